What follows belongs to an exercise in optimizing a design on an open flow for small area and a short achievable clock period; a production flow would make more cautious choices. Where RTL was checked, it was by simulation tests only, not by an equivalence proof against the original. Order is by start time. A run may have started before the one above it ended, and the first run may already hold edits. The series may have gaps, and a smaller design here may also do less where the tests do not look. The RTL of run 2 was laid out without a check of its function.

--- flow/run.sh ---
#!/bin/bash
# synth_recipe.tcl (not shown) runs the flow's synth.tcl, then flattens the netlist and writes it again
# the make line also repeats each setting of config.mk as NAME=value (left out here)
make -C /OpenROAD-flow-scripts/flow DESIGN_CONFIG=/design/flow/config.mk WORK_HOME=/design/flow/orfs CLKGATE_MAP_FILE= SYNTH_SCRIPT=/design/flow/synth_recipe.tcl finish
--- flow/design.v ---
module fir_filter #(
    parameter coeff_width = 16,
    parameter input_width = 16,
    parameter output_width = 16,
    parameter internal_width = 16
) (    
    input                                   aclk,
    input[input_width-1:0]                  s_axis_tdata,
    input                                   s_axis_tlast,
    input                                   s_axis_tvalid,
    output                                  s_axis_tready,
    output[output_width-1:0]                m_axis_tdata,
    output reg                              m_axis_tlast,
    output reg                              m_axis_tvalid,
    input                                   m_axis_tready,
    input                                   rst_i,    
    input signed[coeff_width-1:0]           b0_i,
    input signed[coeff_width-1:0]           b1_i,
    input signed[coeff_width-1:0]           b2_i,
    input signed[coeff_width-1:0]           b3_i,
    input signed[coeff_width-1:0]           b4_i,
    input signed[coeff_width-1:0]           b5_i,
    input signed[coeff_width-1:0]           b6_i,
    input signed[coeff_width-1:0]           b7_i,
    input signed[coeff_width-1:0]           b8_i,
    input signed[coeff_width-1:0]           b9_i,
    input signed[coeff_width-1:0]           b10_i,
    input signed[coeff_width-1:0]           b11_i,
    input signed[coeff_width-1:0]           b12_i,
    input signed[coeff_width-1:0]           b13_i,
    input signed[coeff_width-1:0]           b14_i,
    input signed[coeff_width-1:0]           b15_i,
    input signed[coeff_width-1:0]           b16_i,
    input signed[coeff_width-1:0]           b17_i,
    input signed[coeff_width-1:0]           b18_i,
    input signed[coeff_width-1:0]           b19_i,
    input signed[coeff_width-1:0]           b20_i,
    input signed[coeff_width-1:0]           b21_i,
    input signed[coeff_width-1:0]           b22_i,
    input signed[coeff_width-1:0]           b23_i,
    input signed[coeff_width-1:0]           b24_i,
    input signed[coeff_width-1:0]           b25_i,
    input signed[coeff_width-1:0]           b26_i,
    input signed[coeff_width-1:0]           b27_i,
    input signed[coeff_width-1:0]           b28_i,
    input signed[coeff_width-1:0]           b29_i,
    input signed[coeff_width-1:0]           b30_i
);
    reg signed[internal_width-1:0] pipe0, pipe1, pipe2, pipe3, pipe4, pipe5, pipe6, pipe7, pipe8, pipe9, pipe10, 
                                pipe11, pipe12, pipe13, pipe14, pipe15, pipe16, pipe17, pipe18, pipe19, pipe20,
                                pipe21, pipe22, pipe23, pipe24, pipe25, pipe26, pipe27, pipe28, pipe29, pipe30;
    reg signed[internal_width + internal_width:0] acc0, acc1, acc2, acc3, acc4, acc5, acc6, acc7, acc8, acc9, acc10, 
                                                acc11, acc12, acc13, acc14, acc15, acc16, acc17, acc18, acc19, acc20,
                                                acc21, acc22, acc23, acc24, acc25, acc26, acc27, acc28, acc29, acc30;
    assign s_axis_tready = 1'b1;
    reg valid_d, last_d;
    always @(posedge aclk) begin
        if(rst_i) begin
            valid_d <= 0;
            last_d <= 0;
            m_axis_tvalid <= 0;
            m_axis_tlast <= 0;
        end
        else begin
            valid_d <= s_axis_tvalid;
            last_d <= s_axis_tlast;
            m_axis_tvalid <= valid_d;
            m_axis_tlast <= last_d;
        end
    end
    always @(posedge aclk) begin
        if(rst_i) begin 
            pipe0 <= 0;
            pipe1 <= 0;
            pipe2 <= 0;
            pipe3 <= 0;
            pipe4 <= 0;
            pipe5 <= 0;
            pipe6 <= 0;
            pipe7 <= 0;
            pipe8 <= 0;
            pipe9 <= 0;
            pipe10 <= 0;
            pipe11 <= 0;
            pipe12 <= 0;
            pipe13 <= 0;
            pipe14 <= 0;
            pipe15 <= 0;
            pipe16 <= 0;
            pipe17 <= 0;
            pipe18 <= 0;
            pipe19 <= 0;
            pipe20 <= 0;
            pipe21 <= 0;
            pipe22 <= 0;
            pipe23 <= 0;
            pipe24 <= 0;
            pipe25 <= 0;
            pipe26 <= 0;
            pipe27 <= 0;
            pipe28 <= 0;
            pipe29 <= 0;
            pipe30 <= 0;
        end
        else if(s_axis_tvalid) begin
            pipe0 <= s_axis_tdata;
            pipe1 <= pipe0;
            pipe2 <= pipe1;
            pipe3 <= pipe2;
            pipe4 <= pipe3;
            pipe5 <= pipe4;
            pipe6 <= pipe5;
            pipe7 <= pipe6;
            pipe8 <= pipe7;
            pipe9 <= pipe8;
            pipe10 <= pipe9;
            pipe11 <= pipe10;
            pipe12 <= pipe11;
            pipe13 <= pipe12;
            pipe14 <= pipe13;
            pipe15 <= pipe14;
            pipe16 <= pipe15;
            pipe17 <= pipe16;
            pipe18 <= pipe17;
            pipe19 <= pipe18;
            pipe20 <= pipe19;
            pipe21 <= pipe20;
            pipe22 <= pipe21;
            pipe23 <= pipe22;
            pipe24 <= pipe23;
            pipe25 <= pipe24;
            pipe26 <= pipe25;
            pipe27 <= pipe26;
            pipe28 <= pipe27;
            pipe29 <= pipe28;
            pipe30 <= pipe29;
        end
    end
    always @(posedge aclk) begin
        acc0 <= b0_i * pipe0;
        acc1 <= b1_i * pipe1;
        acc2 <= b2_i * pipe2;
        acc3 <= b3_i * pipe3;
        acc4 <= b4_i * pipe4;
        acc5 <= b5_i * pipe5;
        acc6 <= b6_i * pipe6;
        acc7 <= b7_i * pipe7;
        acc8 <= b8_i * pipe8;
        acc9 <= b9_i * pipe9;
        acc10 <= b10_i * pipe10;
        acc11 <= b11_i * pipe11;
        acc12 <= b12_i * pipe12;
        acc13 <= b13_i * pipe13;
        acc14 <= b14_i * pipe14;
        acc15 <= b15_i * pipe15;
        acc16 <= b16_i * pipe16;
        acc17 <= b17_i * pipe17;
        acc18 <= b18_i * pipe18;
        acc19 <= b19_i * pipe19;
        acc20 <= b20_i * pipe20;
        acc21 <= b21_i * pipe21;
        acc22 <= b22_i * pipe22;
        acc23 <= b23_i * pipe23;
        acc24 <= b24_i * pipe24;
        acc25 <= b25_i * pipe25;
        acc26 <= b26_i * pipe26;
        acc27 <= b27_i * pipe27;
        acc28 <= b28_i * pipe28;
        acc29 <= b29_i * pipe29;
        acc30 <= b30_i * pipe30;
    end
    assign m_axis_tdata = acc0 + acc1 + acc2 + acc3 + acc4 + acc5 + acc6 + acc7 + acc8 + acc9 + acc10 
                        + acc11 + acc12 + acc13 + acc14 + acc15 + acc16 + acc17 + acc18 + acc19 + acc20
                        + acc21 + acc22 + acc23 + acc24 + acc25 + acc26 + acc27 + acc28 + acc29 + acc30; 
endmodule
--- flow/constraint.sdc ---
create_clock -name core_clock -period 10.0 [get_ports {aclk}]
set_input_delay 2.0000 -clock core_clock [delete_from_list [all_inputs] [get_ports {aclk}]]
set_output_delay 2.0000 -clock core_clock [all_outputs]
set_load 0.01 [all_outputs]
--- flow/config.mk ---
export PLATFORM = sky130hd
export DESIGN_NAME = fir_filter
export DESIGN_NICKNAME = fir_filter
export VERILOG_FILES = /design/flow/design.v
export SDC_FILE = /design/flow/constraint.sdc
export NUM_CORES = 4
export LEC_CHECK = 0
export CAP_MARGIN = 20
export CORE_MARGIN = 2
export CORE_UTILIZATION = 40
export SLEW_MARGIN = 20
==> results of run 1 <==
==> logic make-up after synthesis <==
| kind of cell | count (synthesis) | synth area share (%) |
|---|---|---|
| DFF | 996 | 12.0 |
| adders and majority gates | 4780 | 48.9 |
| and+or+nand+nor | 5188 | 15.0 |
| xor gates and xnor gates | 1372 | 7.24 |
| other | 1 | 0.00226 |
| muxes | 496 | 2.99 |
| buffers and inverters | 5051 | 11.5 |
| AOI/OAI and AO/OA | 616 | 2.35 |
==> layout make-up <==
cell class / instances / area [um^2]
inverters: 4398 / 16500
clock buffers: 179 / 3980
well taps: 5474 / 6850
multi-input cells: 12500 / 127000
fillers: 40700 / 232000
repair buffers: 565 / 5670
clock inverters: 74 / 913
flip-flops and latches: 996 / 19900
diodes: 77 / 193
==> critical path: stages, from the launching register on <==
cell and delay [ps]:
dfxtp_1 300, inv_1 50, fa_1 540, inv_1 60, fa_1 540, inv_1 110, fa_1 560, inv_1 60
fa_1 490, inv_1 50, fa_1 580, fa_1 450, fa_1 470, fa_1 490, inv_1 50, ha_1 210
or4_1 540, nand4_1 120, and4b_4 290, a21oi_4 80, a31oi_4 260, xnor2_4 220, clkdlybuf4s15_1 300
==> final timing paths <==
| kind | to |
|---|---|
| max reg2reg | acc29[15] |
| min reg2reg | m_axis_tvalid |
| min | m_axis_tvalid |
| max | m_axis_tdata[15] |
==> what timing repair did <==
| action | 4_1_cts | 5_1_grt |
|---|---|---|
| setup endpoints to repair | 4 | 6 |
| hold buffers | 0 | 0 |
| gates resized for setup | 11 | 13 |
| pin swaps | 0 | 10 |
==> placed cells by master, fill, tap and decap left out, types with 22 or more instances in the layout <==
master,synthesis,routed
dfxtp_1,996,994
o21a_1,27,27
clkdlybuf4s50_1,0,525
buf_4,1,26
nand3_1,55,55
mux2i_1,496,496
nand2_1,2344,2344
a21oi_1,267,267
clkbuf_16,0,145
a41oi_1,28,28
nor3_1,40,40
inv_1,4398,4395
a21o_1,94,94
o21bai_1,31,31
nor2b_1,89,88
xor2_1,257,257
nor2_1,619,619
o21ai_0,85,85
xnor2_1,1115,1114
diode_2,0,77
ha_1,1922,1921
and2_1,1982,1982
fa_1,2858,2857
clkbuf_8,0,22
==> stage by stage <==
stage                     worst slack [ps]  cell area, um^2  cells
after floorplan                       1660           166000  18500
after global placement                 339           176000  23900
after detailed placement               325           176000  23900
after CTS                             22.9           181000  24100
after global routing               0.00711           181000  24200
final                                  299           181000  24200
==> routing by layer <==
| layer | vias up | track usage (%) | part of all wire, % | wire, um |
|---|---|---|---|---|
| li1 | 54300 | - | - | - |
| met2 | 2558 | 39.8 | 49 | 230000 |
| met4 | 58 | 8.96 | 4.2 | 19800 |
| met3 | 759 | 3.32 | 5.2 | 24600 |
| met5 | - | 0 | 0.069 | 326 |
| met1 | 59100 | 28.6 | 42 | 196000 |
==> run notes, run 1 <==
- Status: complete, no violations
- R2r worst-path depth: 19
- Worst EP required: 8000 ps
- IO Pins: 536
- Startpoint Class: flip-flop
- Setup Buffers After CTS: 0
- CP Capture Type: output port
- Synth top area share: 34.4%
- Leading area contributor after synthesis: fa_1
- Async SR Flop Fraction: 0%
- Worst Skew: 100 ps
- RD Place Congestion: 0.911
- Clk sinks: 996
- Unique cell type count in the Yosys netlist: 48
- DP HPWL: 387000 um
- Synthesized flop and latch total: 996
- Cells after Synth: 18500
- Vias per inst: 4.82
- Row count: 236
- Worst hold stages: 1
- Crit path DAT: 7700 ps
- Max_cap viols: 0
- Hold Slack: 434 ps
- RSZ-0062 raised after global routing: true
- Tot GR Track Use: 22.9%
- Hold_sp: valid_d
- Initial core utilization: 40.2%
- Number of global-route vias before repair: 125000
- DR vias: 117000
- Fraction of layout cells with a size suffix above 1: 1.77%
- Crit path time final: 9700 ps
- Slew of the pin with the lowest slew margin: 1080 ps
- Synth area leaders: fa_1 34%, ha_1 14%, dfxtp_1 12%, inv_1 9.9%, and2_1 7.5%
- Cts bufs inserted: 144
- Remaining routing DRC violations: 0
- Post-synth EDFFs: 0
- Clk slew on worst S/H paths: 60 ps
- Routed len/inst: 19.4 um
- Critical path class: reg2out
- Mapped Area: 166000 um^2
- PortBufs: 533
- Min-Delay Path Class: reg2reg
- 1st-pass router iterations: 7
- Maximum clock insertion buffer count: 4
- CTS tree: yes
- Initial antenna violation count: 113
- Most frequent cell after synthesis: inv_1
- Worst Setup SP: acc21[7]
- Final core utilization: 43.8%
- Die width: 648 um
- Hold Violations, Final: 0
- CP max FO: 4
- GRT overflow: 0
- H-tree depth: 4
- Worst-Skew Late Latency: 890 ps
- Yosys Warn Count: 1
- CTS root buf: clkbuf_16
- Aggregate routed wire length: 470000 um
- Layout area overhead: 9.09%
- Max Slew Vio Count: 0
- CORE AREA: 413000 um^2
- Final setup viols: 0
- Post-synth top cells: 4398 x inv_1, 2858 x fa_1, 2344 x nand2_1
- R2R setup slack: 3920 ps
- Slew headroom: 28.3%
- Max frequency: 103 MHz
- First-pass GRT wire length: 740000 um
- Die ar.: 420000 um^2
- TNS Setup: 0 ps
- ANT nets after route: 0
- Seq/Total Area, Yosys: 12.0%
- Mean Syn Cell Area: 8.98 um^2
- Starting DRT DRC Count: 5718
- Fin nets: 23900
- Die Ht: 648 um
- Most common flop cell mapped by yosys: dfxtp_1
- Largest net degree at the start of global routing: 163
- Crit share post-route: 97.0%
- Reg2reg start: pipe29[1]
Power of run 1 is not shown: the default activity estimate is doubtful for this run.
## Run 2: large edit since run 1, in outline
flow/design.v: 175 -> 9746 lines; modules unchanged: 0
  fir_filter: edited, 175 -> 9739 lines, shown in part
  fir_fa: new, 4 lines
  fir_pp: new, 3 lines
==> module fir_filter, changes in run 2, first 35 of 9832 lines <==
@@ -3,7 +3,7 @@
     parameter input_width = 16,
     parameter output_width = 16,
     parameter internal_width = 16
-) (    
+) (
     input                                   aclk,
     input[input_width-1:0]                  s_axis_tdata,
     input                                   s_axis_tlast,
@@ -13,7 +13,7 @@
     output reg                              m_axis_tlast,
     output reg                              m_axis_tvalid,
     input                                   m_axis_tready,
-    input                                   rst_i,    
+    input                                   rst_i,
     input signed[coeff_width-1:0]           b0_i,
     input signed[coeff_width-1:0]           b1_i,
     input signed[coeff_width-1:0]           b2_i,
@@ -46,130 +46,9694 @@
     input signed[coeff_width-1:0]           b29_i,
     input signed[coeff_width-1:0]           b30_i
 );
-    reg signed[internal_width-1:0] pipe0, pipe1, pipe2, pipe3, pipe4, pipe5, pipe6, pipe7, pipe8, pipe9, pipe10, 
-                                pipe11, pipe12, pipe13, pipe14, pipe15, pipe16, pipe17, pipe18, pipe19, pipe20,
-                                pipe21, pipe22, pipe23, pipe24, pipe25, pipe26, pipe27, pipe28, pipe29, pipe30;
-    reg signed[internal_width + internal_width:0] acc0, acc1, acc2, acc3, acc4, acc5, acc6, acc7, acc8, acc9, acc10, 
-                                                acc11, acc12, acc13, acc14, acc15, acc16, acc17, acc18, acc19, acc20,
-                                                acc21, acc22, acc23, acc24, acc25, acc26, acc27, acc28, acc29, acc30;
     assign s_axis_tready = 1'b1;
-    reg valid_d, last_d;
+    reg [15:0] xr, x3r;
+    reg vr, lr, rr, hr, vy, ly;
     always @(posedge aclk) begin
-        if(rst_i) begin
-            valid_d <= 0;
==> module fir_fa as of run 2 <==
module fir_fa (input a, input b, input c, output s, output co);
    assign s = a ^ b ^ c;
    assign co = (a & b) | (a & c) | (b & c);
endmodule
==> module fir_pp as of run 2 <==
module fir_pp (input a, input b, input c, input d, input e, input f, output y);
    assign y = ~((a & b) | (c & d) | (e & f));
endmodule
--- a/flow/config.mk
+++ b/flow/config.mk
@@ -5,7 +5,9 @@
 export SDC_FILE = /design/flow/constraint.sdc
 export NUM_CORES = 4
 export LEC_CHECK = 0
+export ABC_CLOCK_PERIOD_IN_PS = 3000
 export CAP_MARGIN = 20
 export CORE_MARGIN = 2
 export CORE_UTILIZATION = 40
 export SLEW_MARGIN = 20
+export SYNTH_HIERARCHICAL = 1
==> run 2 against run 1 <==
Net effect:
- setup slack better by 1700 ps
- final cell count fell by 51%
- area after synthesis fell by 37%
- via count fell by 25%
- first-iteration DRC count rose to 4.1 times the previous value
- register-to-register slack got worse by 1900 ps
- die area fell by 37%
- non-clock buffer count rose by 196
- clock skew fell by 40 ps
- wire length decreased by 13%
- synthesized cell count shrank 59%
- design area down 33%
- critical path type is now reg2reg
- largest cell class unchanged
==> run notes, run 2 <==
- Crit path depth: 17 (-23%)
- IO Pins: 536 (unchanged)
- Layout area overhead: 16.5%
- TNS Setup: 0 ps (unchanged)
- Yosys Warn Count: 7 (+6)
- Fraction of layout cells with a size suffix above 1: 6.83% (+5.1 points)
- Synth area leaders: fa_1 38%, dfxtp_1 29%, a222oi_1 19%, a221o_1 6.4%, nor2b_1 3.0%
- Worst hold stages: 0 (-1)
- Global-route met1 utilization: 39.8% (+11 points)
- DR vias: 88000 (-25%)
- Biggest regs: x3r: 16 flops, yo: 16 flops, xr: 15 flops
- Crit path time final: 8000 ps (-1700 ps)
- CP Capture Type: flip-flop
- Post-synth EDFFs: 0 (unchanged)
- Gr busiest metal: met2
- RSZ-0062 raised after global routing: false
- Met2 usage: 44.6% (+4.8 points)
- Routed len/inst: 34.7 um (+79%)
- CTS tree: yes
- DP HPWL: 269000 um (-30%)
- Mapped Area: 104000 um^2 (-37%)
- Initial core utilization: 40.2% (about the same)
- Slew of the pin with the lowest slew margin: 1170 ps (+92.0 ps)
- Maximum clock insertion buffer count: 3 (-1)
- Die width: 514 um (-21%)
- Largest family of logic cells by synthesized area: adder cells
- Critical path class: reg2reg
- Async SR Flop Fraction: 0% (unchanged)
- First-pass GRT wire length: 609000 um (-18%)
- Delay-heaviest family, CP: adder cells
- Synthesized flop and latch total: 1491 (+50%)
- CP max FO: 47 (+43)
- Critical Path Most Common Cell: fa_1
- Post-synth top cells: 1984 x a222oi_1, 1973 x fa_1, 1491 x dfxtp_1
- Max frequency: 125 MHz (+21%)
- Seq/Total Area, Yosys: 28.7% (+17 points)
- Remaining routing DRC violations: 0 (unchanged)
- Slowest CP cell: dfxtp_4
- ANT nets after route: 0 (unchanged)
- Cts bufs inserted: 176 (+22%)
- Vias per inst: 7.45 (+54%)
- Crit share post-route: 80.0% (-17 points)
- Slew headroom: 22.1% (-6.1 points)
- Worst EP required: 10670 ps (+2670 ps)
- Fillcell total: 22800 (-44%)
- Max Slew Vio Count: 0 (unchanged)
- Most common flop cell mapped by yosys: dfxtp_1
- Die Ht: 514 um (-21%)
- Die ar.: 264000 um^2 (-37%)
- Worst Skew: 60.7 ps (-39.6 ps)
- RD Place Congestion: 0.891 (-2.2%)
- Hold Violations, Final: 0 (unchanged)
- Synth top area share: 38.0% (+3.5 points)
- Largest net degree at the start of global routing: 202 (+24%)
- Status: complete, no violations
- Post-synthesis adder-cell area fraction: 38.2% (-11 points)
- Clk sinks: 1491 (+50%)
- 1st-pass router iterations: 15 (+8)
- Startpoint Class: flip-flop
- Leading area contributor after synthesis: fa_1
- Worst stage delay on the critical path: 970 ps (+390 ps)
- Row count: 187 (-21%)
- Multiplexer area fraction after synthesis: 0.0217% (-3.0 points)
- Aggregate routed wire length: 410000 um (-13%)
- R2r worst-path depth: 17 (-2)
- M3 GR Usage: 9.57% (+6.2 points)
- Initial antenna violation count: 60 (-47%)
- Post-DP Area: 115000 um^2 (-35%)
- Final setup viols: 0 (unchanged)
- Fin area: 121000 um^2 (-33%)
- Commonest non-fill, non-tap cell in the layout: a222oi_1
- CP cell instances: buf_12 -> a222oi_1 -> fa_1 -> fa_1 -> fa_1 -> fa_1 -> fa_1 -> fa_1 -> fa_1 -> fa_1 -> fa_1 -> fa_1 -> fa_1 -> fa_1 -> fa_1 -> fa_1 -> a221o_1
- Most frequent cell after synthesis: a222oi_1
- Max_cap viols: 0 (unchanged)
- Crit path DAT: 8670 ps (+970 ps)
- PortBufs: 533 (unchanged)
- Post-cts hold buffer count: 0 (unchanged)
- Cells after Synth: 7543 (-59%)
- Crit path buffers/inverters: 1 (-6)
- Synth Area in Compound Gates: 27.1% (+25 points)
- Min-Delay Path Class: reg2reg
- Mean Syn Cell Area: 13.8 um^2 (+54%)
- Synth Area in XOR/XNOR: 0.177% (-7.1 points)
- Post-Synth Simple-Gate Area: 4.78% (-10 points)
- CORE AREA: 259000 um^2 (-37%)
- Worst-Skew Late Latency: 850 ps (-40 ps)
- CTS resizes: 0 (-11)
- Starting DRT DRC Count: 23400 (+310%)
- Number of global-route vias before repair: 92300 (-26%)
- Unique cell type count in the Yosys netlist: 48 (unchanged)
- Tot GR Track Use: 30.3% (+7.4 points)
- GRT overflow: 0 (unchanged)
- Clk slew on worst S/H paths: 60 ps (about the same)
- Setup Buffers After CTS: 0 (unchanged)
- CTS root buf: clkbuf_16
- Fin nets: 10700 (-55%)
- Commonest non-fill, non-tap cells in the layout: 1984 x a222oi_1, 1973 x fa_1, 1457 x dfxtp_1
- H-tree depth: 4 (unchanged)
run 2: metrics by stage:
| step | worst slack, ps | std cells | hold WS (ps) | utilization [%] |
|---|---|---|---|---|
| global route | 1920 | 11800 | 341 | 46.8 |
| detailed placement | 2150 | 11500 | 315 | 44.4 |
| CTS | 2120 | 11800 | 329 | 46.7 |
| finish | 2000 | 11800 | 326 | 46.8 |
| floorplan | 136 | 7543 | 310 | - |
| global placement | 2220 | 11500 | 311 | 44.4 |
run 2: worst reg2reg max path, cell delays in order (launching register included):
cell,delay (ps)
dfxtp_4,970
buf_12,500
a222oi_1,230
fa_1,460
fa_1,440
fa_1,420
fa_1,400
fa_1,420
fa_1,410
fa_1,400
fa_1,410
fa_1,410
fa_1,400
fa_1,400
fa_1,400
fa_1,390
fa_1,430
a221o_1,350
run 2: layout make-up:
| type | count | area, um^2 | area share, % |
|---|---|---|---|
| multi-input combinational | 5780 | 73100 | 60.4 |
| timing repair buffer | 761 | 7480 | 6.18 |
| antenna | 34 | 85.1 | 0.0702 |
| tap | 3402 | 4260 | 3.51 |
| clock buffer | 220 | 4810 | 3.97 |
| clock inverter | 106 | 1310 | 1.08 |
| inverter | 21 | 78.8 | 0.0651 |
| sequential | 1491 | 30000 | 24.7 |
run 2: cells by family (layout without fill, tap and decap cells):
family | count (synthesis) | count (layout)
other | 1 | 35
adder cells (fa/ha/maj) | 1995 | 1995
AND/OR/NAND/NOR | 802 | 802
AO/OA/AOI/OAI | 2959 | 2959
multiplexers | 2 | 2
flip-flops | 1491 | 1491
XOR/XNOR | 21 | 21
buffers and inverters | 272 | 1108
run 2: per-layer routing:
metal	vias to the layer above	wire length, um
li1	34200	-
met1	44800	151000
met2	7710	179000
met3	1304	57500
met4	31	22900
met5	-	272
run 2: path summary, 6_finish.rpt:
check                           start           end  slack (ps)
worst max-delay path            xr[2]     st10_15_0        2000
worst min-delay path               ly  m_axis_tlast         330
worst max register to register  xr[2]     st10_15_0        2000
worst min register to register     ly  m_axis_tlast         330
run 2: per-module statistics from Yosys, one instance, submodules excluded:
module	times used	cells
fir_fa	1971	1
fir_filter	1	3588
fir_pp	1984	1
Power of run 2 is not shown: the default activity estimate is doubtful for this run.
## Run 3: large edit since run 2, in outline
flow/design.v: 9746 -> 12143 lines; modules unchanged: 2
  fir_filter: edited, 9739 -> 12121 lines, shown in part
  fir_xreg: new, 6 lines
  fir_sel: new, 3 lines
  fir_xnor: new, 3 lines
  fir_or: new, 3 lines
==> module fir_filter, changes in run 3, first 46 of 19150 lines <==
@@ -47,156 +47,235 @@
     input signed[coeff_width-1:0]           b30_i
 );
     assign s_axis_tready = 1'b1;
-    reg [15:0] xr, x3r;
-    reg vr, lr, rr, hr, vy, ly;
+    reg [15:0] xa;
+    reg va, la, lr, vr, rr, hr, vy, ly;
+    wire [15:0] x1 = xa & {16{~rst_i}};
+    wire [15:0] x3 = (xa + {xa[14:0], 1'b0}) & {16{~rst_i}};
+    wire [15:0] xr0, x3r0;
+    fir_xreg ux0 (.clk(aclk), .d(x1), .d3(x3), .q(xr0), .q3(x3r0));
+    wire [15:0] xr1, x3r1;
+    fir_xreg ux1 (.clk(aclk), .d(x1), .d3(x3), .q(xr1), .q3(x3r1));
+    wire [15:0] xr2, x3r2;
+    fir_xreg ux2 (.clk(aclk), .d(x1), .d3(x3), .q(xr2), .q3(x3r2));
+    wire [15:0] xr3, x3r3;
+    fir_xreg ux3 (.clk(aclk), .d(x1), .d3(x3), .q(xr3), .q3(x3r3));
+    wire [15:0] xr4, x3r4;
+    fir_xreg ux4 (.clk(aclk), .d(x1), .d3(x3), .q(xr4), .q3(x3r4));
+    wire [15:0] xr5, x3r5;
+    fir_xreg ux5 (.clk(aclk), .d(x1), .d3(x3), .q(xr5), .q3(x3r5));
+    wire [15:0] xr6, x3r6;
+    fir_xreg ux6 (.clk(aclk), .d(x1), .d3(x3), .q(xr6), .q3(x3r6));
+    wire [15:0] xr7, x3r7;
+    fir_xreg ux7 (.clk(aclk), .d(x1), .d3(x3), .q(xr7), .q3(x3r7));
     always @(posedge aclk) begin
-        xr  <= s_axis_tdata;
-        x3r <= s_axis_tdata + {s_axis_tdata[14:0], 1'b0};
-        lr  <= s_axis_tlast;
-        vr  <= s_axis_tvalid & ~rst_i;
+        xa  <= s_axis_tdata & {16{s_axis_tvalid & ~rst_i}};
+        va  <= s_axis_tvalid & ~rst_i;
+        la  <= s_axis_tlast;
+        lr  <= la;
+        vr  <= va & ~rst_i;
         rr  <= rst_i;
-        hr  <= ~s_axis_tvalid & ~rst_i;
+        hr  <= ~va & ~rst_i;
         ly  <= lr;
         vy  <= vr & ~rst_i;
         m_axis_tlast  <= ly;
         m_axis_tvalid <= vy & ~rst_i;
     end
-    reg [7:0] d0_1, d0_2, d0_3;
-    reg [7:0] d1_1, d1_2, d1_3;
==> module fir_xreg as of run 3 <==
module fir_xreg (input clk, input [15:0] d, input [15:0] d3, output reg [15:0] q, output reg [15:0] q3);
    always @(posedge clk) begin
        q <= d;
        q3 <= d3;
    end
endmodule
==> module fir_sel as of run 3 <==
module fir_sel (input g, input a, input h, input b, input r, output y);
    assign y = (g & a) | (h & b) | r;
endmodule
==> module fir_xnor as of run 3 <==
module fir_xnor (input a, input b, output y);
    assign y = ~(a ^ b);
endmodule
==> module fir_or as of run 3 <==
module fir_or (input a, input b, output y);
    assign y = a | b;
endmodule
--- a/flow/config.mk
+++ b/flow/config.mk
@@ -8,6 +8,7 @@
 export ABC_CLOCK_PERIOD_IN_PS = 3000
 export CAP_MARGIN = 20
 export CORE_MARGIN = 2
-export CORE_UTILIZATION = 40
+export CORE_UTILIZATION = 35
+export PLACE_DENSITY = 0.45
 export SLEW_MARGIN = 20
 export SYNTH_HIERARCHICAL = 1
==> run 3 against run 2 <==
Net effect:
- design area grew 6.9%
- utilization shrank 4.9 points
- first-iteration DRC count shrank 1.3%
- clock skew shrank 18 ps
- fmax grew 54%
- via count grew 4.5%
- global-route usage shrank 1.1 points
- clock-buffer cell count grew 26
- largest cell class unchanged
==> run notes, run 3 <==
- Status: complete, no violations
- Tot GR Track Use: 29.2% (-1.1 points)
- Crit share post-route: 52.1% (-28 points)
- Wire length on met3: 59800 um (+4.0%)
- Worst setup margin: 4790 ps (+2790 ps)
- Aggregate routed wire length: 472000 um (+15%)
- Row count: 204 (+9.1%)
- Dpl cells: 13000 (+13%)
- Cts bufs inserted: 194 (+10%)
- Max Used Layer: met4
- TNS Setup: 0 ps (unchanged)
- First-pass GRT wire length: 685000 um (+13%)
- Max_cap viols: 0 (unchanged)
- Wire length on met1: 186000 um (+23%)
- Clk sinks: 1499 (+0.54%)
- CP max FO: 154 (+230%)
- Met2 wire length: 206000 um (+15%)
- CP cell instances: buf_4 -> buf_12 -> a221o_1 -> fa_1 -> fa_1 -> fa_1 -> fa_1 -> fa_1 -> fa_1
- Worst-Skew Late Latency: 910 ps (+60 ps)
- Setup Buffers After CTS: 0 (unchanged)
- Layout area overhead: 18.7%
- Crit path DAT: 5990 ps (-2680 ps)
- Hold Violations, Final: 0 (unchanged)
- Die Ht: 562 um (+9.4%)
- CTS tree: yes
- Max frequency: 192 MHz (+54%)
- Yosys Warn Count: 8 (+1)
- CTS resizes: 0 (unchanged)
- 1st-pass router iterations: 17 (+2)
- DP HPWL: 316000 um (+17%)
- PortBufs: 533 (unchanged)
- Critical Path Most Common Cell: fa_1
- Post-cts hold buffer count: 0 (unchanged)
- Cells after Synth: 7866 (+4.3%)
- Fin nets: 11700 (+8.8%)
- Final setup viols: 0 (unchanged)
- Die width: 562 um (+9.4%)
- Area of the multi-input gates: 80000 um^2 (+9.4%)
- Slew headroom: 13.6% (-8.6 points)
- Initial core utilization: 35.2% (-4.9 points)
- Crit path time final: 5210 ps (-2790 ps)
- Final Non-Filler Cells: 13400 (+13%)
- Slew of the pin with the lowest slew margin: 1290 ps (+126 ps)
- Min-Delay Path Class: reg2reg
- Initial antenna violation count: 34 (-43%)
- GRT overflow: 0 (unchanged)
- Vias per inst: 6.87 (-7.8%)
- Largest net degree at the start of global routing: 172 (-15%)
- Critical path class: reg2reg
- Fraction of layout cells with a size suffix above 1: 7.20% (+0.38 points)
- Dpl ws: 4900 ps (+2760 ps)
- Mapped Area: 109000 um^2 (+4.8%)
- DR vias: 92000 (+4.5%)
- Worst Skew: 42.9 ps (-17.8 ps)
- Register area: 30100 um^2 (+0.38%)
- Commonest non-fill, non-tap cells in the layout: 2106 x fa_1, 1984 x a222oi_1, 1444 x dfxtp_1
- Startpoint Class: flip-flop
- CTS root buf: clkbuf_16
- Number of global-route vias before repair: 95700 (+3.7%)
- Max Slew Vio Count: 0 (unchanged)
- CP Capture Type: flip-flop
- Maximum clock insertion buffer count: 4 (+1)
- RD Place Congestion: 0.896 (+0.53%)
- Mean Syn Cell Area: 13.9 um^2 (+0.54%)
- Starting DRT DRC Count: 23100 (-1.3%)
- H-tree depth: 4 (unchanged)
- Remaining routing DRC violations: 0 (unchanged)
- Clk slew on worst S/H paths: 70 ps (about the same)
- Slowest CP cell: dfxtp_4
- RSZ-0062 raised after global routing: false
- ANT nets after route: 0 (unchanged)
- Die ar.: 316000 um^2 (+20%)
- Routed len/inst: 35.3 um (+1.7%)
- IO Pins: 536 (unchanged)
- Worst EP required: 10780 ps (+110 ps)
- Fillcell total: 28900 (+27%)
- Worst stage delay on the critical path: 980 ps (about the same)
- CORE AREA: 309000 um^2 (+19%)
- Hold Slack: 327 ps (+0.749 ps)
- Commonest non-fill, non-tap cell in the layout: fa_1
## run 3: final timing paths
check	start	end	slack (ps)	depth (start not counted)
max	hr	st22_10_0	4790	9
max reg2reg	hr	st22_10_0	4790	9
min	la	lr	330	0
min reg2reg	la	lr	330	0
## run 3: stage by stage
step / util (%) / instance area [um^2]
after global routing: 41.8 / 129000
final: 41.9 / 129000
after CTS: 41.8 / 129000
after detailed placement: 39.6 / 122000
after floorplan: - / 110000
after global placement: 39.5 / 122000
## run 3: cell type report
cell class                      instances  area share (%)
Antenna cell                           59           0.114
Clock buffer                          246            4.14
Clock inverter                        112            1.17
Inverter                               21          0.0609
Multi-Input combinational cell       6580            61.8
Sequential cell                      1499            23.2
Tap cell                             4120            3.98
Timing Repair Buffer                  748            5.49
## run 3: critical path: cells and delay by family, from the launching register on
family | cells | cell delay [ps]
AO/OA/AOI/OAI | 1 | 300
adder cells (fa/ha/maj) | 6 | 2300
buffers and inverters | 2 | 1210
flip-flops | 1 | 980
## run 3: metal layers
layer / global-route usage (%) / up-vias
li1: - / 36300
met1: 39.9 / 47500
met2: 43.0 / 7251
met3: 8.65 / 859
met4: 12.3 / 0
met5: 0 / -
Power of run 3 is not shown: the default activity estimate is doubtful for this run.
==> run 4: too many edits to list; what changed since run 3 <==
flow/design.v: 12143 -> 12210 lines; modules unchanged: 6
  fir_filter: edited, 12121 -> 12181 lines, shown in part
  fir_ctl: new, 7 lines
==> module fir_filter, changes in run 4, first 29 of 2700 lines <==
@@ -1696,60 +1696,62 @@
         st0_15_0 <= fc8741;
         st0_15_1 <= fs8756;
     end
+    wire vr_30, hr_30, rr_30;
+    fir_ctl uc30 (.clk(aclk), .va(va), .rst(rst_i), .vr(vr_30), .hr(hr_30), .rr(rr_30));
     wire m30_15_1;
-    fir_sel um30_15_1 (.g(vr), .a(1'b1), .h(hr), .b(st30_15_1), .r(rr), .y(m30_15_1));
+    fir_sel um30_15_1 (.g(vr_30), .a(1'b1), .h(hr_30), .b(st30_15_1), .r(rr_30), .y(m30_15_1));
     wire m30_15_0;
-    fir_sel um30_15_0 (.g(vr), .a(1'b1), .h(hr), .b(st30_15_0), .r(rr), .y(m30_15_0));
+    fir_sel um30_15_0 (.g(vr_30), .a(1'b1), .h(hr_30), .b(st30_15_0), .r(rr_30), .y(m30_15_0));
     wire m30_14_1;
-    fir_sel um30_14_1 (.g(vr), .a(1'b1), .h(hr), .b(st30_14_1), .r(rr), .y(m30_14_1));
+    fir_sel um30_14_1 (.g(vr_30), .a(1'b1), .h(hr_30), .b(st30_14_1), .r(rr_30), .y(m30_14_1));
     wire m30_14_0;
-    fir_sel um30_14_0 (.g(vr), .a(1'b1), .h(hr), .b(st30_14_0), .r(rr), .y(m30_14_0));
+    fir_sel um30_14_0 (.g(vr_30), .a(1'b1), .h(hr_30), .b(st30_14_0), .r(rr_30), .y(m30_14_0));
     wire m30_13_1;
-    fir_sel um30_13_1 (.g(vr), .a(1'b1), .h(hr), .b(st30_13_1), .r(rr), .y(m30_13_1));
+    fir_sel um30_13_1 (.g(vr_30), .a(1'b1), .h(hr_30), .b(st30_13_1), .r(rr_30), .y(m30_13_1));
     wire m30_13_0;
-    fir_sel um30_13_0 (.g(vr), .a(1'b1), .h(hr), .b(st30_13_0), .r(rr), .y(m30_13_0));
+    fir_sel um30_13_0 (.g(vr_30), .a(1'b1), .h(hr_30), .b(st30_13_0), .r(rr_30), .y(m30_13_0));
     wire m30_12_1;
-    fir_sel um30_12_1 (.g(vr), .a(1'b1), .h(hr), .b(1'b1), .r(rr), .y(m30_12_1));
+    fir_sel um30_12_1 (.g(vr_30), .a(1'b1), .h(hr_30), .b(1'b1), .r(rr_30), .y(m30_12_1));
     wire m30_12_0;
-    fir_sel um30_12_0 (.g(vr), .a(1'b1), .h(hr), .b(st30_12_0), .r(rr), .y(m30_12_0));
==> module fir_ctl as of run 4 <==
module fir_ctl (input clk, input va, input rst, output reg vr, output reg hr, output reg rr);
    always @(posedge clk) begin
        vr <= va & ~rst;
        hr <= ~va & ~rst;
        rr <= rst;
    end
endmodule
removed: flow/run.sh
==> flow/flow/run.sh (new file) <==
#!/bin/bash
# The standard layout, with two changes to how it is made:
#  - port buffers are buf_2 cells (every port still gets its own buffer);
#  - timing repair aims for more setup slack than the clock period needs,
#    so that the tools work on the paths that set the achieved period.
# The constraints (constraint.sdc) are the standard flow's, unchanged.
set -uo pipefail
bash standard.sh SETUP_SLACK_MARGIN=6.4 "BUFFER_PORTS_ARGS=-buffer_cell sky130_fd_sc_hd__buf_2" finish > standard.log 2>&1
status=$?
cp -r orfs/logs logs_orfs 2>/dev/null || true
exit $status
==> flow/standard.sh (new file) <==
#!/bin/bash
# synth_recipe.tcl (not shown) runs the flow's synth.tcl, then flattens the netlist and writes it again
# the make line also repeats each setting of config.mk as NAME=value (left out here)
make -C /OpenROAD-flow-scripts/flow DESIGN_CONFIG=/design/flow/config.mk WORK_HOME=/design/flow/orfs CLKGATE_MAP_FILE= SYNTH_SCRIPT=/design/flow/synth_recipe.tcl "${@:-finish}"
==> run 4 against run 3 <==
Net effect:
- setup slack improved by 1600 ps
- worst hold slack improved by 2.3 ps
- wire length increased by 1.3%
- non-clock buffer count increased by 193
- via count increased by 2.3%
- clock-buffer cell count increased by 11
- flip-flop and latch count increased by 88
- fmax increased by 43%
- global-route usage decreased by 0.76 points
- utilization increased by 0.40 points
- critical path type unchanged
- largest cell class unchanged
==> run notes, run 4 <==
- Mean Syn Cell Area: 13.9 um^2 (+0.21%)
- Routed len/inst: 34.7 um (-1.6%)
- Final core utilization: 42.2% (+0.40 points)
- Commonest non-fill, non-tap cells in the layout: 1984 x a222oi_1, 1915 x fa_1, 1359 x dfxtp_1
- PortBufs: 533 (unchanged)
- CTS tree: yes
- H-tree depth: 4 (unchanged)
- Max frequency: 275 MHz (+43%)
- Maximum clock insertion buffer count: 4 (unchanged)
- Number of global-route vias before repair: 95900 (+0.22%)
- RD Place Congestion: 0.891 (-0.55%)
- Clk slew on worst S/H paths: 60 ps (about the same)
- Critical Path Most Common Cell: fa_1
- Startpoint Class: flip-flop
- Max Slew Vio Count: 0 (unchanged)
- 1st-pass router iterations: 14 (-3)
- Post-DP Area: 122000 um^2 (-0.31%)
- Worst-Skew Late Latency: 940 ps (+30 ps)
- Clk sinks: 1587 (+5.9%)
- Vias per inst: 6.82 (-0.74%)
- Mapped Area: 111000 um^2 (+2.1%)
- Worst stage delay on the critical path: 890 ps (-90 ps)
- Status: complete, no violations
- Critical path class: reg2reg
- RSZ-0062 raised after global routing: true
- GRT overflow: 0 (unchanged)
- Initial core utilization: 35.1% (-0.16 points)
- Commonest non-fill, non-tap cell in the layout: a222oi_1
- CP cell instances: a222oi_1 -> fa_1 -> fa_1 -> fa_2 -> fa_1 -> fa_1
- CP Capture Type: flip-flop
- Die width: 568 um (+1.0%)
- Min-Delay Path Class: reg2reg
- Fillcell total: 29400 (+1.6%)
- Remaining routing DRC violations: 0 (unchanged)
- Initial antenna violation count: 39 (+15%)
- Die Ht: 568 um (+1.0%)
- CP max FO: 8 (-95%)
- First-pass GRT wire length: 682000 um (-0.46%)
- IO Pins: 536 (unchanged)
- Post-cts hold buffer count: 0 (unchanged)
- Fin nets: 12000 (+3.0%)
- Worst setup margin: 6360 ps (+1560 ps)
- ANT nets after route: 0 (unchanged)
- Hold Violations, Final: 0 (unchanged)
- DP HPWL: 318000 um (+0.76%)
- Final setup viols: 0 (unchanged)
- Crit share post-route: 36.4% (-16 points)
- Area of the multi-input gates: 82500 um^2 (+3.1%)
- Layout area overhead: 20.4%
- Cts bufs inserted: 201 (+3.6%)
- Dpl ws: 5820 ps (+921 ps)
- Max_cap viols: 0 (unchanged)
- Cells after Synth: 8013 (+1.9%)
- DR vias: 94000 (+2.3%)
- Die ar.: 323000 um^2 (+2.1%)
- Yosys Warn Count: 9 (+1)
- Fin area: 134000 um^2 (+3.5%)
- Worst EP required: 10770 ps (about the same)
- Slew of the pin with the lowest slew margin: 1080 ps (-211 ps)
- Row count: 207 (+1.5%)
- TNS Setup: 0 ps (unchanged)
- Fraction of layout cells with a size suffix above 1: 22.0% (+15 points)
- CORE AREA: 317000 um^2 (+2.6%)
- Register area: 32300 um^2 (+7.3%)
- Largest net degree at the start of global routing: 73 (-58%)
- CTS root buf: clkbuf_16
- Aggregate routed wire length: 478000 um (+1.3%)
- Starting DRT DRC Count: 23100 (+0.013%)
- Slew headroom: 27.7% (+14 points)
- Crit path time final: 3640 ps (-1560 ps)
- Tot GR Track Use: 28.4% (-0.76 points)
- Crit path DAT: 4410 ps (-1580 ps)
- Slowest CP cell: dfxtp_1
- Worst Skew: 52.0 ps (+9.04 ps)
run 4: cell count changes in the layout (fill, tap and decap cells not counted), moves of 120 or more:
cell	before	now
clkdlybuf4s50_1	532	0
nor2b_4	7	195
nor2b_1	486	288
fa_2	0	191
buf_2	2	534
fa_1	2106	1915
buf_6	0	120
run 4: layout make-up:
| type | count | area share [%] |
|---|---|---|
| Multi-Input combinational cell | 6642 | 61.6 |
| Sequential cell | 1587 | 24.1 |
| Timing Repair Buffer | 941 | 4.96 |
| Clock buffer | 257 | 4.19 |
| Tap cell | 4180 | 3.90 |
| Clock inverter | 114 | 1.15 |
| Antenna cell | 46 | 0.0859 |
| Inverter | 22 | 0.0616 |
run 4: routing by layer:
layer	GRT usage, %	routed length, um	vias to the layer above
met5	0.387	263	-
met4	11.8	21700	12
met3	8.37	59100	1082
met2	42.7	213000	7216
met1	38.2	185000	48500
li1	-	-	37200
run 4: final timing paths:
check / from / end / slack [ps] / cells past startpoint
max reg2reg: ux4.q3[12] / st17_15_1 / 6360 / 6
min: ly / m_axis_tlast / 330 / 0
max: ux4.q3[12] / st17_15_1 / 6360 / 6
min reg2reg: ly / m_axis_tlast / 330 / 0
run 4: per-stage QoR:
stage	instances	hold WS, ps
finish	13800	329
global route	13800	335
floorplan	8276	310
detailed placement	13200	316
global placement	13200	319
CTS	13600	330
run 4: repair_timing:
item | 4_1_cts | 5_1_grt
buffers inserted | 38 | 137
gates resized for setup | 637 | 527
setup endpoints to repair | 326 | 177
pin swaps | 84 | 296
cloned | 0 | 7
run 4: critical path, delay by kind of cell, from the launching register on:
kind	cells	cell delay [ps]
flops	1	890
fa+ha+maj	5	2350
compound gates	1	280
Power of run 4 is not shown: the default activity estimate is doubtful for this run.
## Run 5: large edit since run 4, in outline
flow/design.v: 12210 -> 12060 lines; modules unchanged: 6
  fir_filter: edited, 12181 -> 12031 lines, shown in part
  fir_ctl: edited, 7 -> 7 lines
==> module fir_filter, changes in run 5, first 45 of 7258 lines <==
@@ -48,9 +48,9 @@
 );
     assign s_axis_tready = 1'b1;
     reg [15:0] xa;
-    reg va, la, lr, vr, rr, hr, vy, ly;
-    wire [15:0] x1 = xa & {16{~rst_i}};
-    wire [15:0] x3 = (xa + {xa[14:0], 1'b0}) & {16{~rst_i}};
+    reg va, la, lr, vr, rr, hr, vy, ly, rd;
+    wire [15:0] x1 = xa;
+    wire [15:0] x3 = xa + {xa[14:0], 1'b0};
     wire [15:0] xr0, x3r0;
     fir_xreg ux0 (.clk(aclk), .d(x1), .d3(x3), .q(xr0), .q3(x3r0));
     wire [15:0] xr1, x3r1;
@@ -59,14 +59,6 @@
     fir_xreg ux2 (.clk(aclk), .d(x1), .d3(x3), .q(xr2), .q3(x3r2));
     wire [15:0] xr3, x3r3;
     fir_xreg ux3 (.clk(aclk), .d(x1), .d3(x3), .q(xr3), .q3(x3r3));
-    wire [15:0] xr4, x3r4;
-    fir_xreg ux4 (.clk(aclk), .d(x1), .d3(x3), .q(xr4), .q3(x3r4));
-    wire [15:0] xr5, x3r5;
-    fir_xreg ux5 (.clk(aclk), .d(x1), .d3(x3), .q(xr5), .q3(x3r5));
-    wire [15:0] xr6, x3r6;
-    fir_xreg ux6 (.clk(aclk), .d(x1), .d3(x3), .q(xr6), .q3(x3r6));
-    wire [15:0] xr7, x3r7;
-    fir_xreg ux7 (.clk(aclk), .d(x1), .d3(x3), .q(xr7), .q3(x3r7));
     always @(posedge aclk) begin
         xa  <= s_axis_tdata & {16{s_axis_tvalid & ~rst_i}};
         va  <= s_axis_tvalid & ~rst_i;
@@ -74,6 +66,7 @@
         lr  <= la;
         vr  <= va & ~rst_i;
         rr  <= rst_i;
+        rd  <= rst_i;
         hr  <= ~va & ~rst_i;
         ly  <= lr;
         vy  <= vr & ~rst_i;
@@ -1697,197 +1690,170 @@
         st0_15_1 <= fs8756;
     end
     wire vr_30, hr_30, rr_30;
-    fir_ctl uc30 (.clk(aclk), .va(va), .rst(rst_i), .vr(vr_30), .hr(hr_30), .rr(rr_30));
-    wire m30_15_1;
-    fir_sel um30_15_1 (.g(vr_30), .a(1'b1), .h(hr_30), .b(st30_15_1), .r(rr_30), .y(m30_15_1));
-    wire m30_15_0;
-    fir_sel um30_15_0 (.g(vr_30), .a(1'b1), .h(hr_30), .b(st30_15_0), .r(rr_30), .y(m30_15_0));
==> module fir_ctl as of run 5 <==
module fir_ctl (input clk, input va, input rst, input rd, output reg vr, output reg hr, output reg rr);
    always @(posedge clk) begin
        vr <= va & ~rst;
        hr <= ~va & ~rst;
        rr <= rst | rd;
    end
endmodule
--- a/flow/flow/run.sh
+++ b/flow/flow/run.sh
@@ -5,7 +5,7 @@
 #    so that the tools work on the paths that set the achieved period.
 # The constraints (constraint.sdc) are the standard flow's, unchanged.
 set -uo pipefail
-bash standard.sh SETUP_SLACK_MARGIN=6.4 "BUFFER_PORTS_ARGS=-buffer_cell sky130_fd_sc_hd__buf_2" finish > standard.log 2>&1
+bash standard.sh SETUP_SLACK_MARGIN=6.5 "BUFFER_PORTS_ARGS=-buffer_cell sky130_fd_sc_hd__buf_2" finish > standard.log 2>&1
 status=$?
 cp -r orfs/logs logs_orfs 2>/dev/null || true
 exit $status
--- a/flow/config.mk
+++ b/flow/config.mk
@@ -9,6 +9,8 @@
 export CAP_MARGIN = 20
 export CORE_MARGIN = 2
 export CORE_UTILIZATION = 35
+export CTS_CLUSTER_DIAMETER = 60
+export CTS_CLUSTER_SIZE = 25
 export PLACE_DENSITY = 0.45
 export SLEW_MARGIN = 20
 export SYNTH_HIERARCHICAL = 1
==> run 5 against run 4 <==
Net effect:
- still clean on timing, DRC and antenna
- area after synthesis is 3.2% lower
- fmax grew 1.4%
- critical path depth shrank 1
- first-iteration DRC count is 9.4% higher
- flip-flop and latch count down 123
- design area increased by 2.5%
- clock skew rose by 20 ps
- register-to-register slack improved by 50 ps
- utilization up 2.7 points
- non-clock buffer count grew 431
- worst hold slack got worse by 3.6 ps
- sequential share of layout area down 2.2 points
- critical path type unchanged
==> run notes, run 5 <==
- Fin nets: 12000 (-0.066%)
- Die width: 559 um (-1.6%)
- Crit path DAT: 4390 ps (-20 ps)
- Number of global-route vias before repair: 98400 (+2.5%)
- CP Capture Type: flip-flop
- Starting DRT DRC Count: 25200 (+9.4%)
- H-tree depth: 4 (unchanged)
- Vias per inst: 7.19 (+5.4%)
- Crit path time final: 3590 ps (-49.6 ps)
- Cells after Synth: 7845 (-2.1%)
- Max frequency: 278 MHz (+1.4%)
- Min-Delay Path Class: reg2reg
- Slowest CP cell: dfxtp_1
- TNS Setup: 0 ps (unchanged)
- Slew of the pin with the lowest slew margin: 1150 ps (+66.6 ps)
- Worst setup margin: 6410 ps (+49.6 ps)
- First-pass GRT wire length: 738000 um (+8.2%)
- RD Place Congestion: 0.883 (-0.92%)
- Crit share post-route: 35.9% (-0.50 points)
- Maximum clock insertion buffer count: 4 (unchanged)
- DP HPWL: 311000 um (-2.1%)
- Post-DP Area: 117000 um^2 (-4.1%)
- Yosys Warn Count: 9 (unchanged)
- CTS tree: yes
- Max Slew Vio Count: 0 (unchanged)
- Fin area: 137000 um^2 (+2.5%)
- Layout area overhead: 27.6%
- Clk slew on worst S/H paths: 80 ps (+20 ps)
- Commonest non-fill, non-tap cells in the layout: 1984 x a222oi_1, 1783 x fa_1, 1174 x dfxtp_1
- Initial core utilization: 35.2% (+0.11 points)
- Startpoint Class: flip-flop
- 1st-pass router iterations: 17 (+3)
- Initial antenna violation count: 26 (-33%)
- Worst Skew: 72.4 ps (+20.4 ps)
- Status: complete, no violations
- CP cell instances: a222oi_1 -> fa_1 -> fa_1 -> fa_1 -> fa_1
- Hold Violations, Final: 0 (unchanged)
- Aggregate routed wire length: 561000 um (+17%)
- Critical Path Most Common Cell: fa_1
- Largest net degree at the start of global routing: 71 (-2.7%)
- Fillcell total: 27900 (-5.2%)
- Routed len/inst: 41.0 um (+18%)
- Tot GR Track Use: 32.8% (+4.4 points)
- Critical path class: reg2reg
- CP max FO: 8 (unchanged)
- Worst EP required: 10800 ps (+30 ps)
- ANT nets after route: 0 (unchanged)
- Worst-Skew Late Latency: 940 ps (about the same)
- Final setup viols: 0 (unchanged)
- Die ar.: 312000 um^2 (-3.2%)
- Row count: 203 (-1.9%)
- RSZ-0062 raised after global routing: true
- Fraction of layout cells with a size suffix above 1: 28.8% (+6.8 points)
- Max_cap viols: 0 (unchanged)
- GRT overflow: 0 (unchanged)
- Commonest non-fill, non-tap cell in the layout: a222oi_1
- CTS root buf: clkbuf_16
- DR vias: 98400 (+4.6%)
- Dpl ws: 5500 ps (-326 ps)
- Worst stage delay on the critical path: 1070 ps (+180 ps)
- Clk sinks: 1464 (-7.8%)
- Post-cts hold buffer count: 0 (unchanged)
- Die Ht: 559 um (-1.6%)
- Cts bufs inserted: 197 (-2.0%)
- IO Pins: 536 (unchanged)
- Remaining routing DRC violations: 0 (unchanged)
- Slew headroom: 23.3% (-4.4 points)
- CORE AREA: 306000 um^2 (-3.5%)
- Mean Syn Cell Area: 13.7 um^2 (-1.2%)
- Mapped Area: 108000 um^2 (-3.2%)
- PortBufs: 533 (unchanged)
[run 5: cell types whose count changed in the layout (fill, tap and decap cells not counted), moves of 104 or more]
cell,change
a221o_1,-142
dfxtp_1,-185
conb_1,-263
buf_4,+222
buf_12,+104
fa_1,-132
fa_2,+132
[run 5: critical path: cells and delay by family, from the launching register on]
family | cells | cell delay (ps)
fa+ha+maj | 4 | 2040
flops | 1 | 1070
compound gates | 1 | 340
[run 5: layout make-up]
type / instances / area [um^2] / share of cell area, %
Antenna cell: 28 / 70.1 / 0.0510
Clock buffer: 211 / 5160 / 3.75
Clock inverter: 155 / 2100 / 1.53
Inverter: 23 / 86.3 / 0.0628
Multi-Input combinational cell: 6328 / 81000 / 58.9
Sequential cell: 1464 / 30100 / 21.9
Tap cell: 4100 / 5130 / 3.73
Timing Repair Buffer: 1372 / 13800 / 10.0
[run 5: repair_timing]
item,4_1_cts,5_1_grt
endpoints found under the hold margin,0,0
gates resized for setup,1125,506
endpoints found under the setup margin,469,173
setup buffers,373,211
cloned,32,59
pin swaps,242,402
[run 5: worst paths after layout]
check | end | slack [ps] | startpoint | depth (start not counted)
max | st23_15_1 | 6410 | ux2.q3[15] | 5
min | m_axis_tlast | 330 | ly | 0
max reg2reg | st23_15_1 | 6410 | ux2.q3[15] | 5
min reg2reg | m_axis_tlast | 330 | ly | 0
[run 5: metrics by stage]
stage	hold WS, ps	util, %	instances
finish	326	44.9	13700
global route	330	44.9	13700
CTS	329	43.4	13400
detailed placement	314	38.2	12600
global placement	310	38.2	12600
floorplan	310	-	7845
[run 5: layer usage]
metal  wire (um)  GRT usage (%)
met2      241000           49.5
met1      202000           42.1
met4       38800           17.6
met5         287          0.216
met3       79200           10.0
Power of run 5 is not shown: the default activity estimate is doubtful for this run.
==> run 6: too many edits to list; what changed since run 5 <==
flow/design.v: 12060 -> 12068 lines; modules unchanged: 7
  fir_filter: edited, 12031 -> 12039 lines, shown in part
==> module fir_filter, changes in run 6, first 31 of 5820 lines <==
@@ -59,6 +59,14 @@
     fir_xreg ux2 (.clk(aclk), .d(x1), .d3(x3), .q(xr2), .q3(x3r2));
     wire [15:0] xr3, x3r3;
     fir_xreg ux3 (.clk(aclk), .d(x1), .d3(x3), .q(xr3), .q3(x3r3));
+    wire [15:0] xr4, x3r4;
+    fir_xreg ux4 (.clk(aclk), .d(x1), .d3(x3), .q(xr4), .q3(x3r4));
+    wire [15:0] xr5, x3r5;
+    fir_xreg ux5 (.clk(aclk), .d(x1), .d3(x3), .q(xr5), .q3(x3r5));
+    wire [15:0] xr6, x3r6;
+    fir_xreg ux6 (.clk(aclk), .d(x1), .d3(x3), .q(xr6), .q3(x3r6));
+    wire [15:0] xr7, x3r7;
+    fir_xreg ux7 (.clk(aclk), .d(x1), .d3(x3), .q(xr7), .q3(x3r7));
     always @(posedge aclk) begin
         xa  <= s_axis_tdata & {16{s_axis_tvalid & ~rst_i}};
         va  <= s_axis_tvalid & ~rst_i;
@@ -1718,142 +1726,142 @@
     wire m30_2_0 = vr_30 | (hr_30 & st30_2_0) | rr_30;
     wire m30_1_0 = vr_30 | (hr_30 & st30_1_0) | rr_30;
     wire m30_0_0 = vr_30 | (hr_30 & st30_0_0) | rr_30;
-    wire p30_0_0 = ~(d30_0[0] & xr3[0]);
+    wire p30_0_0 = ~(d30_0[0] & xr7[0]);
     wire p30_0_1;
-    fir_pp up30_0_1 (.a(d30_1[0]), .b(xr3[1]), .c(d30_2[0]), .d(xr3[0]), .e(d30_3[0]), .f(x3r3[1]), .y(p30_0_1));
+    fir_pp up30_0_1 (.a(d30_1[0]), .b(xr7[1]), .c(d30_2[0]), .d(xr7[0]), .e(d30_3[0]), .f(x3r7[1]), .y(p30_0_1));
     wire p30_0_2;
-    fir_pp up30_0_2 (.a(d30_1[0]), .b(xr3[2]), .c(d30_2[0]), .d(xr3[1]), .e(d30_3[0]), .f(x3r3[2]), .y(p30_0_2));
+    fir_pp up30_0_2 (.a(d30_1[0]), .b(xr7[2]), .c(d30_2[0]), .d(xr7[1]), .e(d30_3[0]), .f(x3r7[2]), .y(p30_0_2));
     wire p30_0_3;
-    fir_pp up30_0_3 (.a(d30_1[0]), .b(xr3[3]), .c(d30_2[0]), .d(xr3[2]), .e(d30_3[0]), .f(x3r3[3]), .y(p30_0_3));
+    fir_pp up30_0_3 (.a(d30_1[0]), .b(xr7[3]), .c(d30_2[0]), .d(xr7[2]), .e(d30_3[0]), .f(x3r7[3]), .y(p30_0_3));
     wire p30_0_4;
--- a/flow/flow/run.sh
+++ b/flow/flow/run.sh
@@ -5,7 +5,7 @@
 #    so that the tools work on the paths that set the achieved period.
 # The constraints (constraint.sdc) are the standard flow's, unchanged.
 set -uo pipefail
-bash standard.sh SETUP_SLACK_MARGIN=6.5 "BUFFER_PORTS_ARGS=-buffer_cell sky130_fd_sc_hd__buf_2" finish > standard.log 2>&1
+bash standard.sh SETUP_SLACK_MARGIN=6.4 "BUFFER_PORTS_ARGS=-buffer_cell sky130_fd_sc_hd__buf_2" finish > standard.log 2>&1
 status=$?
 cp -r orfs/logs logs_orfs 2>/dev/null || true
 exit $status
--- a/flow/config.mk
+++ b/flow/config.mk
@@ -9,8 +9,7 @@
 export CAP_MARGIN = 20
 export CORE_MARGIN = 2
 export CORE_UTILIZATION = 35
-export CTS_CLUSTER_DIAMETER = 60
-export CTS_CLUSTER_SIZE = 25
+export CTS_BUF_LIST = sky130_fd_sc_hd__clkbuf_8
 export PLACE_DENSITY = 0.45
 export SLEW_MARGIN = 20
 export SYNTH_HIERARCHICAL = 1
==> run 6 against run 5 <==
Net effect:
- still clean
- wire length is 15% lower
- flip-flop and latch count is 124 higher
- synthesized cell count is 1.5% higher
- sequential share of layout area is 2.5 points higher
- clock skew hardly changed
- critical path depth is 2 higher
- first-iteration DRC count is 6.3% lower
- largest cell class unchanged
==> run notes, run 6 <==
- Status: complete, no violations
- Initial antenna violation count: 32 (+23%)
- Initial core utilization: 35.3% (+0.063 points)
- Worst Skew: 72.5 ps (+0.127 ps)
- R2r worst-path depth: 7 (+2)
- Die width: 565 um (+1.1%)
- Aggregate routed wire length: 476000 um (-15%)
- Slowest CP cell: a222oi_1
- CORE AREA: 312000 um^2 (+2.1%)
- Worst-Skew Late Latency: 1110 ps (+170 ps)
- IO Pins: 536 (unchanged)
- DR vias: 93400 (-5.1%)
- Starting DRT DRC Count: 23600 (-6.3%)
- Fin nets: 11900 (-1.2%)
- Tot GR Track Use: 28.6% (-4.2 points)
- Max Slew Vio Count: 0 (unchanged)
- Slew headroom: 25.8% (+2.6 points)
- Die Ht: 565 um (+1.1%)
- Routed len/inst: 34.8 um (-15%)
- Clk slew on worst S/H paths: 60 ps (-20 ps)
- Maximum clock insertion buffer count: 4 (unchanged)
- CP Capture Point: st23_15_1
- Yosys Warn Count: 9 (unchanged)
- Met2 usage: 43.0% (-6.5 points)
- Layout area overhead: 20.1%
- GRT overflow: 0 (unchanged)
- RR Endpoint: st23_15_1
- Worst Setup SP: cf23[3]
- RD Place Congestion: 0.883 (about the same)
- Crit share post-route: 35.7% (-0.24 points)
- First-pass GRT wire length: 676000 um (-8.4%)
- 1st-pass router iterations: 22 (+5)
- Global-route met1 utilization: 38.5% (-3.6 points)
- Final setup viols: 0 (unchanged)
- Max_cap viols: 0 (unchanged)
- Critical path class: reg2reg
- R2R setup slack: 6430 ps (+20 ps)
- Hold Violations, Final: 0 (unchanged)
- Hold Slack: 308 ps (-17.6 ps)
- Fraction of layout cells with a size suffix above 1: 23.8% (-5.0 points)
- Cells after Synth: 7960 (+1.5%)
- Slew of the pin with the lowest slew margin: 1110 ps (-37.1 ps)
- Reg2reg start: cf23[3]
- CP cell instances: nor2b_4 -> a222oi_1 -> fa_1 -> fa_1 -> fa_1 -> fa_1 -> fa_1
- Critical Path Most Common Cell: fa_1
- Mean Syn Cell Area: 13.8 um^2 (+0.78%)
- Row count: 205 (+0.99%)
- Largest net degree at the start of global routing: 65 (-8.5%)
- CTS root buf: clkbuf_8
- Commonest non-fill, non-tap cell in the layout: a222oi_1
- PortBufs: 533 (unchanged)
- Max frequency: 280 MHz (+0.68%)
- Commonest non-fill, non-tap cells in the layout: 1984 x a222oi_1, 1974 x fa_1, 1350 x dfxtp_1
- Remaining routing DRC violations: 0 (unchanged)
- M3 GR Usage: 7.68% (-2.3 points)
- Crit path time final: 3570 ps (-24.2 ps)
- Cts bufs inserted: 311 (+58%)
- Die ar.: 319000 um^2 (+2.2%)
- Crit path DAT: 4490 ps (+100 ps)
- CTS tree: yes
- Worst stage delay on the critical path: 540 ps (-530 ps)
- ANT nets after route: 0 (unchanged)
- H-tree depth: 5 (+1)
- Clk sinks: 1588 (+8.5%)
- Gr busiest metal: met2
- TNS Setup: 0 ps (unchanged)
- CP Capture Type: flip-flop
- DP HPWL: 317000 um (+1.8%)
- Number of global-route vias before repair: 95600 (-2.8%)
- Startpoint Class: flip-flop
- Worst EP required: 10920 ps (+120 ps)
- RSZ-0062 raised after global routing: true
- CP max FO: 9 (+1)
- Vias per inst: 6.83 (-5.0%)
- Mapped Area: 110000 um^2 (+2.3%)
- Min-Delay Path Class: reg2reg
[run 6: what timing repair did]
| item | 4_1_cts | 5_1_grt |
|---|---|---|
| resized for setup | 679 | 503 |
| buffers inserted | 85 | 151 |
| pin swaps | 102 | 279 |
| cloned | 2 | 4 |
| hold buffers | 0 | 0 |
| endpoints found under the setup margin | 404 | 170 |
[run 6: critical path, delay by kind of cell (launching register included)]
kind	cells	cell delay (ps)
flip-flops	1	490
AND/OR/NAND/NOR	1	120
adder cells (fa/ha/maj)	5	2300
AO/OA/AOI/OAI	1	540
[run 6: metal layers]
| metal | routed length (um) | vias up |
|---|---|---|
| met4 | 22500 | 4 |
| met2 | 212000 | 7420 |
| li1 | - | 36700 |
| met5 | 75 | - |
| met3 | 57100 | 1147 |
| met1 | 185000 | 48100 |
[run 6: final cells by class]
cell class                      instances  area (um^2)
Antenna cell                           50          125
Fill cell                           29300       180000
Clock buffer                          385         5300
Sequential cell                      1588        32300
Timing Repair Buffer                 1001         7180
Multi-Input combinational cell       6316        80500
Inverter                               24         90.1
Clock inverter                        174         1690
Tap cell                             4140         5180
[run 6: stage by stage]
stage          setup WS (ps)  cells  utilization (%)  cell area, um^2
2_1_floorplan           6420   7960                -           110000
3_3_place_gp            5720  12800             38.3           120000
3_5_place_dp            5660  12800             38.3           120000
4_1_cts                 6360  13500             41.4           129000
5_1_grt                 6360  13700             42.4           132000
6_report                6430  13700             42.4           132000
[run 6: how the worst min path moves through the flow]
stage,from,cells after the start,to,slack [ps]
6_report,ly,0,m_axis_tlast,310
5_1_grt,ly,0,m_axis_tlast,320
4_1_cts,ly,0,m_axis_tlast,320
3_5_place_dp,lr,0,ly,320
3_3_place_gp,la,0,lr,320
2_1_floorplan,la,0,lr,310
Power of run 6 is not shown: the default activity estimate is doubtful for this run.
==> run 7, diff against run 6 <==
--- a/flow/config.mk
+++ b/flow/config.mk
@@ -6,10 +6,9 @@
 export NUM_CORES = 4
 export LEC_CHECK = 0
 export ABC_CLOCK_PERIOD_IN_PS = 3000
-export CAP_MARGIN = 20
+export CAP_MARGIN = 10
 export CORE_MARGIN = 2
 export CORE_UTILIZATION = 35
-export CTS_BUF_LIST = sky130_fd_sc_hd__clkbuf_8
 export PLACE_DENSITY = 0.45
-export SLEW_MARGIN = 20
+export SLEW_MARGIN = 10
 export SYNTH_HIERARCHICAL = 1
==> run 7 against run 6 <==
Net effect:
- sequential share of layout area is essentially flat
- synthesized cell count is the same
- register-to-register slack lost 120 ps
- setup slack lost 120 ps
- final cell count shrank 1.5%
- die area is the same
- worst hold slack gained 24 ps
- non-clock buffer count grew 3
- design area grew 0.16%
- clock skew shrank 21 ps
- global-route usage is essentially flat
- wire length shrank 0.48%
- critical path type unchanged
==> run notes, run 7 <==
- Status: complete, no violations
- Critical path class: reg2reg
- First-pass GRT wire length: 675000 um (-0.15%)
- Area of the multi-input gates: 80600 um^2 (+0.12%)
- Max_cap viols: 0 (unchanged)
- Clk sinks: 1588 (unchanged)
- Final setup viols: 0 (unchanged)
- DP HPWL: 317000 um (about the same)
- Critical Path Most Common Cell: fa_1
- Crit share post-route: 36.9% (+1.2 points)
- Worst Setup SP: cf7[0]
- IO Pins: 536 (unchanged)
- ANT nets after route: 0 (unchanged)
- RD Place Congestion: 0.883 (unchanged)
- Commonest non-fill, non-tap cell in the layout: a222oi_1
- Fraction of layout cells with a size suffix above 1: 22.9% (-0.82 points)
- DR vias: 92300 (-1.2%)
- CTS tree: yes
- Slew of the pin with the lowest slew margin: 1210 ps (+96.5 ps)
- Crit path DAT: 4440 ps (-50 ps)
- RSZ-0062 raised after global routing: true
- Die ar.: 319000 um^2 (unchanged)
- CP Capture Type: flip-flop
- CP max FO: 8 (-1)
- GRT overflow: 0 (unchanged)
- Worst EP required: 10750 ps (-170 ps)
- Initial antenna violation count: 28 (-13%)
- TNS Setup: 0 ps (unchanged)
- Largest net degree at the start of global routing: 65 (unchanged)
- Commonest non-fill, non-tap cells in the layout: 1984 x a222oi_1, 1959 x fa_1, 1348 x dfxtp_1
- Starting DRT DRC Count: 23200 (-1.8%)
- Slowest CP cell: a222oi_1
- Cells after Synth: 7960 (unchanged)
- H-tree depth: 4 (-1)
- Vias per inst: 6.85 (+0.31%)
- 1st-pass router iterations: 20 (-9.1%)
- Max Slew Vio Count: 0 (unchanged)
- Aggregate routed wire length: 474000 um (-0.48%)
- PortBufs: 533 (unchanged)
- Worst Skew: 51.4 ps (-21.1 ps)
- Hold Violations, Final: 0 (unchanged)
- Min-Delay Path Class: reg2reg
- Crit path buffers/inverters: 1 (+1)
- Die width: 565 um (unchanged)
- Startpoint Class: flip-flop
- Mapped Area: 110000 um^2 (unchanged)
- Fillcell total: 29100 (-0.67%)
- Maximum clock insertion buffer count: 4 (unchanged)
- CP cell instances: nor2b_4 -> buf_4 -> a222oi_1 -> fa_1 -> fa_1 -> fa_1 -> fa_1
- Row count: 205 (unchanged)
- CORE AREA: 312000 um^2 (unchanged)
- Worst stage delay on the critical path: 840 ps (+300 ps)
- Initial core utilization: 35.3% (unchanged)
- Yosys Warn Count: 9 (unchanged)
- Die Ht: 565 um (unchanged)
- Mean Syn Cell Area: 13.8 um^2 (unchanged)
- Register area: 32300 um^2 (about the same)
- Fin nets: 11800 (-0.85%)
- Slew headroom: 19.4% (-6.4 points)
- Crit path time final: 3690 ps (+117 ps)
- Delay-heaviest family, CP: adder cells
- CTS root buf: clkbuf_16
- Reg2reg start: cf7[0]
- Max frequency: 271 MHz (-3.2%)
- Routed len/inst: 35.2 um (+1.0%)
- Number of global-route vias before repair: 94700 (-0.99%)
- Tot GR Track Use: 28.5% (-0.045 points)
- Hold_sp: ly
- Post-cts hold buffer count: 0 (unchanged)
- Worst-Skew Late Latency: 910 ps (-200 ps)
- Remaining routing DRC violations: 0 (unchanged)
- Cts bufs inserted: 202 (-35%)
- Clk slew on worst S/H paths: 60 ps (about the same)
- Layout area overhead: 20.3%
run 7: what timing repair did:
item	CTS	global route
resized for setup	695	523
setup endpoints to repair	398	186
cloned	1	10
pin swaps	107	289
setup buffers	93	146
run 7: worst register-to-register path: cells and delay by family, from the launching register on:
kind | cells | cell delay (ps)
buf+inv | 1 | 180
fa+ha+maj | 4 | 1970
compound gates | 1 | 840
flops | 1 | 380
simple gates | 1 | 160
run 7: final timing paths:
check,to,slack [ps],depth (start not counted)
setup / recovery,st7_15_1,6310,7
hold / removal,m_axis_tlast,330,0
setup reg to reg,st7_15_1,6310,7
hold reg to reg,m_axis_tlast,330,0
run 7: layout make-up:
type,instances,share of cell area [%]
antenna,31,0.0585
clock buffer,253,4.18
clock inverter,111,1.19
inverter,24,0.0680
multi-input combinational,6321,60.8
sequential,1588,24.4
tap,4140,3.91
timing repair buffer,1004,5.43
run 7: through the flow:
step	hold WS (ps)	instance area (um^2)	util (%)	std cells	setup WS [ps]
global route	336	133000	42.4	13500	6380
CTS	334	130000	41.5	13300	6380
detailed placement	318	120000	38.3	12800	5660
floorplan	310	110000	-	7960	6420
global placement	317	120000	38.3	12800	5720
finish	332	133000	42.4	13500	6310
run 7: routing by layer:
metal | global-route usage (%) | vias to the layer above | share of wire [%]
met1 | 38.4 | 47800 | 39
met2 | 43.2 | 7027 | 45
met4 | 12.6 | 6 | 4.8
met5 | 0.283 | - | 0.040
li1 | - | 36500 | -
met3 | 7.44 | 1028 | 12
Power of run 7 is not shown: the default activity estimate is doubtful for this run.

[static timing again, ports no longer ideal]
How much do the figures lean on ideal ports? The routed layouts below were timed once more, with nothing changed but the port constraints.
Step 1: set_driving_cell puts a clkbuf_16 on aclk and a buf_2 on each other input, an assumption about the parent block.
Step 2 adds t to the input delays and takes it off the output delays; t is the mean of the earliest and latest rising clock arrival at the registers after step 1. Input paths then give back, and output paths get back, about the clock's delay inside the block.
Slacks: ideal / step 1 / step 2; pairs: ideal / step 1.
| run | t, ns | slack for setup (ns) | worst hold slack (ns) | slew at the worst register clock pin (ns) | pins driven straight from the clock port |
|---|---|---|---|---|---|
| run 1 | 0.950 | 0.299 / 0.191 / 1.142 | 0.434 / 0.434 / 0.434 | 0.07 / 0.07 | 1 |
| run 2 | 0.924 | 2.004 / 2.004 / 2.004 | 0.326 / 0.326 / 0.326 | 0.07 / 0.07 | 1 |
| run 3 | 0.996 | 4.795 / 4.795 / 4.795 | 0.327 / 0.327 / 0.327 | 0.07 / 0.07 | 1 |
| run 4 | 1.024 | 6.357 / 6.357 / 6.005 | 0.329 / 0.329 / 0.329 | 0.07 / 0.07 | 1 |
| run 5 | 1.005 | 6.407 / 6.407 / 6.049 | 0.326 / 0.326 / 0.326 | 0.09 / 0.09 | 1 |
| run 6 | 1.172 | 6.431 / 6.407 / 6.431 | 0.308 / 0.308 / 0.308 | 0.08 / 0.08 | 1 |
| run 7 | 0.991 | 6.314 / 6.314 / 6.314 | 0.332 / 0.332 / 0.332 | 0.07 / 0.07 | 1 |
After both steps setup and hold are still met in every run listed. The setup slack of run 5, which loses most, moves by 0.000 ns with the drivers and by -0.358 ns with both steps.
